From an optimization exercise on the open Yosys and OpenROAD flow, aimed at small area; shortcuts taken in it are not production practice.
At most, simulation tests tie the RTL to the original design; equivalence was not proved.
Order is by start time. A run may have started before the one above it ended, and the first run may already hold edits.
Some runs may be left out. An edit can pass the tests and still lose a function that they never use.
The RTL of run 11 was laid out without a check of its function.
No driver is modelled on the clock port, so clocking that relies on it looks cheaper here than on a real chip.

--- flow/config.mk ---
export PLATFORM = sky130hd
export DESIGN_NAME = DE2_115
export DESIGN_NICKNAME = DE2_115
export VERILOG_FILES = /design/flow/design.v
export SDC_FILE = /design/flow/constraint.sdc
export NUM_CORES = 4
export LEC_CHECK = 0
export CAP_MARGIN = 20
export CORE_MARGIN = 2
export CORE_UTILIZATION = 40
export SLEW_MARGIN = 20
--- flow/design.v ---
module SevenHexDecoder(
	input [7:0] i_hex,
	input i_mode,
	output logic [6:0] o_seven_ten,
	output logic [6:0] o_seven_one
);
	parameter D0 = 7'b1000000;
	parameter D1 = 7'b1111001;
	parameter D2 = 7'b0100100;
	parameter D3 = 7'b0110000;
	parameter D4 = 7'b0011001;
	parameter D5 = 7'b0010010;
	parameter D6 = 7'b0000010;
	parameter D7 = 7'b1011000;
	parameter D8 = 7'b0000000;
	parameter D9 = 7'b0010000;
	parameter DA = 7'b0001000;
	parameter DB = 7'b0000011;
	parameter DC = 7'b1000110;
	parameter DD = 7'b0100001;
	parameter DE = 7'b0000110;
	parameter DF = 7'b0001110;
	always_comb begin
		if (i_mode == 0) begin
			case(i_hex[3:0])
				4'h0: begin o_seven_ten = D0; o_seven_one = D0; end
				4'h1: begin o_seven_ten = D0; o_seven_one = D1; end
				4'h2: begin o_seven_ten = D0; o_seven_one = D2; end
				4'h3: begin o_seven_ten = D0; o_seven_one = D3; end
				4'h4: begin o_seven_ten = D0; o_seven_one = D4; end
				4'h5: begin o_seven_ten = D0; o_seven_one = D5; end
				4'h6: begin o_seven_ten = D0; o_seven_one = D6; end
				4'h7: begin o_seven_ten = D0; o_seven_one = D7; end
				4'h8: begin o_seven_ten = D0; o_seven_one = D8; end
				4'h9: begin o_seven_ten = D0; o_seven_one = D9; end
				4'ha: begin o_seven_ten = D1; o_seven_one = D0; end
				4'hb: begin o_seven_ten = D1; o_seven_one = D1; end
				4'hc: begin o_seven_ten = D1; o_seven_one = D2; end
				4'hd: begin o_seven_ten = D1; o_seven_one = D3; end
				4'he: begin o_seven_ten = D1; o_seven_one = D4; end
				4'hf: begin o_seven_ten = D1; o_seven_one = D5; end
			endcase
		end
		else begin
			case(i_hex[3:0])
				4'h0: begin o_seven_one = D0; end
				4'h1: begin o_seven_one = D1; end
				4'h2: begin o_seven_one = D2; end
				4'h3: begin o_seven_one = D3; end
				4'h4: begin o_seven_one = D4; end
				4'h5: begin o_seven_one = D5; end
				4'h6: begin o_seven_one = D6; end
				4'h7: begin o_seven_one = D7; end
				4'h8: begin o_seven_one = D8; end
				4'h9: begin o_seven_one = D9; end
				4'ha: begin o_seven_one = DA; end
				4'hb: begin o_seven_one = DB; end
				4'hc: begin o_seven_one = DC; end
				4'hd: begin o_seven_one = DD; end
				4'he: begin o_seven_one = DE; end
				4'hf: begin o_seven_one = DF; end
			endcase
			case(i_hex[7:4])
				4'h0: begin o_seven_ten = D0; end
				4'h1: begin o_seven_ten = D1; end
				4'h2: begin o_seven_ten = D2; end
				4'h3: begin o_seven_ten = D3; end
				4'h4: begin o_seven_ten = D4; end
				4'h5: begin o_seven_ten = D5; end
				4'h6: begin o_seven_ten = D6; end
				4'h7: begin o_seven_ten = D7; end
				4'h8: begin o_seven_ten = D8; end
				4'h9: begin o_seven_ten = D9; end
				4'ha: begin o_seven_ten = DA; end
				4'hb: begin o_seven_ten = DB; end
				4'hc: begin o_seven_ten = DC; end
				4'hd: begin o_seven_ten = DD; end
				4'he: begin o_seven_ten = DE; end
				4'hf: begin o_seven_ten = DF; end
			endcase
		end
	end
endmodule
module Debounce(
	input i_in,
	input i_clk,
	input i_rst,
	output o_debounced,
	output o_neg,
	output o_pos
);
	parameter CNT_N = 7;
	localparam CNT_BIT = $clog2(CNT_N+1);
	logic o_debounced_r, o_debounced_w;
	logic [CNT_BIT-1:0] counter_r, counter_w;
	logic neg_r, neg_w, pos_r, pos_w;
	assign o_debounced = o_debounced_r;
	assign o_pos = pos_r;
	assign o_neg = neg_r;
	always_comb begin
		if (i_in != o_debounced_r) begin
			counter_w = counter_r - 1;
		end else begin
			counter_w = CNT_N;
		end
		if (counter_r == 0) begin
			o_debounced_w = ~o_debounced_r;
		end else begin
			o_debounced_w = o_debounced_r;
		end
		pos_w = ~o_debounced_r &  o_debounced_w;
		neg_w =  o_debounced_r & ~o_debounced_w;
	end
	always_ff @(posedge i_clk or negedge i_rst) begin
		if (!i_rst) begin
			o_debounced_r <= '0;
			counter_r <= '0;
			neg_r <= '0;
			pos_r <= '0;
		end else begin
			o_debounced_r <= o_debounced_w;
			counter_r <= counter_w;
			neg_r <= neg_w;
			pos_r <= pos_w;
		end
	end
endmodule
module Top(
	input i_clk,
	input i_rst,
	input i_start_0,
	input i_start_1,
	output logic [7:0] o_random_out,
	output logic o_mode
);
logic state;
logic [30:0] lfsr;
logic [63:0] counter;
logic [63:0] changed_count;
parameter IDLE = '0, RUN = '1;
parameter STEP = 1000;
parameter LIMIT = 50000;
always_ff @(posedge i_clk or negedge i_rst) begin
	if (!i_rst) begin
		state <= IDLE;
		lfsr <= 1;
		o_random_out <= 0;
		o_mode <= 0;
		counter <= 0;
		changed_count <= 0;
	end 
	else begin
		if (i_start_0) begin
			o_mode <= 0;
			counter <= 0;
			changed_count <= 0;
			state <= RUN;
		end
		else if (i_start_1) begin
			o_mode <= 1;
			counter <= 0;
			changed_count <= 0;
			state <= RUN;
		end
		else if (state == RUN) begin
		    counter <= counter + 1;
			if (counter == changed_count) begin
				changed_count <= changed_count + STEP;
				if (o_mode == 0) o_random_out <= {4'b0000, lfsr[30:27]};
				else o_random_out <= lfsr[30:23];
				counter <= 0;
				if (changed_count == LIMIT)
					state <= IDLE;
			end
		end
		lfsr <= {lfsr[28] ^ lfsr[0], lfsr[30:1]};
	end
end
endmodule
module DE2_115(
	input CLOCK_50,
	input RST_N,
	input KEY0,
	input KEY2,
	output [6:0] HEX0,
	output [6:0] HEX1
);
	logic keydown_0, keydown_1;
	logic [7:0] random_value;
	logic mode;
	Debounce deb0(
		.i_in(KEY0),
		.i_rst(RST_N),
		.i_clk(CLOCK_50),
		.o_debounced(),
		.o_neg(keydown_0),
		.o_pos()
	);
	Debounce deb1(
		.i_in(KEY2),
		.i_rst(RST_N),
		.i_clk(CLOCK_50),
		.o_debounced(),
		.o_neg(keydown_1),
		.o_pos()
	);
	Top top0(
		.i_clk(CLOCK_50),
		.i_rst(RST_N),
		.i_start_0(keydown_0),
		.i_start_1(keydown_1),
		.o_random_out(random_value),
		.o_mode(mode)
	);
	SevenHexDecoder seven_dec0(
		.i_hex(random_value),
		.i_mode(mode),
		.o_seven_ten(HEX1),
		.o_seven_one(HEX0)
	);
endmodule
--- flow/run.sh ---
#!/bin/bash
# synth_recipe.tcl (not shown) runs the flow's synth.tcl, then flattens the netlist and writes it again
# the make line also repeats each setting of config.mk as NAME=value (left out here)
make -C /OpenROAD-flow-scripts/flow DESIGN_CONFIG=/design/flow/config.mk WORK_HOME=/design/flow/orfs CLKGATE_MAP_FILE= SYNTH_SCRIPT=/design/flow/synth_recipe.tcl finish
--- flow/constraint.sdc ---
create_clock -name core_clock -period 8.0 [get_ports {CLOCK_50}]
set_input_delay 1.6000 -clock core_clock [delete_from_list [all_inputs] [get_ports {CLOCK_50}]]
set_output_delay 1.6000 -clock core_clock [all_outputs]
set_load 0.01 [all_outputs]
==> summary.md, run 1 <==
| Metric | Value |
|---|---|
| Yosys top cell area share | 45.1% |
| Worst-path clk slew | roughly 0.080 ns |
| R2R depth | 8 |
| Antenna violations before repair | 0 |
| CTS H-tree lvls | 4 |
| RR Startpoint | top0.changed_count[55] |
| Worst-Margin Slew | 0.951 ns |
| Post-synthesis cell area | 9710 um^2 |
| RSZ-0062 raised after global routing | false |
| CP cell instances | inv_1, nand2_1, o21ai_0, a32o_1, nand2_1, o21ai_0, clkdlybuf4s50_1 |
| Share of flip-flops with an asynchronous set or reset | between 90% and 100% |
| Core ar. | around 24,000 um^2 |
| Final wirelength | 24,700 um |
| Yosys cell types | between 60 and 70 |
| Post-CTS Setup Bufs | 0 |
| Setup CP Type | flip-flop to primary output |
| Critical Path Max Stage Delay | 0.83 ns |
| TritonCTS clock tree | built |
| Post-synthesis register bit count | between 150 and 200 |
| Startpoint types | flip-flop |
| Hold_sp | top0.lfsr[8] |
| Worst reg2reg setup slack | 4.68 ns |
| Fmax | ~240 MHz |
| Vias in the first global route | 7,216 |
| Drt pass-1 iters | 5 |
| # nets final | roughly 1,100 |
| # clock sinks | 176 |
| Clock buffer depth | 2 |
| WL per Instance | roughly 18 um |
| Max Slew Vio Count | 0 |
| Yosys warns | 3 |
| Max Cap Viol | 0 |
| Share of cells above drive strength 1 | between 7 and 8% |
| Rel. slew slack | roughly 37% |
| DR vias | slightly below 8,000 |
| Worst Hold Depth | 0 |
| Residual DRC | 0 |
| Clock latency (worst-skew pair) | 0.44 ns |
| Die width | ~160 um |
| CP max-delay cell | dfrtp_1 |
| Final period utilization | a little over half |
| P&R area growth vs syn | 10.9% |
| Via density | approximately 5.7 |
| Synth cell count leaders | 175 x dfrtp_1, 92 x nor2_1, 73 x nand2_1 |
| Initial Util | a little over 40% |
| Final setup fails | 0 |
| M1 wire length | between 10,000 and 15,000 um |
| Worst Setup SP | top0.o_mode |
| Root buffer cell | clkbuf_16 |
| Syn_area_per_cell | between 9 and 10 um^2 |
| Top-count cell post-synth | dfrtp_1 |
| Arrival time at the worst endpoint | roughly 2.6 ns |
| Worst min-delay path class | flip-flop to flip-flop |
| DR top layer | met4 |
| Largest net degree at the start of global routing | 100 |
| Most used DFF post-synth | dfrtp_1 |
| IO Pins | 18 |
| Initial DRC count | slightly above 700 |
| Antenna diode instance count | 0 |
| Largest area contributor in the netlist | dfrtp_1 |
| Minimum clock period | around 4.2 ns |
| First-pass GRT wire length | between 40,000 and 50,000 um |
| Status | no timing/DRC/antenna violations |
| Worst Path Max Fanout | 24 |
| CP endpoint kind | primary output |
| Gates resized, CTS repair | 0 |
| Clock skew | 0.0135 ns |
| Synthesized Nets | roughly 1,100 |
| Antenna-violating nets left | 0 |
| Hold Path End | top0.lfsr[7] |
| IO buf count | 17 |
| Final Wtd Congestion | slightly below 0.9 |
| Synth area leaders | dfrtp_1 45%, xor2_1 6.5%, xnor2_1 3.7% |
| CTS buffer count | 17 |
| Die ar. | around 26,000 um^2 |
| Capture point of the worst reg-to-reg path | top0.o_random_out[3] |
| Dpl hpwl | between 15,000 and 20,000 um |
| Met2 wire length | 11,700 um |
| WL met3 | approximately 1200 um |
| Post-Synthesis Cells | 1,038 |
| FP Rows | 57 |
| Final-report hold violation count | 0 |
| Register area share after synthesis | a little under half |
| Setup TNS | 0 ns |
| Remaining global-route overflow | 0 |
| EDFF count, synth | 0 |
| Die height | about 160 um |
| Hold-fix buffers, CTS | 0 |
| GRT Overall Usage | between 10% and 20% |
| Data required, critical path | roughly 6.4 ns |
==> how the worst max path moves through the flow <==
| stage | cells past startpoint | to | slack [ns] |
|---|---|---|---|
| 6_report | 7 | HEX0[1] | 3.78 |
| 4_1_cts | 6 | HEX0[1] | 3.75 |
| 5_1_grt | 7 | HEX0[1] | 3.52 |
| 3_3_place_gp | 6 | HEX0[1] | 4.27 |
| 3_5_place_dp | 6 | HEX0[1] | 4.23 |
| 2_1_floorplan | 5 | HEX1[3] | 4.95 |
==> layout by cell type (no fill, tap or decap), types with 5 or more instances in the layout <==
cell type        count
buf_4                6
or3_1               48
clkbuf_16           17
o21ai_0             48
clkinv_8             8
nand2_1             72
mux2i_1             14
and3_1              25
nand3_1             57
xor2_1              72
o211ai_1             5
o31ai_1             16
a21oi_1             65
mux2_2               5
or4_1               17
dfrtp_1            175
or2_2                5
nand4_1             38
nor4_1              30
nor3_1              19
xnor2_1             41
nand2b_1             8
and4_1               7
clkdlybuf4s50_1     16
nor2_1              92
inv_1               35
ha_1                19
==> logic make-up (layout without fill, tap and decap cells) <==
kind of cell,Yosys count,count (layout),share of synthesized area (%)
adder cells (fa/ha/maj),19,19,2.45
XOR/XNOR,113,113,10.2
AO/OA/AOI/OAI,168,168,10.3
buffers and inverters,90,93,3.76
AND/OR/NAND/NOR,451,451,25.4
multiplexers,21,21,2.49
flip-flops,176,176,45.4
==> stage by stage <==
stage | utilization, % | instance area, um^2 | instances | worst slack [ns] | hold slack, ns
final | 44.7 | 10800 | 1365 | 3.78 | 0.350
after global routing | 44.7 | 10800 | 1365 | 3.52 | 0.356
after CTS | 44.7 | 10800 | 1365 | 3.75 | 0.353
after detailed placement | 42.0 | 10100 | 1333 | 4.23 | 0.336
after global placement | 41.9 | 10100 | 1332 | 4.27 | 0.333
after floorplan | - | 9710 | 1038 | 4.95 | 0.331
==> critical path, delay by kind of cell, from the launching register on <==
family | cells | cell delay, ns
buffers and inverters | 2 | 0.77
and+or+nand+nor | 2 | 0.20
AOI/OAI and AO/OA | 3 | 0.38
DFF | 1 | 0.83
==> cell type report <==
class	count	area [um^2]
clock buffer	17	425
clock inverter	15	209
fill	2340	13300
inverter	37	139
multi-input combinational	772	4940
sequential	176	4410
tap	324	405
timing repair buffer	24	239
==> sequential cells by signal (all words and copies together), names as in the netlist <==
register,flops
deb1.neg_r,1
deb0.counter_r,3
top0.counter,64
top0.o_mode,1
top0.changed_count,61
top0.lfsr,31
deb0.neg_r,1
deb1.counter_r,3
deb1.o_debounced_r,1
top0.state,1
top0.o_random_out,8
deb0.o_debounced_r,1
==> routing by layer <==
metal	vias up	GRT usage, %
met3	31	3.09
li1	3706	-
met5	-	0
met1	3870	27.7
met2	205	31.9
met4	0	4.87
Power of run 1 is not shown: the default activity estimate is doubtful for this run.
==> run 2: changes to the inputs <==
--- a/flow/design.v
+++ b/flow/design.v
@@ -91,35 +91,18 @@
 );
-	parameter CNT_N = 7;
-	localparam CNT_BIT = $clog2(CNT_N+1);
-	logic o_debounced_r, o_debounced_w;
-	logic [CNT_BIT-1:0] counter_r, counter_w;
-	logic neg_r, neg_w, pos_r, pos_w;
-	assign o_debounced = o_debounced_r;
-	assign o_pos = pos_r;
+	logic deb_r, neg_r;
+	logic [2:0] cnt_r;
+	logic flip;
+	assign flip = (cnt_r == 3'd0);
+	assign o_debounced = deb_r;
 	assign o_neg = neg_r;
-	always_comb begin
-		if (i_in != o_debounced_r) begin
-			counter_w = counter_r - 1;
-		end else begin
-			counter_w = CNT_N;
-		end
-		if (counter_r == 0) begin
-			o_debounced_w = ~o_debounced_r;
-		end else begin
-			o_debounced_w = o_debounced_r;
-		end
-		pos_w = ~o_debounced_r &  o_debounced_w;
-		neg_w =  o_debounced_r & ~o_debounced_w;
-	end
+	assign o_pos = 1'b0;
 	always_ff @(posedge i_clk or negedge i_rst) begin
 		if (!i_rst) begin
-			o_debounced_r <= '0;
-			counter_r <= '0;
-			neg_r <= '0;
-			pos_r <= '0;
+			deb_r <= 1'b0;
+			cnt_r <= 3'd0;
+			neg_r <= 1'b0;
 		end else begin
-			o_debounced_r <= o_debounced_w;
-			counter_r <= counter_w;
-			neg_r <= neg_w;
-			pos_r <= pos_w;
+			deb_r <= deb_r ^ flip;
+			cnt_r <= (i_in != deb_r) ? cnt_r - 3'd1 : 3'd7;
+			neg_r <= deb_r & flip;
 		end
@@ -135,45 +118,38 @@
 );
-logic state;
-logic [30:0] lfsr;
-logic [63:0] counter;
-logic [63:0] changed_count;
-parameter IDLE = '0, RUN = '1;
-parameter STEP = 1000;
-parameter LIMIT = 50000;
-always_ff @(posedge i_clk or negedge i_rst) begin
-	if (!i_rst) begin
-		state <= IDLE;
-		lfsr <= 1;
-		o_random_out <= 0;
-		o_mode <= 0;
-		counter <= 0;
-		changed_count <= 0;
-	end 
-	else begin
-		if (i_start_0) begin
-			o_mode <= 0;
-			counter <= 0;
-			changed_count <= 0;
-			state <= RUN;
-		end
-		else if (i_start_1) begin
-			o_mode <= 1;
-			counter <= 0;
-			changed_count <= 0;
-			state <= RUN;
-		end
-		else if (state == RUN) begin
-		    counter <= counter + 1;
-			if (counter == changed_count) begin
-				changed_count <= changed_count + STEP;
-				if (o_mode == 0) o_random_out <= {4'b0000, lfsr[30:27]};
-				else o_random_out <= lfsr[30:23];
-				counter <= 0;
-				if (changed_count == LIMIT)
-					state <= IDLE;
+	localparam logic [9:0] LO_LAST = 10'b1010110010;  
+	localparam logic [5:0] IDX_LAST = 6'b010011;      
+	logic run;
+	logic [30:0] lfsr;
+	logic [9:0] lo;
+	logic [5:0] hi, idx;
+	logic start, lo_wrap, hit;
+	assign start = i_start_0 | i_start_1;
+	assign lo_wrap = (lo == LO_LAST);
+	assign hit = (lo == 10'd0) && (hi == idx);
+	always_ff @(posedge i_clk or negedge i_rst) begin
+		if (!i_rst) begin
+			run <= 1'b0;
+			lfsr <= 31'd1;
+			o_random_out <= 8'd0;
+			o_mode <= 1'b0;
+		end else begin
+			lfsr <= {lfsr[28] ^ lfsr[0], lfsr[30:1]};
+			if (start) begin
+				o_mode <= ~i_start_0;
+				run <= 1'b1;
+			end else if (run && hit) begin
+				if (o_mode) o_random_out <= lfsr[30:23];
+				else o_random_out <= {4'b0000, lfsr[30:27]};
+				if (idx == IDX_LAST) run <= 1'b0;
 			end
 		end
-		lfsr <= {lfsr[28] ^ lfsr[0], lfsr[30:1]};
 	end
-end
+	always_ff @(posedge i_clk) begin
+		if (start || hit || lo_wrap) lo <= 10'd0;
+		else lo <= {lo[8:0], ~(lo[9] ^ lo[6])};
+		if (start || hit) hi <= 6'd0;
+		else if (lo_wrap) hi <= {hi[4:0], ~(hi[5] ^ hi[4])};
+		if (start) idx <= 6'd0;
+		else if (hit) idx <= {idx[4:0], ~(idx[5] ^ idx[4])};
+	end
 endmodule
==> summary.md, run 2 <==
| Metric | Value |
|---|---|
| Synth cell count leaders | 50 x dfrtp_1, 28 x mux2i_1, 24 x nand2_1 |
| DR vias | 1,924 (-75%) |
| Startpoint types | flip-flop |
| Antenna diode instance count | 0 (unchanged) |
| Initial Util | 40.9% (+0.61 points) |
| Largest net degree at the start of global routing | 52 (-48%) |
| Antenna violations before repair | 0 (unchanged) |
| Drt pass-1 iters | 4 (-1) |
| Core ar. | 7650 um^2 (-68%) |
| Hold-fix buffers, CTS | 0 (unchanged) |
| Critical Path Max Stage Delay | 0.90 ns (+0.07 ns) |
| First-pass GRT wire length | 8420 um (-79%) |
| Die height | 92.4 um (-42%) |
| Worst Path Max Fanout | 29 (+21%) |
| Minimum clock period | 4.00 ns (-0.211 ns) |
| Clock skew | 0.0103 ns (-0.00319 ns) |
| CTS H-tree lvls | 3 (-1) |
| IO buf count | 17 (unchanged) |
| Share of cells above drive strength 1 | 10.1% (+2.9 points) |
| Final Wtd Congestion | 0.802 (-10%) |
| # clock sinks | 73 (-59%) |
| Die width | 92.4 um (-42%) |
| Data required, critical path | 6.40 ns (about the same) |
| Initial DRC count | 65 (-91%) |
| Remaining global-route overflow | 0 (unchanged) |
| Commonest non-fill, non-tap cell in the layout | dfrtp_1 |
| Max Cap Viol | 0 (unchanged) |
| Worst-path clk slew | 0.08 ns (about the same) |
| CP cell instances | o21ai_0, mux4_2, clkdlybuf4s50_1 |
| Cell family with most CP delay | flip-flops |
| Final wirelength | 4760 um (-81%) |
| Setup TNS | 0 ns (unchanged) |
| Post-synthesis cell area | 3130 um^2 (-68%) |
| Post-CTS Setup Bufs | 0 (unchanged) |
| CP max-delay cell | dfrtp_1 |
| Worst-Margin Slew | 0.856 ns (-0.0957 ns) |
| Yosys top cell area share | 40.0% (-5.1 points) |
| Fmax | 250 MHz (+5.3%) |
| Antenna-violating nets left | 0 (unchanged) |
| Register area share after synthesis | 54.9% (+9.6 points) |
| Dpl hpwl | 3220 um (-81%) |
| GRT Overall Usage | 12.4% (-7.3 points) |
| CP endpoint kind | primary output |
| Clock latency (worst-skew pair) | 0.34 ns (-0.10 ns) |
| Via density | 4.82 (-16%) |
| Vias in the first global route | 1,836 (-75%) |
| Gates resized, CTS repair | 0 (unchanged) |
| Largest register FFs | 31 (-52%) |
| RSZ-0062 raised after global routing | false |
| Yosys warns | 3 (unchanged) |
| Post-Synthesis Cells | 272 (-74%) |
| Max Slew Vio Count | 0 (unchanged) |
| IO Pins | 18 (unchanged) |
| Final setup fails | 0 (unchanged) |
| TritonCTS clock tree | built |
| Final-report hold violation count | 0 (unchanged) |
| Rel. slew slack | 43.0% (+6.4 points) |
| Synth area leaders | dfrtp_1 40%, dfxtp_1 14%, mux2i_1 9.0% |
| Post-synthesis register bit count | 73 (-59%) |
| Most used DFF post-synth | dfrtp_1 |
| Die ar. | 8540 um^2 (-67%) |
| Syn_area_per_cell | 11.5 um^2 (+23%) |
| Bufs and invs on worst path | 1 (-1) |
| FP Rows | 32 (-44%) |
| Largest area contributor in the netlist | dfrtp_1 |
| Status | no timing/DRC/antenna violations |
| Clock buffer depth | 2 (unchanged) |
| Yosys cell types | 45 (-35%) |
| Arrival time at the worst endpoint | 2.40 ns (-0.22 ns) |
| # nets final | 314 (-70%) |
| Regs by FF count | top0.lfsr x31, top0.lo x10, top0.o_random_out x8 |
| Top-count cell post-synth | dfrtp_1 |
| Most frequent cells in the layout | 50 x dfrtp_1, 28 x mux2i_1, 24 x nand2_1, 22 x dfxtp_1, 19 x nor2_1 |
| Share of flip-flops with an asynchronous set or reset | 69.9% (-30 points) |
| Root buffer cell | clkbuf_8 |
| Largest Register | top0.lfsr |
| Final period utilization | 50.0% (-2.6 points) |
| Setup CP Type | flip-flop to primary output |
| Worst min-delay path class | flip-flop to flip-flop |
| EDFF count, synth | 0 (unchanged) |
| P&R area growth vs syn | 15.6% |
| WL per Instance | 11.9 um (-34%) |
| CTS buffer count | 9 (-8) |
| Synthesized Nets | 294 (-72%) |
| # fillers | 710 (-70%) |
| Residual DRC | 0 (unchanged) |
-- run 2: final timing paths --
check / slack, ns / end / startpoint / cells past startpoint
min in group asynchronous: 1.34 / top0.lfsr[12] / RST_N / 2
worst max register to register: 5.63 / top0.hi[2] / top0.lo[0] / 4
worst min-delay path: 0.35 / top0.lfsr[5] / top0.lfsr[6] / 0
worst min register to register: 0.35 / top0.lfsr[5] / top0.lfsr[6] / 0
worst max-delay path: 4.00 / HEX0[0] / top0.o_mode / 3
max in group asynchronous: 6.24 / top0.o_random_out[5] / RST_N / 2
-- run 2: kinds of logic (layout without fill, tap and decap cells) --
group / count (synthesis) / in the layout / synth area share, %
XOR/XNOR: 13 / 13 / 3.64
adder cells (fa/ha/maj): 18 / 18 / 7.20
AND/OR/NAND/NOR: 78 / 78 / 13.1
buffers and inverters: 27 / 52 / 3.40
flip-flops: 73 / 73 / 54.9
AO/OA/AOI/OAI: 31 / 31 / 6.60
multiplexers: 32 / 32 / 11.1
-- run 2: layout make-up --
cell class              instances  area (um^2)  share of cell area, %
repair buffers                 19          180                   4.98
well taps                     102          128                   3.53
inverters                      17         63.8                   1.76
clock buffers                  10          128                   3.53
multi-input cells             172         1310                   36.2
clock inverters                 6         90.1                   2.49
flip-flops and latches         73         1720                   47.5
-- run 2: routing by layer --
layer / up-vias / share of wire (%) / GRT usage [%]
met4: 0 / 2.1 / 6.59
met1: 896 / 52 / 17.4
met3: 12 / 3.8 / 3.17
li1: 968 / - / -
met5: - / 0 / 0
met2: 48 / 42 / 17.6
-- run 2: metrics by stage --
stage	area [um^2]	setup WS, ns	util, %	hold WS [ns]	cells
after floorplan	3130	4.96	-	0.331	272
after global placement	3400	4.39	44.5	0.334	383
after detailed placement	3400	4.35	44.5	0.335	383
final	3620	4.00	47.3	0.351	399
after CTS	3620	3.98	47.3	0.352	399
after global routing	3620	3.79	47.3	0.357	399
Power of run 2 is not shown: the default activity estimate is doubtful for this run.
==> run 3: changes to the inputs <==
--- a/flow/config.mk
+++ b/flow/config.mk
@@ -9,3 +9,7 @@
 export CORE_MARGIN = 2
-export CORE_UTILIZATION = 40
+export CORE_UTILIZATION = 70
+export CTS_BUF_LIST = sky130_fd_sc_hd__clkbuf_8
+export CTS_CLUSTER_DIAMETER = 200
+export CTS_CLUSTER_SIZE = 80
+export PLACE_DENSITY = 0.8
 export SLEW_MARGIN = 20
==> summary.md, run 3 <==
| Metric | Value |
|---|---|
| Synthesized Nets | 294 (unchanged) |
| TritonCTS clock tree | built |
| Dpl hpwl | 3590 um (+12%) |
| Root buffer cell | clkbuf_8 |
| # nets final | 313 (-0.32%) |
| Largest register FFs | 31 (unchanged) |
| Post-CTS Setup Bufs | 0 (unchanged) |
| CP max-delay cell | dfrtp_1 |
| EDFF count, synth | 0 (unchanged) |
| Antenna-violating nets left | 0 (unchanged) |
| Setup TNS | 0 ns (unchanged) |
| Final setup fails | 0 (unchanged) |
| Core ar. | 4320 um^2 (-43%) |
| Fmax | 248 MHz (-0.59%) |
| Largest area contributor in the netlist | dfrtp_1 |
| Via density | 5.67 (+18%) |
| Clock skew | 0.00997 ns (-0.000356 ns) |
| Yosys cell types | 45 (unchanged) |
| Die width | 70.8 um (-23%) |
| P&R area growth vs syn | 12.6% |
| Largest Register | top0.lfsr |
| Antenna diode instance count | 0 (unchanged) |
| Register area share after synthesis | 54.9% (unchanged) |
| First-pass GRT wire length | 9220 um (+9.4%) |
| IO buf count | 17 (unchanged) |
| Post-Synthesis Cells | 272 (unchanged) |
| Regs by FF count | top0.lfsr x31, top0.lo x10, top0.o_random_out x8 |
| CTS buffer count | 9 (unchanged) |
| Worst hold slack | 0.351 ns (+0.000355 ns) |
| Max Cap Viol | 0 (unchanged) |
| Drt pass-1 iters | 4 (unchanged) |
| Critical Path Max Stage Delay | 0.94 ns (+0.04 ns) |
| Residual DRC | 0 (unchanged) |
| Worst min-delay path class | flip-flop to flip-flop |
| RR Startpoint | top0.lo[0] |
| Final Wtd Congestion | 0.872 (+8.7%) |
| CP cell instances | o21ai_0, mux4_2, clkdlybuf4s50_1 |
| Status | no timing/DRC/antenna violations |
| Rel. slew slack | 39.9% (-3.1 points) |
| Post-synthesis register bit count | 73 (unchanged) |
| Startpoint types | flip-flop |
| Synth area leaders | dfrtp_1 40%, dfxtp_1 14%, mux2i_1 9.0% |
| Gates resized, CTS repair | 0 (unchanged) |
| Initial DRC count | 62 (-4.6%) |
| GRT Overall Usage | 24.1% (+12 points) |
| Worst-path clk slew | 0.07 ns (about the same) |
| Most used DFF post-synth | dfrtp_1 |
| Cell family with most CP delay | flip-flops |
| Worst-Margin Slew | 0.902 ns (+0.0462 ns) |
| Most frequent cells in the layout | 50 x dfrtp_1, 28 x mux2i_1, 24 x nand2_1, 22 x dfxtp_1 |
| CP endpoint kind | primary output |
| Remaining global-route overflow | 0 (unchanged) |
| Commonest non-fill, non-tap cell in the layout | dfrtp_1 |
| Final wirelength | 5280 um (+11%) |
| Syn_area_per_cell | 11.5 um^2 (unchanged) |
| Antenna violations before repair | 0 (unchanged) |
| Arrival time at the worst endpoint | 2.43 ns (+0.03 ns) |
| Max Slew Vio Count | 0 (unchanged) |
| Design Area, Final | 3520 um^2 (-2.7%) |
| Yosys top cell area share | 40.0% (unchanged) |
| Synth cell count leaders | 50 x dfrtp_1, 28 x mux2i_1, 24 x nand2_1 |
| Placed inst area | 3330 um^2 (-2.1%) |
| FP Rows | 24 (-25%) |
| CTS H-tree lvls | 3 (unchanged) |
| Data required, critical path | 6.40 ns (about the same) |
| Post-synthesis cell area | 3130 um^2 (unchanged) |
| Top-count cell post-synth | dfrtp_1 |
| Worst Path Max Fanout | 29 (unchanged) |
| Bufs and invs on worst path | 1 (unchanged) |
| Minimum clock period | 4.03 ns (+0.0239 ns) |
| Clock buffer depth | 2 (unchanged) |
| Die ar. | 5020 um^2 (-41%) |
| IO Pins | 18 (unchanged) |
| Hold_sp | top0.lfsr[12] |
| Yosys warns | 3 (unchanged) |
| Worst Setup SP | top0.o_mode |
| Hold-fix buffers, CTS | 0 (unchanged) |
| Setup CP Type | flip-flop to primary output |
| Largest net degree at the start of global routing | 52 (unchanged) |
| Die height | 70.8 um (-23%) |
| DR vias | 1,972 (+2.5%) |
| Vias in the first global route | 2,048 (+12%) |
| RSZ-0062 raised after global routing | false |
| Initial Util | 72.3% (+31 points) |
| Clock latency (worst-skew pair) | 0.34 ns (about the same) |
| Share of flip-flops with an asynchronous set or reset | 69.9% (unchanged) |
| WL per Instance | 15.2 um (+27%) |
| # clock sinks | 73 (unchanged) |
| Final period utilization | 50.3% (+0.30 points) |
| Share of cells above drive strength 1 | 9.80% (-0.30 points) |
| Final-report hold violation count | 0 (unchanged) |
[run 3: path summary, 6_finish.rpt]
kind / endpoint / slack, ns / cells past startpoint
setup / recovery: HEX0[0] / 3.97 / 3
hold / removal: top0.lfsr[11] / 0.35 / 0
setup reg to reg: top0.lo[2] / 5.68 / 4
hold reg to reg: top0.lfsr[11] / 0.35 / 0
max in group asynchronous: top0.o_random_out[3] / 6.23 / 2
min in group asynchronous: top0.lfsr[3] / 1.34 / 2
[run 3: cell families after synthesis]
logic type / after synthesis / synth area share (%)
flops: 73 / 54.9
xor+xnor: 13 / 3.64
compound gates: 31 / 6.60
simple gates: 78 / 13.1
mux: 32 / 11.1
fa+ha+maj: 18 / 7.20
buf+inv: 27 / 3.40
[run 3: cell type report]
cell class / instances / area (um^2)
Inverter: 17 / 63.8
Fill cell: 257 / 803
Timing Repair Buffer: 18 / 173
Sequential cell: 73 / 1720
Tap cell: 52 / 65.1
Clock buffer: 11 / 151
Multi-Input combinational cell: 172 / 1320
Clock inverter: 5 / 31.3
[run 3: per-stage QoR]
stage                     setup slack (ns)  std cells  util, %
after floorplan                       4.96        272        -
after global placement                4.38        332     77.0
after detailed placement              4.36        332     77.0
after CTS                             3.98        348     81.2
after global routing                  3.76        348     81.4
final                                 3.97        348     81.4
[run 3: per-layer routing]
metal	GRT usage [%]	wire, um
met1	29.8	2340
met2	38.9	2610
met3	7.69	187
met4	11.3	143
met5	0	0
Power of run 3 is not shown: the default activity estimate is doubtful for this run.
==> run 4: changes to the inputs <==
--- a/flow/config.mk
+++ b/flow/config.mk
@@ -9,7 +9,6 @@
 export CORE_MARGIN = 2
-export CORE_UTILIZATION = 70
-export CTS_BUF_LIST = sky130_fd_sc_hd__clkbuf_8
-export CTS_CLUSTER_DIAMETER = 200
-export CTS_CLUSTER_SIZE = 80
-export PLACE_DENSITY = 0.8
+export CORE_UTILIZATION = 40
+export CTS_BUF_LIST = sky130_fd_sc_hd__clkbuf_4
+export CTS_CLUSTER_DIAMETER = 100
+export CTS_CLUSTER_SIZE = 40
 export SLEW_MARGIN = 20
==> summary.md, run 4 <==
| Metric | Value |
|---|---|
| Status | no timing/DRC/antenna violations |
| Vias in the first global route | 1,843 (-10%) |
| Cell family with most CP delay | flip-flops |
| Fmax | 245 MHz (-1.5%) |
| IO buf count | 17 (unchanged) |
| # nets final | 314 (+0.32%) |
| FP Rows | 32 (+33%) |
| Syn_area_per_cell | 11.5 um^2 (unchanged) |
| Critical Path Max Stage Delay | 0.91 ns (-0.03 ns) |
| Final setup fails | 0 (unchanged) |
| Synth area leaders | dfrtp_1 40%, dfxtp_1 14%, mux2i_1 9.0% |
| Drt pass-1 iters | 4 (unchanged) |
| Rel. slew slack | 43.4% (+3.5 points) |
| Antenna violations before repair | 0 (unchanged) |
| Hold_sp | top0.lfsr[4] |
| Clock latency (worst-skew pair) | 0.41 ns (+0.07 ns) |
| Top-count cell post-synth | dfrtp_1 |
| Startpoint types | flip-flop |
| Worst-path clk slew | 0.12 ns (+0.05 ns) |
| Final wirelength | 4770 um (-9.8%) |
| Hold-fix buffers, CTS | 0 (unchanged) |
| Design Area, Final | 3560 um^2 (+1.2%) |
| Post-synthesis cell area | 3130 um^2 (unchanged) |
| Share of cells above drive strength 1 | 10.4% (+0.64 points) |
| WL per Instance | 11.9 um (-21%) |
| DR vias | 1,910 (-3.1%) |
| Yosys top cell area share | 40.0% (unchanged) |
| Largest net degree at the start of global routing | 52 (unchanged) |
| Worst Setup SP | top0.o_mode |
| Die width | 92.4 um (+30%) |
| Dpl hpwl | 3220 um (-10%) |
| Synthesized Nets | 294 (unchanged) |
| Yosys cell types | 45 (unchanged) |
| Minimum clock period | 4.09 ns (+0.0593 ns) |
| Synth cell count leaders | 50 x dfrtp_1, 28 x mux2i_1, 24 x nand2_1 |
| RSZ-0062 raised after global routing | false |
| Arrival time at the worst endpoint | 2.49 ns (+0.06 ns) |
| Gates resized, CTS repair | 0 (unchanged) |
| Clock buffer depth | 2 (unchanged) |
| Setup TNS | 0 ns (unchanged) |
| IO Pins | 18 (unchanged) |
| Final-report hold violation count | 0 (unchanged) |
| Post-synthesis register bit count | 73 (unchanged) |
| Yosys warns | 3 (unchanged) |
| Antenna diode instance count | 0 (unchanged) |
| Register area share after synthesis | 54.9% (unchanged) |
| Residual DRC | 0 (unchanged) |
| CP endpoint kind | primary output |
| Largest area contributor in the netlist | dfrtp_1 |
| Max Cap Viol | 0 (unchanged) |
| Die height | 92.4 um (+30%) |
| RR Startpoint | top0.lo[0] |
| CTS H-tree lvls | 3 (unchanged) |
| Share of flip-flops with an asynchronous set or reset | 69.9% (unchanged) |
| Worst Path Max Fanout | 29 (unchanged) |
| EDFF count, synth | 0 (unchanged) |
| CP max-delay cell | dfrtp_1 |
| Core ar. | 7650 um^2 (+77%) |
| Final Wtd Congestion | 0.802 (-8.0%) |
| Final period utilization | 51.1% (+0.74 points) |
| Regs by FF count | top0.lfsr x31, top0.lo x10, top0.o_random_out x8 |
| CP cell instances | o21ai_0, mux4_2, clkdlybuf4s50_1 |
| Commonest non-fill, non-tap cell in the layout | dfrtp_1 |
| Placed inst area | 3400 um^2 (+2.1%) |
| Max Slew Vio Count | 0 (unchanged) |
| # clock sinks | 73 (unchanged) |
| Most frequent cells in the layout | 50 x dfrtp_1, 28 x mux2i_1, 24 x nand2_1, 22 x dfxtp_1, 19 x nor2_1 |
| Via density | 4.79 (-16%) |
| Antenna-violating nets left | 0 (unchanged) |
| First-pass GRT wire length | 8440 um (-8.5%) |
| GRT Overall Usage | 12.6% (-12 points) |
| Largest Register | top0.lfsr |
| CTS buffer count | 9 (unchanged) |
| Die ar. | 8540 um^2 (+70%) |
| Remaining global-route overflow | 0 (unchanged) |
| Root buffer cell | clkbuf_4 |
| Post-Synthesis Cells | 272 (unchanged) |
| Worst-Margin Slew | 0.850 ns (-0.0522 ns) |
| P&R area growth vs syn | 14.0% |
| TritonCTS clock tree | built |
| Initial DRC count | 60 (-3.2%) |
| Worst min-delay path class | flip-flop to flip-flop |
| Bufs and invs on worst path | 1 (unchanged) |
| Data required, critical path | 6.40 ns (about the same) |
| Setup CP Type | flip-flop to primary output |
| Clock skew | 0.0156 ns (+0.00564 ns) |
| Most used DFF post-synth | dfrtp_1 |
| Largest register FFs | 31 (unchanged) |
| Post-CTS Setup Bufs | 0 (unchanged) |
| # fillers | 708 (+180%) |
| Initial Util | 40.9% (-31 points) |
==> run 4: cell counts after synthesis <==
No cell type changed its count.
==> run 4: path summary, 6_finish.rpt <==
| check | slack, ns | depth (start not counted) | endpoint |
|---|---|---|---|
| min in group asynchronous | 1.25 | 2 | top0.lfsr[12] |
| worst max register to register | 5.61 | 4 | top0.hi[2] |
| worst min register to register | 0.36 | 0 | top0.lfsr[3] |
| worst max-delay path | 3.91 | 3 | HEX0[0] |
| worst min-delay path | 0.36 | 0 | top0.lfsr[3] |
| max in group asynchronous | 6.33 | 2 | top0.o_random_out[4] |
==> run 4: metrics by stage <==
| step | utilization [%] | cells | hold slack, ns | worst slack (ns) |
|---|---|---|---|---|
| CTS | 46.6 | 399 | 0.357 | 3.87 |
| global placement | 44.5 | 383 | 0.334 | 4.39 |
| finish | 46.6 | 399 | 0.356 | 3.91 |
| floorplan | - | 272 | 0.331 | 4.96 |
| detailed placement | 44.5 | 383 | 0.335 | 4.35 |
| global route | 46.6 | 399 | 0.362 | 3.68 |
==> run 4: metal layers <==
layer  part of all wire, %  up-vias  global-route usage [%]
met4                   2.3        0                    6.97
li1                      -      972                       -
met5                     0        -                       0
met3                   3.9        9                    3.66
met2                    42       42                    17.8
met1                    52      887                    17.3
==> run 4: final cells by class <==
type	count	area (um^2)	share of cell area, %
Tap cell	102	128	3.58
Inverter	17	63.8	1.79
Clock buffer	10	75.1	2.11
Timing Repair Buffer	19	180	5.05
Sequential cell	73	1720	48.2
Clock inverter	6	90.1	2.53
Multi-Input combinational cell	172	1310	36.7
==> run 4: logic make-up (layout without fill, tap and decap cells) <==
| family | Yosys count | after routing | synth area share [%] |
|---|---|---|---|
| fa+ha+maj | 18 | 18 | 7.20 |
| buf+inv | 27 | 52 | 3.40 |
| xor+xnor | 13 | 13 | 3.64 |
| compound gates | 31 | 31 | 6.60 |
| flops | 73 | 73 | 54.9 |
| mux | 32 | 32 | 11.1 |
| simple gates | 78 | 78 | 13.1 |
Power of run 4 is not shown: the default activity estimate is doubtful for this run.
==> run 5: changes to the inputs <==
==> flow/design.v (replaced) <==
module SevenHexDecoder(
	input [7:0] i_hex,
	input i_mode,
	output logic [6:0] o_seven_ten,
	output logic [6:0] o_seven_one
);
	function automatic logic [6:0] seg(input logic [3:0] d);
		case (d)
			4'h0: seg = 7'b1000000;
			4'h1: seg = 7'b1111001;
			4'h2: seg = 7'b0100100;
			4'h3: seg = 7'b0110000;
			4'h4: seg = 7'b0011001;
			4'h5: seg = 7'b0010010;
			4'h6: seg = 7'b0000010;
			4'h7: seg = 7'b1011000;
			4'h8: seg = 7'b0000000;
			4'h9: seg = 7'b0010000;
			4'ha: seg = 7'b0001000;
			4'hb: seg = 7'b0000011;
			4'hc: seg = 7'b1000110;
			4'hd: seg = 7'b0100001;
			4'he: seg = 7'b0000110;
			4'hf: seg = 7'b0001110;
		endcase
	endfunction
	logic ge10;
	logic [3:0] one, ten;
	assign ge10 = i_hex[3] & (i_hex[2] | i_hex[1]);
	assign one = (ge10 & ~i_mode) ? i_hex[3:0] - 4'd10 : i_hex[3:0];
	assign ten = i_mode ? i_hex[7:4] : {3'b000, ge10};
	assign o_seven_one = seg(one);
	assign o_seven_ten = seg(ten);
endmodule
module Debounce(
	input i_in,
	input i_clk,
	input i_rst,
	output o_debounced,
	output o_neg,
	output o_pos
);
	logic deb_r, neg_r;
	logic [2:0] cnt_r;
	logic flip;
	assign flip = (cnt_r == 3'd0);
	assign o_debounced = deb_r;
	assign o_neg = neg_r;
	assign o_pos = 1'b0;
	always_ff @(posedge i_clk or negedge i_rst) begin
		if (!i_rst) begin
			deb_r <= 1'b0;
			cnt_r <= 3'd0;
			neg_r <= 1'b0;
		end else begin
			deb_r <= deb_r ^ flip;
			cnt_r <= (i_in != deb_r) ? cnt_r - 3'd1 : 3'd7;
			neg_r <= deb_r & flip;
		end
	end
endmodule
module Top(
	input i_clk,
	input i_rst,
	input i_start_0,
	input i_start_1,
	output logic [7:0] o_random_out,
	output logic o_mode
);
	localparam logic [9:0] LO_LAST = 10'b1010110010;  
	localparam logic [5:0] IDX_LAST = 6'b010011;      
	logic run;
	logic [30:0] lfsr;
	logic [9:0] lo;
	logic [5:0] hi, idx;
	logic start, lo_wrap, hit;
	assign start = i_start_0 | i_start_1;
	assign lo_wrap = (lo == LO_LAST);
	assign hit = (lo == 10'd0) && (hi == idx);
	always_ff @(posedge i_clk or negedge i_rst) begin
		if (!i_rst) begin
			run <= 1'b0;
			lfsr <= 31'd1;
			o_random_out <= 8'd0;
			o_mode <= 1'b0;
		end else begin
			lfsr <= {lfsr[28] ^ lfsr[0], lfsr[30:1]};
			if (start) begin
				o_mode <= ~i_start_0;
				run <= 1'b1;
			end else if (run && hit) begin
				if (o_mode) o_random_out <= lfsr[30:23];
				else o_random_out <= {4'b0000, lfsr[30:27]};
				if (idx == IDX_LAST) run <= 1'b0;
			end
		end
	end
	always_ff @(posedge i_clk) begin
		if (start || hit || lo_wrap) lo <= 10'd0;
		else lo <= {lo[8:0], ~(lo[9] ^ lo[6])};
		if (start || hit) hi <= 6'd0;
		else if (lo_wrap) hi <= {hi[4:0], ~(hi[5] ^ hi[4])};
		if (start) idx <= 6'd0;
		else if (hit) idx <= {idx[4:0], ~(idx[5] ^ idx[4])};
	end
endmodule
module DE2_115(
	input CLOCK_50,
	input RST_N,
	input KEY0,
	input KEY2,
	output [6:0] HEX0,
	output [6:0] HEX1
);
	logic keydown_0, keydown_1;
	logic [7:0] random_value;
	logic mode;
	Debounce deb0(
		.i_in(KEY0),
		.i_rst(RST_N),
		.i_clk(CLOCK_50),
		.o_debounced(),
		.o_neg(keydown_0),
		.o_pos()
	);
	Debounce deb1(
		.i_in(KEY2),
		.i_rst(RST_N),
		.i_clk(CLOCK_50),
		.o_debounced(),
		.o_neg(keydown_1),
		.o_pos()
	);
	Top top0(
		.i_clk(CLOCK_50),
		.i_rst(RST_N),
		.i_start_0(keydown_0),
		.i_start_1(keydown_1),
		.o_random_out(random_value),
		.o_mode(mode)
	);
	SevenHexDecoder seven_dec0(
		.i_hex(random_value),
		.i_mode(mode),
		.o_seven_ten(HEX1),
		.o_seven_one(HEX0)
	);
endmodule
==> flow/flow/run.sh (new file) <==
#!/bin/bash
# Standard ORFS layout with two changes: port buffers are buf_1 cells, and the clock
# tree is built without dummy loads from clkbuf_16 cells in large clusters.
set -euo pipefail
export BUFFER_PORTS_ARGS="-buffer_cell sky130_fd_sc_hd__buf_1"
export CTS_ARGS="-sink_clustering_enable -repair_clock_nets -dont_use_dummy_load -sink_clustering_size 100 -sink_clustering_max_diameter 500 -buf_list sky130_fd_sc_hd__clkbuf_16"
bash standard.sh > standard.log 2>&1
==> flow/standard.sh (new file) <==
#!/bin/bash
# synth_recipe.tcl (not shown) runs the flow's synth.tcl, then flattens the netlist and writes it again
# the make line also repeats each setting of config.mk as NAME=value (left out here)
make -C /OpenROAD-flow-scripts/flow DESIGN_CONFIG=/design/flow/config.mk WORK_HOME=/design/flow/orfs CLKGATE_MAP_FILE= SYNTH_SCRIPT=/design/flow/synth_recipe.tcl "${@:-finish}"
--- a/flow/config.mk
+++ b/flow/config.mk
@@ -10,5 +10,2 @@
 export CORE_UTILIZATION = 40
-export CTS_BUF_LIST = sky130_fd_sc_hd__clkbuf_4
-export CTS_CLUSTER_DIAMETER = 100
-export CTS_CLUSTER_SIZE = 40
 export SLEW_MARGIN = 20
removed: flow/run.sh
==> summary.md, run 5 <==
| Metric | Value |
|---|---|
| Clock skew | 0.0152 ns (-0.000416 ns) |
| Synth area leaders | dfrtp_1 41%, dfxtp_1 15%, mux2i_1 6.3% |
| Worst min-delay path class | flip-flop to flip-flop |
| Die ar. | 8300 um^2 (-2.8%) |
| Initial DRC count | 75 (+25%) |
| # clock sinks | 73 (unchanged) |
| Startpoint types | flip-flop |
| Worst Setup SP | top0.o_mode |
| Clock latency (worst-skew pair) | 0.32 ns (-0.09 ns) |
| Critical Path Max Stage Delay | 0.76 ns (-0.15 ns) |
| Minimum clock period | 4.65 ns (+0.566 ns) |
| Cell family with most CP delay | compound AO/OA/AOI/OAI gates |
| Data required, critical path | 6.40 ns (about the same) |
| Final-report hold violation count | 0 (unchanged) |
| DR top layer | met4 |
| Initial Util | 41.6% (+0.74 points) |
| Hold-fix buffers, CTS | 0 (unchanged) |
| # nets final | 307 (-2.2%) |
| Antenna diode instance count | 0 (unchanged) |
| Hold_sp | top0.lfsr[2] |
| Most frequent cells in the layout | 50 x dfrtp_1, 24 x nand2_1, 24 x nor2_1, 22 x dfxtp_1, 19 x mux2i_1 |
| RSZ-0062 raised after global routing | false |
| Synthesized Nets | 289 (-1.7%) |
| Largest register FFs | 31 (unchanged) |
| Post-synthesis register bit count | 73 (unchanged) |
| Worst-path clk slew | 0.05 ns (-0.07 ns) |
| EDFF count, synth | 0 (unchanged) |
| Setup CP Type | flip-flop to primary output |
| Share of flip-flops with an asynchronous set or reset | 69.9% (unchanged) |
| M1 wire length | 2460 um (-0.40%) |
| Commonest non-fill, non-tap cell in the layout | dfrtp_1 |
| Largest net degree at the start of global routing | 52 (unchanged) |
| Yosys cell types | 38 (-16%) |
| Synth cell count leaders | 50 x dfrtp_1, 24 x nand2_1, 24 x nor2_1 |
| Max Cap Viol | 0 (unchanged) |
| Setup TNS | 0 ns (unchanged) |
| Gates resized, CTS repair | 0 (unchanged) |
| Clock buffer depth | 2 (unchanged) |
| Worst-Margin Slew | 0.964 ns (+0.114 ns) |
| Antenna violations before repair | 0 (unchanged) |
| IO buf count | 17 (unchanged) |
| Fmax | 215 MHz (-12%) |
| First-pass GRT wire length | 8060 um (-4.5%) |
| Die width | 91.1 um (-1.4%) |
| Core ar. | 7290 um^2 (-4.6%) |
| Largest area contributor in the netlist | dfrtp_1 |
| Yosys top cell area share | 41.2% (+1.2 points) |
| Worst Path Max Fanout | 21 (-28%) |
| Max Slew Vio Count | 0 (unchanged) |
| Final period utilization | 58.2% (+7.1 points) |
| Syn_area_per_cell | 11.2 um^2 (-2.2%) |
| Root buffer cell | clkbuf_16 |
| Residual DRC | 0 (unchanged) |
| Bufs and invs on worst path | 2 (+1) |
| CP endpoint kind | primary output |
| Vias in the first global route | 1,719 (-6.7%) |
| TritonCTS clock tree | built |
| WL per Instance | 12.2 um (+2.0%) |
| Antenna-violating nets left | 0 (unchanged) |
| Via density | 4.80 (+0.27%) |
| Arrival time at the worst endpoint | 3.05 ns (+0.56 ns) |
| P&R area growth vs syn | 12.0% |
| Regs by FF count | top0.lfsr x31, top0.lo x10, top0.o_random_out x8 |
| Drt pass-1 iters | 6 (+2) |
| FP Rows | 31 (-3.1%) |
| Final Wtd Congestion | 0.787 (-1.8%) |
| Status | no timing/DRC/antenna violations |
| CTS buffer count | 9 (unchanged) |
| CP max-delay cell | dfrtp_1 |
| Top-count cell post-synth | dfrtp_1 |
| Yosys warns | 3 (unchanged) |
| Most used DFF post-synth | dfrtp_1 |
| Rel. slew slack | 35.2% (-8.2 points) |
| Final wirelength | 4690 um (-1.5%) |
| DR vias | 1,848 (-3.2%) |
| Largest Register | top0.lfsr |
| Register area share after synthesis | 56.6% (+1.7 points) |
| RR Startpoint | top0.hi[4] |
| Met2 wire length | 1990 um (-0.15%) |
| Post-synthesis cell area | 3040 um^2 (-2.9%) |
| WL met3 | 172 um (-7.0%) |
| CP cell instances | nand2b_1, a21boi_0, inv_1, ha_1, nor2_1, a32o_1, a21oi_1, buf_1 |
| Post-Synthesis Cells | 270 (-0.74%) |
| Share of cells above drive strength 1 | 7.69% (-2.7 points) |
| Remaining global-route overflow | 0 (unchanged) |
| CTS H-tree lvls | 3 (unchanged) |
| GRT Overall Usage | 12.3% (-0.25 points) |
| IO Pins | 18 (unchanged) |
| Dpl hpwl | 3150 um (-2.1%) |
| Die height | 91.1 um (-1.4%) |
| Post-CTS Setup Bufs | 0 (unchanged) |
| Final setup fails | 0 (unchanged) |
| Final worst slack | 3.35 ns (-0.566 ns) |
| Pre-CTS WS | 3.67 ns (-0.681 ns) |
## run 5: cell types whose count changed after synthesis, sizes merged, moves of 5 or more
cell,change
nor3b,-5
mux2i,-9
nor3,+9
o22ai,+5
mux2,+5
nor2,+5
inv,-5
## run 5: final cells by class
cell class	instances	area, um^2
timing repair buffer	18	72.6
clock buffer	9	225
fill	705	3890
sequential	73	1720
multi-input combinational	174	1220
tap	99	124
inverter	12	45.0
## run 5: kinds of logic after synthesis
| logic type | synth area share (%) |
|---|---|
| mux | 9.11 |
| fa+ha+maj | 6.18 |
| flops | 56.6 |
| compound gates | 7.54 |
| simple gates | 12.9 |
| xor+xnor | 4.33 |
| buf+inv | 3.34 |
## run 5: path summary, 6_finish.rpt
path	end	slack [ns]	cells past startpoint
max	HEX1[3]	3.35	8
min	top0.lfsr[1]	0.35	0
max reg2reg	top0.o_random_out[3]	5.75	5
min reg2reg	top0.lfsr[1]	0.35	0
max in group asynchronous	top0.lfsr[4]	6.20	2
min in group asynchronous	top0.lfsr[23]	1.37	2
## run 5: per-stage QoR
step	utilization, %	hold slack (ns)	std cells	area (um^2)
global route	46.7	0.354	385	3400
CTS	46.7	0.349	385	3400
detailed placement	43.6	0.336	376	3180
finish	46.7	0.347	385	3400
floorplan	-	0.331	270	3040
global placement	43.6	0.336	376	3180
## run 5: routing by layer
metal	vias up	GRT usage [%]
met5	-	0
met4	0	4.92
met3	6	4.73
met2	26	18.0
met1	875	16.5
li1	941	-
Power of run 5 is not shown: the default activity estimate is doubtful for this run.
==> run 6: changes to the inputs <==
==> flow/flow/run.sh (replaced) <==
#!/bin/bash
# Own layout flow. It is the standard layout (standard.sh) with three changes:
#  1. after the standard synthesis, the combinational logic is mapped again with a stronger
#     ABC area script (flow/remap.tcl); every flip-flop instance is kept as it is;
#  2. port buffers are buf_1 cells;
#  3. the clock is buffered by flow/cts.tcl: the flip-flops are split into four groups by
#     position and each group gets one clock buffer, driven by the clock port.
# Each tool writes its full output to a log file of its own in this folder.
set -euo pipefail
R=orfs/results/sky130hd/DE2_115/base
export BUFFER_PORTS_ARGS="-buffer_cell sky130_fd_sc_hd__buf_1"

bash standard.sh synth > 1_standard_synth.log 2>&1
cp $R/1_2_yosys.v $R/1_2_yosys_standard.v
Y=$FLOW_HOME/../tools/install/yosys/bin/yosys; [ -x $Y ] || Y=yosys
$Y -c flow/remap.tcl > 1_remap_yosys.log 2>&1
rm -f $R/1_synth.odb
bash standard.sh place > 2_standard_place.log 2>&1
openroad -exit -no_init flow/cts.tcl > 3_cts_openroad.log 2>&1
cp $R/4_1_cts.odb $R/4_cts.odb
bash standard.sh > 4_standard_finish.log 2>&1
test -s out/final.def
==> flow/flow/cts.tcl (new file) <==
# Clock buffering in place of TritonCTS: the clock sinks are split into four groups by
# k-means on their positions and each group gets one buffer at its centre, driven
# straight from the clock port (which then feeds four cell pins).
set R orfs/results/sky130hd/DE2_115/base
set P $::env(FLOW_HOME)/platforms/sky130hd
read_liberty $P/lib/sky130_fd_sc_hd__tt_025C_1v80.lib
read_db $R/3_place.odb
read_sdc $R/3_place.sdc
source $P/setRC.tcl
set K 4
set cell sky130_fd_sc_hd__buf_12
set block [ord::get_db_block]
set sinks {}
foreach it [[$block findNet CLOCK_50] getITerms] {
  set inst [$it getInst]
  lassign [$inst getLocation] x y
  lappend sinks [list $x $y [$inst getName]/[[$it getMTerm] getName]]
}
set n [llength $sinks]
set cents {}
set sorted [lsort -real -index 0 $sinks]
for {set i 0} {$i < $K} {incr i} {
  set s [lindex $sorted [expr {int(($i + 0.5) * $n / $K)}]]
  lappend cents [list [lindex $s 0] [lindex $s 1]]
}
for {set iter 0} {$iter < 30} {incr iter} {
  set groups {}
  for {set i 0} {$i < $K} {incr i} { lappend groups {} }
  foreach s $sinks {
    set best 0; set bd 1e30
    for {set i 0} {$i < $K} {incr i} {
      lassign [lindex $cents $i] cx cy
      set d [expr {abs([lindex $s 0] - $cx) + abs([lindex $s 1] - $cy)}]
      if {$d < $bd} { set bd $d; set best $i }
    }
    lset groups $best [concat [lindex $groups $best] [list $s]]
  }
  set cents {}
  foreach g $groups {
    set sx 0; set sy 0
    foreach s $g { set sx [expr {$sx + [lindex $s 0]}]; set sy [expr {$sy + [lindex $s 1]}] }
    set m [llength $g]; if {$m == 0} { set m 1 }
    lappend cents [list [expr {$sx / $m}] [expr {$sy / $m}]]
  }
}
set dbu [$block getDbUnitsPerMicron]
set i 0
foreach g $groups c $cents {
  if {[llength $g] == 0} continue
  set pins {}
  foreach s $g { lappend pins [get_pins [lindex $s 2]] }
  puts "clock group $i: [llength $pins] sinks"
  insert_buffer -buffer_cell $cell -load_pins $pins \
    -location [list [expr {[lindex $c 0] / double($dbu)}] [expr {[lindex $c 1] / double($dbu)}]] \
    -buffer_name clkbuf_g$i -net_name clknet_g$i
  incr i
}
foreach inst [$block getInsts] {
  if {[string match clkbuf_g* [$inst getName]]} {
    foreach it [$inst getITerms] { if {[[$it getMTerm] getName] eq "X"} { [$it getNet] setSigType CLOCK } }
  }
}
detailed_placement
check_placement -verbose
set_propagated_clock [all_clocks]
estimate_parasitics -placement
report_clock_skew
report_worst_slack -max
report_worst_slack -min
write_db $R/4_1_cts.odb
exec cp $R/3_place.sdc $R/4_cts.sdc
==> flow/flow/remap.tcl (new file) <==
# Maps the combinational logic of the standard synthesis netlist again, for area.
# Flip-flops (and tie cells) are kept as the same instances; everything else is
# flattened into gates and mapped by ABC.
yosys -import
set R orfs/results/sky130hd/DE2_115/base
set lib /OpenROAD-flow-scripts/flow/platforms/sky130hd/lib/sky130_fd_sc_hd__tt_025C_1v80.lib
if {[info exists ::env(FLOW_HOME)]} { set lib $::env(FLOW_HOME)/platforms/sky130hd/lib/sky130_fd_sc_hd__tt_025C_1v80.lib }
set dont_use {}
foreach c {sky130_fd_sc_hd__probe_p_8 sky130_fd_sc_hd__probec_p_8 sky130_fd_sc_hd__lpflow_bleeder_1 sky130_fd_sc_hd__lpflow_clkbufkapwr_1 sky130_fd_sc_hd__lpflow_clkbufkapwr_16 sky130_fd_sc_hd__lpflow_clkbufkapwr_2 sky130_fd_sc_hd__lpflow_clkbufkapwr_4 sky130_fd_sc_hd__lpflow_clkbufkapwr_8 sky130_fd_sc_hd__lpflow_clkinvkapwr_1 sky130_fd_sc_hd__lpflow_clkinvkapwr_16 sky130_fd_sc_hd__lpflow_clkinvkapwr_2 sky130_fd_sc_hd__lpflow_clkinvkapwr_4 sky130_fd_sc_hd__lpflow_clkinvkapwr_8 sky130_fd_sc_hd__lpflow_decapkapwr_12 sky130_fd_sc_hd__lpflow_decapkapwr_3 sky130_fd_sc_hd__lpflow_decapkapwr_4 sky130_fd_sc_hd__lpflow_decapkapwr_6 sky130_fd_sc_hd__lpflow_decapkapwr_8 sky130_fd_sc_hd__lpflow_inputiso0n_1 sky130_fd_sc_hd__lpflow_inputiso0p_1 sky130_fd_sc_hd__lpflow_inputiso1n_1 sky130_fd_sc_hd__lpflow_inputiso1p_1 sky130_fd_sc_hd__lpflow_inputisolatch_1 sky130_fd_sc_hd__lpflow_isobufsrc_1 sky130_fd_sc_hd__lpflow_isobufsrc_16 sky130_fd_sc_hd__lpflow_isobufsrc_2 sky130_fd_sc_hd__lpflow_isobufsrc_4 sky130_fd_sc_hd__lpflow_isobufsrc_8 sky130_fd_sc_hd__lpflow_isobufsrckapwr_16 sky130_fd_sc_hd__lpflow_lsbuf_lh_hl_isowell_tap_1 sky130_fd_sc_hd__lpflow_lsbuf_lh_hl_isowell_tap_2 sky130_fd_sc_hd__lpflow_lsbuf_lh_hl_isowell_tap_4 sky130_fd_sc_hd__lpflow_lsbuf_lh_isowell_4 sky130_fd_sc_hd__lpflow_lsbuf_lh_isowell_tap_1 sky130_fd_sc_hd__lpflow_lsbuf_lh_isowell_tap_2 sky130_fd_sc_hd__lpflow_lsbuf_lh_isowell_tap_4} { lappend dont_use -dont_use $c }
read_liberty -ignore_miss_func $lib
read_verilog $R/1_2_yosys_standard.v
hierarchy -top DE2_115
setattr -mod -set keep_hierarchy 1 sky130_fd_sc_hd__df* sky130_fd_sc_hd__conb_1
flatten
opt_clean -purge
abc -liberty $lib {*}$dont_use -script "+strash;&get,-n;&deepsyn,-T,40;&put;dch,-f;amap;topo"
opt_clean -purge
hilomap -singleton -hicell sky130_fd_sc_hd__conb_1 HI -locell sky130_fd_sc_hd__conb_1 LO
splitnets
opt_clean -purge
select DE2_115
stat -liberty $lib
write_verilog -noattr -nohex -nodec -selected $R/1_2_yosys.v
==> summary.md, run 6 <==
| Metric | Value |
|---|---|
| Largest Register | top0.lfsr |
| Setup CP Type | flip-flop to primary output |
| FP Rows | 29 (-6.5%) |
| Share of cells above drive strength 1 | 2.51% (-5.2 points) |
| Minimum clock period | 3.67 ns (-0.988 ns) |
| RSZ-0062 raised after global routing | false |
| Post-synthesis cell area | 2610 um^2 (-14%) |
| Max Cap Viol | 0 (unchanged) |
| Routing usage on met1 | 18.6% (+2.1 points) |
| DR vias | 1,788 (-3.2%) |
| Clock skew | 0.0157 ns (+0.000454 ns) |
| Startpoint types | flip-flop |
| Max Slew Vio Count | 0 (unchanged) |
| Data required, critical path | 6.40 ns (about the same) |
| # fillers | 609 (-14%) |
| CP cell instances | o21ai_0, nor2_1, o211ai_1, nor2_1, clkinv_1, o221ai_1, nand2_1, a21oi_1, a21oi_1, nor3_1, buf_1 |
| Antenna violations before repair | 0 (unchanged) |
| Die width | 84.8 um (-6.9%) |
| WL per Instance | 12.0 um (-2.0%) |
| CP endpoint kind | primary output |
| Largest net degree at the start of global routing | 52 (unchanged) |
| Die height | 84.8 um (-6.9%) |
| Final worst slack | 4.33 ns (+0.988 ns) |
| GRT Overall Usage | 11.8% (-0.54 points) |
| GRT met2 Usage | 18.5% (+0.52 points) |
| Final period utilization | 45.8% (-12 points) |
| Dpl hpwl | 3040 um (-3.6%) |
| Worst-Margin Slew | 0.570 ns (-0.394 ns) |
| Status | no timing/DRC/antenna violations |
| Final design utilization | 45.1% (-1.6 points) |
| Initial DRC count | 102 (+36%) |
| Drt pass-1 iters | 4 (-2) |
| Final Wtd Congestion | 0.960 (+22%) |
| IO Pins | 18 (unchanged) |
| Residual DRC | 0 (unchanged) |
| P&R area growth vs syn | 9.53% |
| Die ar. | 7200 um^2 (-13%) |
| Vias in the first global route | 1,671 (-2.8%) |
| Antenna-violating nets left | 0 (unchanged) |
| Rel. slew slack | 61.0% (+26 points) |
| # nets final | 285 (-7.2%) |
| CP max-delay cell | dfrtp_1 |
| Largest register FFs | 31 (unchanged) |
| Yosys warns | 3 (unchanged) |
| Pre-CTS WS | 4.53 ns (+0.862 ns) |
| Antenna diode instance count | 0 (unchanged) |
| Critical Path Max Stage Delay | 0.46 ns (-0.30 ns) |
| Regs by FF count | top0.lfsr x31, top0.lo x10, top0.o_random_out x8 |
| Worst Path Max Fanout | 7 (-67%) |
| Synthesized Nets | 261 (-9.7%) |
| GR Layer Usage met3 | 0.681% (-4.0 points) |
| Final wirelength | 4260 um (-9.4%) |
| Commonest non-fill, non-tap cell in the layout | dfrtp_1 |
| Initial Util | 41.2% (-0.48 points) |
| First-pass GRT wire length | 7340 um (-8.9%) |
| Worst-path clk slew | 0.07 ns (+0.02 ns) |
| Worst min-delay path class | flip-flop to flip-flop |
| Final-report hold violation count | 0 (unchanged) |
| Fmax | 273 MHz (+27%) |
| Via density | 5.02 (+4.6%) |
| IO buf count | 17 (unchanged) |
| Syn_area_per_cell | 10.2 um^2 (-9.6%) |
| Clock latency (worst-skew pair) | 0.12 ns (-0.20 ns) |
| Arrival time at the worst endpoint | 2.07 ns (-0.98 ns) |
| Worst hold slack | 0.349 ns (+0.00205 ns) |
| Remaining global-route overflow | 0 (unchanged) |
| Post-Synthesis Cells | 257 (-4.8%) |
| Setup TNS | 0 ns (unchanged) |
| Most frequent cells in the layout | 50 x dfrtp_1, 43 x nor2_1, 41 x clkinv_1, 22 x dfxtp_1, 17 x o22ai_1 |
| Core ar. | 6350 um^2 (-13%) |
| Final setup fails | 0 (unchanged) |
| Most crowded layer after global routing | met1 |
## run 6: cell types whose count changed in the layout (fill, tap and decap cells not counted), sizes merged, moves of 12 or more
cell    previous run  this run
nand2             24        12
mux2i             19         0
o22ai              5        17
inv               12         0
ha                15         0
nor2              24        43
clkinv             0        41
## run 6: worst paths after layout
check,start,end,slack [ns],depth (start not counted)
worst max register to register,top0.hi[2],top0.o_random_out[3],5.00,9
max in group asynchronous,RST_N,top0.run,6.02,2
worst min-delay path,top0.lfsr[5],top0.lfsr[4],0.35,0
worst min register to register,top0.lfsr[5],top0.lfsr[4],0.35,0
worst max-delay path,top0.o_random_out[2],HEX0[2],4.33,11
min in group asynchronous,RST_N,top0.lfsr[13],1.57,2
## run 6: through the flow
stage                     cells  instance area (um^2)
after floorplan             257                  2610
after global placement      352                  2780
after detailed placement    352                  2780
after global routing        356                  2860
final                       356                  2860
## run 6: critical path: cells and delay by family (launching register included)
kind | cells | cell delay, ns
buffers and inverters | 2 | 0.26
and+or+nand+nor | 4 | 0.60
AOI/OAI and AO/OA | 5 | 0.64
DFF | 1 | 0.46
## run 6: final cells by class
cell class,count,area (um^2),area share (%)
timing repair buffer,18,72.6,2.53
inverter,41,154,5.38
multi-input combinational,143,742,25.9
sequential,73,1720,60.0
clock buffer,4,80.1,2.80
tap,77,96.3,3.37
## run 6: layer usage
layer	routed length, um	up-vias
met5	0	-
met4	61	0
met3	168	4
met2	1770	46
met1	2260	819
li1	-	919
Power of run 6 is not shown: the default activity estimate is doubtful for this run.
==> run 7: changes to the inputs <==
--- a/flow/flow/run.sh
+++ b/flow/flow/run.sh
@@ -3,6 +3,8 @@
 #  1. after the standard synthesis, the combinational logic is mapped again with a stronger
-#     ABC area script (flow/remap.tcl); every flip-flop instance is kept as it is;
+#     ABC area script (flow/remap.tcl, four seeds, smallest kept); every flip-flop instance
+#     is kept as it is;
 #  2. port buffers are buf_1 cells;
 #  3. the clock is buffered by flow/cts.tcl: the flip-flops are split into four groups by
-#     position and each group gets one clock buffer, driven by the clock port.
+#     position and each group gets one clock buffer (buf_8, or buf_12 if the estimated
+#     clock slew is high), driven by the clock port.
 # Each tool writes its full output to a log file of its own in this folder.
@@ -15,3 +17,10 @@
 Y=$FLOW_HOME/../tools/install/yosys/bin/yosys; [ -x $Y ] || Y=yosys
-$Y -c flow/remap.tcl > 1_remap_yosys.log 2>&1
+# four ABC runs with different seeds; the smallest netlist is kept
+for s in 2 3 5 6; do
+  REMAP_T=40 REMAP_SEED=$s REMAP_OUT=$R/1_2_yosys_remap$s.v $Y -c flow/remap.tcl > 1_remap_yosys_$s.log 2>&1 &
+done
+wait
+best=$(for s in 2 3 5 6; do echo "$(awk '/Chip area/ {print $NF}' $R/1_2_yosys_remap$s.v.stat) $s"; done | sort -g | head -1 | cut -d' ' -f2)
+echo "remap areas:"; for s in 2 3 5 6; do grep "Chip area" $R/1_2_yosys_remap$s.v.stat; done; echo "kept seed $best"
+cp $R/1_2_yosys_remap$best.v $R/1_2_yosys.v
 rm -f $R/1_synth.odb
--- a/flow/flow/cts.tcl
+++ b/flow/flow/cts.tcl
@@ -10,3 +10,3 @@
 set K 4
-set cell sky130_fd_sc_hd__buf_12
+set cell sky130_fd_sc_hd__buf_8
 set block [ord::get_db_block]
@@ -66,2 +66,18 @@
 estimate_parasitics -placement
+# If a flip-flop clock pin's estimated slew is high, use stronger buffers.
+proc max_clk_slew {} {
+  set mx 0
+  foreach p [get_pins -hierarchical */CLK] { set s [get_property $p slew_max]; if {$s > $mx} { set mx $s } }
+  return $mx
+}
+set slew [max_clk_slew]
+puts "max clock pin slew with $cell: $slew"
+if {$slew > 0.115} {
+  foreach inst [$block getInsts] {
+    if {[string match clkbuf_g* [$inst getName]]} { replace_cell [$inst getName] sky130_fd_sc_hd__buf_12 }
+  }
+  detailed_placement
+  estimate_parasitics -placement
+  puts "max clock pin slew with buf_12: [max_clk_slew]"
+}
 report_clock_skew
--- a/flow/flow/remap.tcl
+++ b/flow/flow/remap.tcl
@@ -15,3 +15,3 @@
 opt_clean -purge
-abc -liberty $lib {*}$dont_use -script "+strash;&get,-n;&deepsyn,-T,40;&put;dch,-f;amap;topo"
+abc -liberty $lib {*}$dont_use -script "+strash;&get,-n;&deepsyn,-T,$::env(REMAP_T),-S,$::env(REMAP_SEED);&put;dch,-f;amap;topo"
 opt_clean -purge
@@ -21,3 +21,3 @@
 select DE2_115
-stat -liberty $lib
-write_verilog -noattr -nohex -nodec -selected $R/1_2_yosys.v
+tee -o $::env(REMAP_OUT).stat stat -liberty $lib
+write_verilog -noattr -nohex -nodec -selected $::env(REMAP_OUT)
--- a/flow/config.mk
+++ b/flow/config.mk
@@ -9,3 +9,4 @@
 export CORE_MARGIN = 2
-export CORE_UTILIZATION = 40
+export CORE_UTILIZATION = 65
+export PLACE_DENSITY = 0.8
 export SLEW_MARGIN = 20
==> summary.md, run 7 <==
| Metric | Value |
|---|---|
| CP endpoint kind | primary output |
| Residual DRC | 0 (unchanged) |
| Status | no timing/DRC/antenna violations |
| Worst Path Max Fanout | 11 (+4) |
| Antenna diode instance count | 0 (unchanged) |
| R2R depth | 7 (-2) |
| P&R area growth vs syn | 7.42% |
| Drt pass-1 iters | 4 (unchanged) |
| Minimum clock period | 3.78 ns (+0.113 ns) |
| Clock skew | 0.0316 ns (+0.0159 ns) |
| Startpoint types | flip-flop |
| Setup TNS | 0 ns (unchanged) |
| Final period utilization | 47.2% (+1.4 points) |
| First-pass GRT wire length | 7300 um (-0.56%) |
| DR vias | 1,800 (+0.67%) |
| RSZ-0062 raised after global routing | false |
| Capture point of the worst reg-to-reg path | top0.o_random_out[0] |
| FP Rows | 22 (-24%) |
| CP max-delay cell | dfrtp_1 |
| Largest net degree at the start of global routing | 52 (unchanged) |
| Syn_area_per_cell | 10.4 um^2 (+2.2%) |
| Die height | 67.2 um (-21%) |
| Fmax | 265 MHz (-3.0%) |
| Yosys warns | 3 (unchanged) |
| GRT Overall Usage | 20.3% (+8.5 points) |
| IO Pins | 18 (unchanged) |
| Setup CP Type | flip-flop to primary output |
| Worst min-delay path class | flip-flop to flip-flop |
| Critical Path Max Stage Delay | 0.53 ns (+0.07 ns) |
| Share of cells above drive strength 1 | 2.57% (+0.065 points) |
| Commonest non-fill, non-tap cell in the layout | dfrtp_1 |
| Dpl hpwl | 3100 um (+1.8%) |
| Synthesized Nets | 254 (-2.7%) |
| Die ar. | 4520 um^2 (-37%) |
| # nets final | 278 (-2.5%) |
| RR Startpoint | top0.idx[2] |
| Post-synthesis cell area | 2600 um^2 (-0.62%) |
| Most frequent cells in the layout | 50 x dfrtp_1, 42 x clkinv_1, 29 x nor2_1, 22 x dfxtp_1, 21 x o22ai_1 |
| Worst-Margin Slew | 0.799 ns (+0.229 ns) |
| Rel. slew slack | 46.5% (-14 points) |
| Max Slew Vio Count | 0 (unchanged) |
| Max Cap Viol | 0 (unchanged) |
| Final setup fails | 0 (unchanged) |
| Via density | 5.63 (+12%) |
| Die width | 67.2 um (-21%) |
| Largest register FFs | 31 (unchanged) |
| Hold_sp | top0.lfsr[10] |
| Worst Hold Depth | 0 (unchanged) |
| Data required, critical path | 6.40 ns (about the same) |
| Antenna violations before repair | 0 (unchanged) |
| Arrival time at the worst endpoint | 2.18 ns (+0.11 ns) |
| Worst reg2reg setup slack | 5.47 ns (+0.47 ns) |
| IO buf count | 17 (unchanged) |
| Post-Synthesis Cells | 250 (-2.7%) |
| Final Wtd Congestion | 0.830 (-14%) |
| Largest Register | top0.lfsr |
| Hold Path End | top0.lfsr[9] |
| WL per Instance | 13.2 um (+10%) |
| Antenna-violating nets left | 0 (unchanged) |
| CP cell instances | clkinv_1, nor2_1, nor2_1, nand2_1, o32a_1, o22ai_1, nand2_1, o21ai_0, o32ai_1, buf_1 |
| Vias in the first global route | 1,665 (-0.36%) |
| Final wirelength | 4220 um (-0.75%) |
| Initial DRC count | 137 (+34%) |
| Core ar. | 3740 um^2 (-41%) |
| Worst-path clk slew | 0.10 ns (+0.03 ns) |
| Final-report hold violation count | 0 (unchanged) |
| Initial Util | 69.4% (+28 points) |
| Clock latency (worst-skew pair) | 0.13 ns (about the same) |
| Regs by FF count | top0.lfsr x31, top0.lo x10, top0.o_random_out x8 |
| Remaining global-route overflow | 0 (unchanged) |
==> run 7: cell types whose count changed in the layout (fill, tap and decap cells not counted), sizes merged, moves of 3 or more <==
cell and delta:
nor3 -9, a21oi -3, nand3 +3, nand2 +8, nor2 -14, o22ai +4
==> run 7: how the worst max path moves through the flow <==
stage / end / start / cells after the start
2_1_floorplan: HEX0[5] / top0.o_mode / 10
3_3_place_gp: HEX0[1] / top0.o_mode / 10
3_5_place_dp: HEX0[1] / top0.o_mode / 10
5_1_grt: HEX0[1] / top0.o_mode / 10
6_report: HEX0[1] / top0.o_mode / 10
==> run 7: cell type report <==
type	count	area, um^2
well taps	48	60.1
repair buffers	18	72.6
flip-flops and latches	73	1720
multi-input cells	135	722
clock buffers	4	60.1
inverters	42	158
fillers	265	953
==> run 7: critical path: cells and delay by family (launching register included) <==
kind	cells	cell delay, ns
AO/OA/AOI/OAI	4	0.60
buffers and inverters	2	0.44
AND/OR/NAND/NOR	4	0.48
flip-flops	1	0.53
==> run 7: stage by stage <==
step / cells / worst slack (ns) / hold WS [ns] / instance area, um^2 / util [%]
finish: 320 / 4.22 / 0.333 / 2790 / 74.5
global route: 320 / 4.01 / 0.339 / 2790 / 74.5
detailed placement: 316 / 4.39 / 0.336 / 2730 / 72.9
global placement: 316 / 4.52 / 0.333 / 2730 / 72.9
floorplan: 250 / 4.56 / 0.331 / 2600 / -
==> run 7: metal layers <==
layer | global-route usage, % | share of wire [%] | vias to the layer above
met4 | 1.53 | 0.88 | 0
li1 | - | - | 905
met3 | 1.83 | 3.8 | 3
met1 | 31.4 | 50 | 852
met5 | 0 | 0 | -
met2 | 33.3 | 45 | 40
Power of run 7 is not shown: the default activity estimate is doubtful for this run.
==> run 8: changes to the inputs <==
--- a/flow/config.mk
+++ b/flow/config.mk
@@ -9,4 +9,3 @@
 export CORE_MARGIN = 2
-export CORE_UTILIZATION = 65
-export PLACE_DENSITY = 0.8
+export CORE_UTILIZATION = 40
 export SLEW_MARGIN = 20
==> summary.md, run 8 <==
| Metric | Value |
|---|---|
| Status | no timing/DRC/antenna violations |
| Clock latency (worst-skew pair) | 0.13 ns (about the same) |
| # nets final | 278 (unchanged) |
| Die width | 84.6 um (+26%) |
| Worst Setup SP | top0.o_mode |
| CP max-delay cell | dfrtp_1 |
| DR vias | 1,755 (-2.5%) |
| First-pass GRT wire length | 7510 um (+2.9%) |
| Post-synthesis cell area | 2600 um^2 (unchanged) |
| RSZ-0062 raised after global routing | false |
| Arrival time at the worst endpoint | 2.13 ns (-0.05 ns) |
| Setup TNS | 0 ns (unchanged) |
| Synthesized Nets | 254 (unchanged) |
| Drt pass-1 iters | 4 (unchanged) |
| IO buf count | 17 (unchanged) |
| Final wirelength | 4180 um (-0.97%) |
| Worst Path Max Fanout | 11 (unchanged) |
| Max Cap Viol | 0 (unchanged) |
| GRT Overall Usage | 12.1% (-8.2 points) |
| FP Rows | 29 (+32%) |
| Most frequent cells in the layout | 50 x dfrtp_1, 42 x clkinv_1, 29 x nor2_1, 22 x dfxtp_1, 21 x o22ai_1 |
| Share of cells above drive strength 1 | 2.57% (unchanged) |
| Syn_area_per_cell | 10.4 um^2 (unchanged) |
| Setup crit end | HEX0[1] |
| RR Startpoint | top0.hi[5] |
| Via density | 5.03 (-11%) |
| Sequential standard cell area | 1720 um^2 (unchanged) |
| Data required, critical path | 6.40 ns (about the same) |
| Worst min-delay path class | flip-flop to flip-flop |
| Capture point of the worst reg-to-reg path | top0.o_random_out[4] |
| Dpl hpwl | 3040 um (-1.8%) |
| Yosys warns | 3 (unchanged) |
| Worst-Margin Slew | 0.825 ns (+0.0257 ns) |
| Commonest non-fill, non-tap cell in the layout | dfrtp_1 |
| Final-report hold violation count | 0 (unchanged) |
| Antenna-violating nets left | 0 (unchanged) |
| Largest net degree at the start of global routing | 52 (unchanged) |
| Vias in the first global route | 1,683 (+1.1%) |
| Rel. slew slack | 44.8% (-1.7 points) |
| Critical Path Max Stage Delay | 0.53 ns (about the same) |
| Final setup fails | 0 (unchanged) |
| Largest register FFs | 31 (unchanged) |
| Residual DRC | 0 (unchanged) |
| Worst reg2reg setup slack | 5.43 ns (-0.04 ns) |
| Die height | 84.6 um (+26%) |
| Largest Register | top0.lfsr |
| Antenna violations before repair | 0 (unchanged) |
| R2R depth | 9 (+2) |
| Die ar. | 7150 um^2 (+58%) |
| Regs by FF count | top0.lfsr x31, top0.lo x10, top0.o_random_out x8 |
| Initial DRC count | 116 (-15%) |
| Footprint of the multi-input gates | 722 um^2 (unchanged) |
| Clock skew | 0.0162 ns (-0.0154 ns) |
| Core ar. | 6310 um^2 (+69%) |
| Max Slew Vio Count | 0 (unchanged) |
| Startpoint types | flip-flop |
| Initial Util | 41.1% (-28 points) |
| # fillers | 614 (+130%) |
| Final Wtd Congestion | 0.931 (+12%) |
| Setup CP Type | flip-flop to primary output |
| WL per Instance | 12.0 um (-9.2%) |
| Worst Hold Depth | 0 (unchanged) |
| Remaining global-route overflow | 0 (unchanged) |
| CP endpoint kind | primary output |
| Fmax | 268 MHz (+1.3%) |
| IO Pins | 18 (unchanged) |
| Worst-path clk slew | 0.10 ns (about the same) |
| Minimum clock period | 3.73 ns (-0.0469 ns) |
| Final period utilization | 46.6% (-0.59 points) |
| Post-Synthesis Cells | 250 (unchanged) |
| CP cell instances | clkinv_1, nor2_1, nor2_1, nand2_1, o32a_1, o22ai_1, nand2_1, o21ai_0, o32ai_1, buf_1 |
| P&R area growth vs syn | 8.82% |
| Antenna diode instance count | 0 (unchanged) |
-- run 8: cell counts in the layout (fill, tap and decap cells not counted) --
No cell type changed its count.
-- run 8: cell type report --
type | count | area share [%]
multi-input cells | 135 | 25.5
flip-flops and latches | 73 | 60.8
repair buffers | 18 | 2.57
clock buffers | 4 | 2.12
well taps | 77 | 3.41
inverters | 42 | 5.58
-- run 8: how the worst min path moves through the flow --
| stage | startpoint | to | slack [ns] |
|---|---|---|---|
| 6_report | top0.lfsr[20] | top0.lfsr[19] | 0.35 |
| 5_1_grt | top0.lfsr[12] | top0.lfsr[11] | 0.36 |
| 3_5_place_dp | top0.lfsr[13] | top0.lfsr[12] | 0.33 |
| 3_3_place_gp | top0.lfsr[16] | top0.lfsr[15] | 0.33 |
| 2_1_floorplan | top0.lfsr[11] | top0.lfsr[10] | 0.33 |
-- run 8: metrics by stage --
step	utilization [%]	hold slack (ns)	cells	area, um^2	setup WS [ns]
after floorplan	-	0.331	250	2600	4.56
after global placement	43.8	0.334	345	2770	4.49
after detailed placement	43.8	0.335	345	2770	4.41
after global routing	44.8	0.364	349	2830	3.92
final	44.8	0.354	349	2830	4.27
-- run 8: critical path: cells and delay by family (launching register included) --
kind	cells	cell delay (ns)
AOI/OAI and AO/OA	4	0.57
DFF	1	0.53
buffers and inverters	2	0.44
and+or+nand+nor	4	0.48
-- run 8: layer usage --
metal / global-route usage (%) / wire, um / vias to the layer above
li1: - / - / 908
met1: 17.5 / 2100 / 823
met2: 21.0 / 1930 / 17
met3: 0.787 / 106 / 7
met4: 1.44 / 53 / 0
met5: 0 / 0 / -
Power of run 8 is not shown: the default activity estimate is doubtful for this run.
==> run 9: changes to the inputs <==
--- a/flow/flow/run.sh
+++ b/flow/flow/run.sh
@@ -3,3 +3,3 @@
 #  1. after the standard synthesis, the combinational logic is mapped again with a stronger
-#     ABC area script (flow/remap.tcl, four seeds, smallest kept); every flip-flop instance
+#     ABC area script (flow/remap.tcl, eight seeds, smallest kept); every flip-flop instance
 #     is kept as it is;
@@ -17,9 +17,11 @@
 Y=$FLOW_HOME/../tools/install/yosys/bin/yosys; [ -x $Y ] || Y=yosys
-# four ABC runs with different seeds; the smallest netlist is kept
-for s in 2 3 5 6; do
-  REMAP_T=40 REMAP_SEED=$s REMAP_OUT=$R/1_2_yosys_remap$s.v $Y -c flow/remap.tcl > 1_remap_yosys_$s.log 2>&1 &
+# eight ABC runs with different seeds, four at a time; the smallest netlist is kept
+SEEDS="1 2 3 4 5 6 7 8"
+for s in $SEEDS; do
+  REMAP_T=30 REMAP_SEED=$s REMAP_OUT=$R/1_2_yosys_remap$s.v $Y -c flow/remap.tcl > 1_remap_yosys_$s.log 2>&1 &
+  if [ $s -eq 4 ]; then wait; fi
 done
 wait
-best=$(for s in 2 3 5 6; do echo "$(awk '/Chip area/ {print $NF}' $R/1_2_yosys_remap$s.v.stat) $s"; done | sort -g | head -1 | cut -d' ' -f2)
-echo "remap areas:"; for s in 2 3 5 6; do grep "Chip area" $R/1_2_yosys_remap$s.v.stat; done; echo "kept seed $best"
+best=$(for s in $SEEDS; do echo "$(awk '/Chip area/ {print $NF}' $R/1_2_yosys_remap$s.v.stat) $s"; done | sort -g | head -1 | cut -d' ' -f2)
+echo "remap areas:"; for s in $SEEDS; do grep "Chip area" $R/1_2_yosys_remap$s.v.stat; done; echo "kept seed $best"
 cp $R/1_2_yosys_remap$best.v $R/1_2_yosys.v
--- a/flow/flow/remap.tcl
+++ b/flow/flow/remap.tcl
@@ -15,3 +15,27 @@
 opt_clean -purge
-abc -liberty $lib {*}$dont_use -script "+strash;&get,-n;&deepsyn,-T,$::env(REMAP_T),-S,$::env(REMAP_SEED);&put;dch,-f;amap;topo"
+design -save base
+# deepsyn (seeded, time limited) makes a small AIG; it is saved and then mapped with a few
+# scripts, and the smallest mapping is kept.
+set aig $::env(REMAP_OUT).aig.blif
+abc -liberty $lib {*}$dont_use -script "+strash;&get,-n;&deepsyn,-T,$::env(REMAP_T),-S,$::env(REMAP_SEED);&put;write_blif,$aig;dch,-f;amap;topo"
+proc chip_area {f} {
+  set fd [open $f]; set a 1e9
+  while {[gets $fd line] >= 0} { if {[regexp {Chip area[^:]*:\s*([0-9.]+)} $line -> v]} { set a $v } }
+  close $fd; return $a
+}
+tee -q -o $::env(REMAP_OUT).try stat -liberty $lib
+set best [chip_area $::env(REMAP_OUT).try]
+design -save best
+puts "mapping 0: $best"
+set i 0
+foreach m {"amap" "dch,-f,-p;amap" "dc2;dch,-f;amap" "dc2;amap" "&get,-n;&dch,-f;&put;amap" "dc2;dch,-f,-p;amap"} {
+  incr i
+  design -load base
+  abc -liberty $lib {*}$dont_use -script "+read_blif,$aig;strash;$m;topo"
+  tee -q -o $::env(REMAP_OUT).try stat -liberty $lib
+  set a [chip_area $::env(REMAP_OUT).try]
+  puts "mapping $i ($m): $a"
+  if {$a < $best} { set best $a; design -save best }
+}
+design -load best
 opt_clean -purge
==> summary.md, run 9 <==
| Metric | Value |
|---|---|
| Status | no timing/DRC/antenna violations |
| Antenna-violating nets left | 0 (unchanged) |
| Die height | 84.2 um (-0.41%) |
| Vias in the first global route | 1,685 (+0.12%) |
| Die ar. | 7100 um^2 (-0.83%) |
| Syn_area_per_cell | 10.4 um^2 (+0.34%) |
| Worst Path Max Fanout | 12 (+1) |
| Critical Path Max Stage Delay | 0.58 ns (+0.05 ns) |
| Most frequent cells in the layout | 50 x dfrtp_1, 37 x clkinv_1, 31 x nor2_1, 22 x o22ai_1, 22 x dfxtp_1 |
| Share of cells above drive strength 1 | 2.60% (+0.029 points) |
| Residual DRC | 0 (unchanged) |
| Core ar. | 6280 um^2 (-0.57%) |
| Die width | 84.2 um (-0.41%) |
| Data required, critical path | 6.40 ns (about the same) |
| Final wirelength | 4220 um (+0.93%) |
| Startpoint types | flip-flop |
| Final non-filler cell total | 346 (-0.86%) |
| Setup CP Type | flip-flop to primary output |
| Clock skew | 0.0200 ns (+0.00379 ns) |
| Drt pass-1 iters | 4 (unchanged) |
| Post-Synthesis Cells | 247 (-1.2%) |
| IO buf count | 17 (unchanged) |
| Synthesized Nets | 251 (-1.2%) |
| Regs by FF count | top0.lfsr x31, top0.lo x10, top0.o_random_out x8 |
| Arrival time at the worst endpoint | 2.06 ns (-0.07 ns) |
| Worst min-delay path class | flip-flop to flip-flop |
| Minimum clock period | 3.66 ns (-0.0744 ns) |
| Placed instance count | 342 (-0.87%) |
| Dpl hpwl | 2970 um (-2.1%) |
| FP Rows | 29 (unchanged) |
| Cell family with most CP delay | flip-flops |
| Largest Register | top0.lfsr |
| Top cell by count, worst path | nor2_1 |
| Largest register FFs | 31 (unchanged) |
| CP max-delay cell | dfrtp_1 |
| P&R area growth vs syn | 8.89% (about the same) |
| Via density | 5.16 (+2.6%) |
| RSZ-0062 raised after global routing | false |
| Commonest non-fill, non-tap cell in the layout | dfrtp_1 |
| Yosys warns | 3 (unchanged) |
| IO Pins | 18 (unchanged) |
| Fmax | 273 MHz (+2.0%) |
| First-pass GRT wire length | 7360 um (-2.0%) |
| Final period utilization | 45.7% (-0.93 points) |
| Rel. slew slack | 45.6% (+0.79 points) |
| Worst-Margin Slew | 0.813 ns (-0.0118 ns) |
| DR vias | 1,785 (+1.7%) |
| Worst-path clk slew | 0.08 ns (-0.02 ns) |
| CP endpoint kind | primary output |
| Setup TNS | 0 ns (unchanged) |
| Post-synthesis cell area | 2570 um^2 (-0.87%) |
| WL per Instance | 12.2 um (+1.8%) |
| Initial DRC count | 80 (-31%) |
| Final setup fails | 0 (unchanged) |
| Antenna violations before repair | 0 (unchanged) |
| Bufs and invs on worst path | 2 (unchanged) |
| Clock latency (worst-skew pair) | 0.13 ns (about the same) |
| Max Cap Viol | 0 (unchanged) |
| # nets final | 275 (-1.1%) |
| Remaining global-route overflow | 0 (unchanged) |
| Max Slew Vio Count | 0 (unchanged) |
| Initial Util | 41.0% (-0.12 points) |
| CP cell instances | clkinv_1, nor2_1, nor2_1, a31oi_1, a21oi_1, a31o_1, buf_1 |
| GRT Overall Usage | 11.8% (-0.30 points) |
| Largest net degree at the start of global routing | 52 (unchanged) |
| Final-report hold violation count | 0 (unchanged) |
| Antenna diode instance count | 0 (unchanged) |
| Final Wtd Congestion | 0.868 (-6.7%) |
## run 9: worst register-to-register path, cell delays in order (launching register included)
cell and delay (ns):
dfxtp_1 0.34, clkinv_1 0.11, a221oi_1 0.35, nand4_1 0.16
a21oi_1 0.21, nand2_1 0.20, nor2_1 0.67, nand2_1 0.24
o221ai_1 0.23
## run 9: layout make-up
cell class	instances	area, um^2
Clock buffer	4	60.1
Inverter	37	139
Tap cell	77	96.3
Multi-Input combinational cell	137	718
Fill cell	609	3470
Sequential cell	73	1720
Timing Repair Buffer	18	72.6
## run 9: stage by stage
| stage | util, % | cell area (um^2) | hold WS [ns] | worst slack, ns |
|---|---|---|---|---|
| after floorplan | - | 2570 | 0.331 | 4.89 |
| after global placement | 43.7 | 2740 | 0.336 | 4.65 |
| after detailed placement | 43.7 | 2740 | 0.335 | 4.53 |
| after global routing | 44.7 | 2800 | 0.363 | 4.12 |
| final | 44.7 | 2800 | 0.351 | 4.34 |
## run 9: per-layer routing
metal  track usage [%]  up-vias  part of all wire (%)
li1                  -      912                     -
met1              17.7      841                    52
met2              19.5       30                    44
met3              1.28        2                   3.9
met4              1.03        0                  0.73
met5                 0        -                     0
## run 9: worst paths after layout
check	slack (ns)	startpoint	cells after the start	endpoint
setup / recovery	4.34	top0.o_mode	7	HEX0[3]
hold / removal	0.35	top0.lfsr[12]	0	top0.lfsr[11]
setup reg to reg	5.42	top0.idx[3]	8	top0.o_random_out[0]
hold reg to reg	0.35	top0.lfsr[12]	0	top0.lfsr[11]
max in group asynchronous	6.02	RST_N	2	top0.o_mode
min in group asynchronous	1.56	RST_N	2	top0.o_random_out[2]
Power of run 9 is not shown: the default activity estimate is doubtful for this run.
==> run 10: changes to the inputs <==
--- a/flow/flow/run.sh
+++ b/flow/flow/run.sh
@@ -3,3 +3,3 @@
 #  1. after the standard synthesis, the combinational logic is mapped again with a stronger
-#     ABC area script (flow/remap.tcl, eight seeds, smallest kept); every flip-flop instance
+#     ABC area script (flow/remap.tcl, sixteen seeds, smallest kept); every flip-flop instance
 #     is kept as it is;
@@ -17,7 +17,7 @@
 Y=$FLOW_HOME/../tools/install/yosys/bin/yosys; [ -x $Y ] || Y=yosys
-# eight ABC runs with different seeds, four at a time; the smallest netlist is kept
-SEEDS="1 2 3 4 5 6 7 8"
+# sixteen ABC runs with different seeds, four at a time; the smallest netlist is kept
+SEEDS="1 2 3 4 5 6 7 8 9 10 11 12 13 14 15 16"
 for s in $SEEDS; do
   REMAP_T=30 REMAP_SEED=$s REMAP_OUT=$R/1_2_yosys_remap$s.v $Y -c flow/remap.tcl > 1_remap_yosys_$s.log 2>&1 &
-  if [ $s -eq 4 ]; then wait; fi
+  if [ $((s % 4)) -eq 0 ]; then wait; fi
 done
==> summary.md, run 10 <==
| Metric | Value |
|---|---|
| Worst reg2reg setup slack | 5.04 ns (-0.38 ns) |
| Data required, critical path | 6.40 ns (about the same) |
| First-pass GRT wire length | 7250 um (-1.6%) |
| Final setup fails | 0 (unchanged) |
| Share of cells above drive strength 1 | 2.67% (+0.070 points) |
| Post-synthesis cell area | 2560 um^2 (-0.68%) |
| Final period utilization | 48.7% (+3.0 points) |
| Most frequent cells in the layout | 50 x dfrtp_1, 33 x clkinv_1, 29 x nor2_1, 25 x o22ai_1, 22 x dfxtp_1 |
| Worst-path clk slew | 0.09 ns (about the same) |
| IO buf count | 17 (unchanged) |
| Die width | 84.0 um (-0.33%) |
| Die height | 84.0 um (-0.33%) |
| Hold Path End | top0.lfsr[16] |
| Setup TNS | 0 ns (unchanged) |
| # fillers | 611 (+0.33%) |
| # nets final | 268 (-2.5%) |
| Initial DRC count | 49 (-39%) |
| CP max-delay cell | dfrtp_1 |
| Synthesized Nets | 244 (-2.8%) |
| IO Pins | 18 (unchanged) |
| Cell family with most CP delay | compound AO/OA/AOI/OAI gates |
| Largest Register | top0.lfsr |
| Capture point of the worst reg-to-reg path | top0.o_random_out[5] |
| R2R depth | 9 (+1) |
| RR Startpoint | top0.hi[5] |
| Vias in the first global route | 1,544 (-8.4%) |
| Worst-Margin Slew | 0.698 ns (-0.115 ns) |
| GRT Overall Usage | 11.8% (+0.025 points) |
| WL per Instance | 12.1 um (-1.0%) |
| Hold_sp | top0.lfsr[17] |
| Worst min-delay path class | flip-flop to flip-flop |
| Core ar. | 6280 um^2 (unchanged) |
| Startpoint types | flip-flop |
| Clock latency (worst-skew pair) | 0.12 ns (about the same) |
| Drt pass-1 iters | 4 (unchanged) |
| Largest net degree at the start of global routing | 52 (unchanged) |
| Largest register FFs | 31 (unchanged) |
| Antenna diode instance count | 0 (unchanged) |
| Worst Path Max Fanout | 16 (+4) |
| Final wirelength | 4090 um (-3.0%) |
| Final Wtd Congestion | 0.918 (+5.7%) |
| Die ar. | 7050 um^2 (-0.65%) |
| Fmax | 257 MHz (-6.1%) |
| Final-report hold violation count | 0 (unchanged) |
| Arrival time at the worst endpoint | 2.30 ns (+0.24 ns) |
| Via density | 5.05 (-2.1%) |
| Critical Path Max Stage Delay | 0.64 ns (+0.06 ns) |
| Setup CP Type | flip-flop to primary output |
| Remaining global-route overflow | 0 (unchanged) |
| CP cell instances | nand2_1, o21ai_0, clkinv_1, o32ai_1, and3_1, nor3_1, clkinv_1, o21ai_0, a31oi_1, nor2_1, buf_1 |
| Initial Util | 40.7% (-0.28 points) |
| Commonest non-fill, non-tap cell in the layout | dfrtp_1 |
| Rel. slew slack | 53.3% (+7.7 points) |
| Clock skew | 0.0135 ns (-0.00644 ns) |
| Worst Hold Depth | 0 (unchanged) |
| Post-Synthesis Cells | 240 (-2.8%) |
| Regs by FF count | top0.lfsr x31, top0.lo x10, top0.o_random_out x8 |
| Bufs and invs on worst path | 3 (+1) |
| DR vias | 1,712 (-4.1%) |
| P&R area growth vs syn | 8.95% (about the same) |
| Dpl hpwl | 2860 um (-3.8%) |
| Max Slew Vio Count | 0 (unchanged) |
| Status | no timing/DRC/antenna violations |
| CP endpoint kind | primary output |
| Syn_area_per_cell | 10.7 um^2 (+2.2%) |
| FP Rows | 29 (unchanged) |
| Antenna-violating nets left | 0 (unchanged) |
| Footprint of the multi-input gates | 716 um^2 (-0.35%) |
| RSZ-0062 raised after global routing | false |
| Residual DRC | 0 (unchanged) |
| Yosys warns | 3 (unchanged) |
| Max Cap Viol | 0 (unchanged) |
| Sequential standard cell area | 1720 um^2 (unchanged) |
| Minimum clock period | 3.90 ns (+0.239 ns) |
| Antenna violations before repair | 0 (unchanged) |
-- run 10: worst max-delay path by stage --
stage                 from       to  depth (start not counted)
2_1_floorplan  top0.o_mode  HEX1[5]                         10
3_3_place_gp   top0.o_mode  HEX1[5]                         11
3_5_place_dp   top0.o_mode  HEX1[5]                         11
5_1_grt        top0.o_mode  HEX1[5]                         11
6_report       top0.o_mode  HEX1[5]                         11
-- run 10: layout make-up --
cell class,instances,area share (%)
flip-flops and latches,73,61.7
multi-input cells,134,25.7
inverters,33,4.45
well taps,77,3.46
repair buffers,18,2.60
clock buffers,4,2.16
-- run 10: per-stage QoR --
stage | setup WS, ns | hold slack, ns | util (%) | instances | area, um^2
final | 4.10 | 0.338 | 44.4 | 339 | 2790
after floorplan | 4.38 | 0.331 | - | 240 | 2560
after global placement | 4.39 | 0.332 | 43.4 | 335 | 2730
after global routing | 3.75 | 0.361 | 44.4 | 339 | 2790
after detailed placement | 4.29 | 0.335 | 43.4 | 335 | 2730
-- run 10: routing by layer --
layer / vias up / GRT usage (%) / wire [um]
met1: 807 / 19.4 / 2180
met4: 0 / 1.17 / 37
met5: - / 0 / 0
met3: 4 / 1.29 / 128
met2: 19 / 17.6 / 1750
li1: 882 / - / -
Power of run 10 is not shown: the default activity estimate is doubtful for this run.
==> run 11: changes to the inputs <==
--- a/flow/design.v
+++ b/flow/design.v
@@ -44,4 +44,6 @@
 	logic [2:0] cnt_r;
-	logic flip;
-	assign flip = (cnt_r == 3'd0);
+	logic flip, diff, fb;
+	assign flip = (cnt_r == 3'b000);
+	assign diff = i_in ^ deb_r;
+	assign fb = ~(cnt_r[2] ^ (cnt_r[1] & ~cnt_r[0]));
 	assign o_debounced = deb_r;
@@ -52,3 +54,3 @@
 			deb_r <= 1'b0;
-			cnt_r <= 3'd0;
+			cnt_r <= 3'b000;
 			neg_r <= 1'b0;
@@ -56,3 +58,3 @@
 			deb_r <= deb_r ^ flip;
-			cnt_r <= (i_in != deb_r) ? cnt_r - 3'd1 : 3'd7;
+			cnt_r <= diff ? {cnt_r[1:0], fb} : 3'b001;
 			neg_r <= deb_r & flip;
==> summary.md, run 11 <==
| Metric | Value |
|---|---|
| Status | no timing/DRC/antenna violations |
| Yosys warns | 3 (unchanged) |
| Bufs and invs on worst path | 3 (unchanged) |
| Post-Synthesis Cells | 247 (+2.9%) |
| Antenna-violating nets left | 0 (unchanged) |
| Worst hold slack | 0.356 ns (+0.0182 ns) |
| Antenna violations before repair | 0 (unchanged) |
| # fillers | 607 (-0.65%) |
| P&R area growth vs syn | 8.86% (about the same) |
| Remaining global-route overflow | 0 (unchanged) |
| Setup crit end | HEX0[3] |
| Data required, critical path | 6.40 ns (about the same) |
| Capture point of the worst reg-to-reg path | top0.o_random_out[1] |
| Post-synthesis cell area | 2580 um^2 (+1.0%) |
| Die height | 84.4 um (+0.49%) |
| Max Slew Vio Count | 0 (unchanged) |
| Clock skew | 0.0119 ns (-0.00162 ns) |
| Arrival time at the worst endpoint | 2.38 ns (+0.08 ns) |
| DR top layer | met4 |
| Worst-Margin Slew | 0.603 ns (-0.0952 ns) |
| R2R depth | 9 (unchanged) |
| CP cell instances | clkinv_1, a22oi_1, o21ai_0, a21oi_1, o21ai_0, clkinv_1, a21oi_1, o21bai_1, nor2_1, a221o_1, buf_1 |
| Residual DRC | 0 (unchanged) |
| Max Cap Viol | 0 (unchanged) |
| Share of cells above drive strength 1 | 2.60% (-0.070 points) |
| Cell family with most CP delay | compound AO/OA/AOI/OAI gates |
| Dpl hpwl | 3050 um (+6.6%) |
| Critical Path Max Stage Delay | 0.42 ns (-0.22 ns) |
| First-pass GRT wire length | 7680 um (+6.0%) |
| Worst Path Max Fanout | 5 (-11) |
| Final-report hold violation count | 0 (unchanged) |
| Most frequent cells in the layout | 50 x dfrtp_1, 44 x clkinv_1, 38 x nor2_1, 24 x o22ai_1, 22 x dfxtp_1 |
| Placed inst area | 2750 um^2 (+0.96%) |
| Design Area, Final | 2810 um^2 (+0.94%) |
| Synthesized Nets | 251 (+2.9%) |
| Setup TNS | 0 ns (unchanged) |
| Syn_area_per_cell | 10.5 um^2 (-1.8%) |
| Final design utilization | 44.6% (+0.16 points) |
| Worst reg2reg setup slack | 5.22 ns (+0.18 ns) |
| Worst min-delay path class | flip-flop to flip-flop |
| DR vias | 1,763 (+3.0%) |
| RR Startpoint | top0.idx[3] |
| Worst-path clk slew | 0.10 ns (about the same) |
| Core ar. | 6310 um^2 (+0.58%) |
| Final period utilization | 49.7% (+1.0 points) |
| Met2 wire length | 1800 um (+2.6%) |
| Final setup fails | 0 (unchanged) |
| CP max-delay cell | dfrtp_1 |
| # nets final | 275 (+2.6%) |
| M1 wire length | 2170 um (-0.14%) |
| Clock latency (worst-skew pair) | 0.13 ns (about the same) |
| Initial Util | 40.9% (+0.18 points) |
| RSZ-0062 raised after global routing | false |
| Largest Register | top0.lfsr |
| Startpoint types | flip-flop |
| Rel. slew slack | 59.8% (+6.5 points) |
| Via density | 5.10 (+0.90%) |
| Final Wtd Congestion | 0.881 (-4.0%) |
| Worst path depth | 11 (unchanged) |
| CP endpoint kind | primary output |
| Largest register FFs | 31 (unchanged) |
| Commonest non-fill, non-tap cell in the layout | dfrtp_1 |
| Vias in the first global route | 1,665 (+7.8%) |
| WL met3 | 195 um (+52%) |
| FP Rows | 29 (unchanged) |
| Initial DRC count | 91 (+86%) |
| Regs by FF count | top0.lfsr x31, top0.lo x10, top0.o_random_out x8 |
| WL per Instance | 12.2 um (+1.0%) |
| Die width | 84.4 um (+0.49%) |
| Sequential standard cell area | 1720 um^2 (unchanged) |
| Worst Setup SP | top0.o_random_out[3] |
| Fmax | 252 MHz (-2.0%) |
| Antenna diode instance count | 0 (unchanged) |
| Largest net degree at the start of global routing | 52 (unchanged) |
| Minimum clock period | 3.98 ns (+0.0797 ns) |
| GRT Overall Usage | 12.5% (+0.63 points) |
| IO buf count | 17 (unchanged) |
| Die ar. | 7120 um^2 (+0.98%) |
| Final wirelength | 4220 um (+3.1%) |
| Footprint of the multi-input gates | 701 um^2 (-2.1%) |
| Drt pass-1 iters | 4 (unchanged) |
| Setup CP Type | flip-flop to primary output |
| IO Pins | 18 (unchanged) |
==> run 11: cell types whose count changed in the layout (fill, tap and decap cells not counted), sizes merged, moves of 4 or more <==
| cell | previous run | this run |
|---|---|---|
| clkinv | 33 | 44 |
| nor2 | 29 | 38 |
| a21oi | 6 | 12 |
| o21ai | 16 | 10 |
| nand2 | 13 | 9 |
| nand3 | 6 | 2 |
==> run 11: layer usage <==
metal / GRT usage [%] / up-vias
li1: - / 893
met1: 19.4 / 826
met2: 19.8 / 38
met3: 1.38 / 6
met4: 1.30 / 0
met5: 0 / -
==> run 11: cell type report <==
type / instances / share of cell area [%]
clock buffer: 4 / 2.14
inverter: 44 / 5.87
multi-input combinational: 130 / 24.9
sequential: 73 / 61.1
tap: 77 / 3.43
timing repair buffer: 18 / 2.58
==> run 11: worst min path at each step <==
stage,cells after the start,slack [ns],from,end
6_report,0,0.36,top0.lfsr[15],top0.lfsr[14]
3_5_place_dp,0,0.33,top0.lfsr[18],top0.lfsr[17]
3_3_place_gp,0,0.33,top0.lfsr[22],top0.lfsr[21]
2_1_floorplan,0,0.33,top0.lfsr[11],top0.lfsr[10]
5_1_grt,0,0.37,top0.lfsr[5],top0.lfsr[4]
==> run 11: metrics by stage <==
stage | setup WS (ns) | instances
finish | 4.02 | 346
global route | 3.78 | 346
floorplan | 4.42 | 247
global placement | 4.36 | 342
detailed placement | 4.26 | 342
==> run 11: worst register-to-register path: stages, from the launching register on <==
cell	delay (ns)
dfxtp_1	0.32
clkinv_1	0.09
o22ai_1	0.08
or4_1	0.41
nor4_1	0.36
nand2b_1	0.26
nor2b_1	0.49
clkinv_1	0.24
nor2_1	0.28
a221oi_1	0.13
Power of run 11 is not shown: the default activity estimate is doubtful for this run.
==> run 12: changes to the inputs <==
==> flow/design.v: back to that of run 2 <==
==> summary.md, run 12 <==
| Metric | Value |
|---|---|
| Status | no timing/DRC/antenna violations |
| Sequential standard cell area | 1720 um^2 (unchanged) |
| Minimum clock period | 3.79 ns (-0.180 ns) |
| Core ar. | 6310 um^2 (unchanged) |
| Final wirelength | 4170 um (-1.2%) |
| Initial Util | 41.1% (+0.18 points) |
| Worst hold slack | 0.345 ns (-0.0110 ns) |
| Final worst slack | 4.21 ns (+0.180 ns) |
| GRT Overall Usage | 11.9% (-0.60 points) |
| Commonest non-fill, non-tap cell in the layout | dfrtp_1 |
| Pre-CTS WS | 4.40 ns (+0.141 ns) |
| CP max-delay cell | dfrtp_1 |
| Startpoint types | flip-flop |
| P&R area growth vs syn | 8.82% (about the same) |
| # nets final | 270 (-1.8%) |
| Footprint of the multi-input gates | 731 um^2 (+4.3%) |
| Setup TNS | 0 ns (unchanged) |
| CP endpoint kind | primary output |
| IO buf count | 17 (unchanged) |
| Final-report hold violation count | 0 (unchanged) |
| CP cell instances | clkinv_1, nor2_1, o31ai_1, o32ai_1, a21oi_1, nand2_1, nand2_1, clkinv_1, o221ai_1, buf_1 |
| Data required, critical path | 6.40 ns (about the same) |
| Dpl hpwl | 2920 um (-4.3%) |
| DR vias | 1,731 (-1.8%) |
| Worst Setup SP | top0.o_mode |
| Antenna diode instance count | 0 (unchanged) |
| WL met3 | 208 um (+6.7%) |
| Via density | 5.08 (-0.38%) |
| Clock skew | 0.0215 ns (+0.00961 ns) |
| Largest net degree at the start of global routing | 52 (unchanged) |
| Worst-path clk slew | 0.10 ns (about the same) |
| Post-Synthesis Cells | 242 (-2.0%) |
| Regs by FF count | top0.lfsr x31, top0.lo x10, top0.o_random_out x8 |
| Critical Path Max Stage Delay | 0.47 ns (+0.05 ns) |
| Antenna-violating nets left | 0 (unchanged) |
| Residual DRC | 0 (unchanged) |
| Drt pass-1 iters | 4 (unchanged) |
| Worst-Margin Slew | 0.596 ns (-0.00749 ns) |
| First-pass GRT wire length | 7400 um (-3.6%) |
| Worst min-delay path class | flip-flop to flip-flop |
| Clock latency (worst-skew pair) | 0.13 ns (about the same) |
| Arrival time at the worst endpoint | 2.19 ns (-0.19 ns) |
| Largest Register | top0.lfsr |
| # fillers | 597 (-1.6%) |
| IO Pins | 18 (unchanged) |
| Final period utilization | 47.4% (-2.3 points) |
| M1 wire length | 2210 um (+1.7%) |
| Max Cap Viol | 0 (unchanged) |
| Final setup fails | 0 (unchanged) |
| Post-synthesis cell area | 2590 um^2 (+0.44%) |
| Worst Hold Depth | 0 (unchanged) |
| Die ar. | 7150 um^2 (+0.42%) |
| Most frequent cells in the layout | 50 x dfrtp_1, 39 x clkinv_1, 24 x nor2_1, 22 x dfxtp_1, 17 x nand2_1 |
| Largest register FFs | 31 (unchanged) |
| Remaining global-route overflow | 0 (unchanged) |
| Initial DRC count | 95 (+4.4%) |
| FP Rows | 29 (unchanged) |
| Final Wtd Congestion | 0.875 (-0.68%) |
| Die width | 84.5 um (+0.21%) |
| RSZ-0062 raised after global routing | false |
| Setup CP Type | flip-flop to primary output |
| DR top layer | met4 |
| Met2 wire length | 1690 um (-5.8%) |
| WL per Instance | 12.2 um (+0.24%) |
| Share of cells above drive strength 1 | 2.65% (+0.049 points) |
| Die height | 84.5 um (+0.21%) |
| Worst reg2reg setup slack | 5.23 ns (about the same) |
| Synthesized Nets | 246 (-2.0%) |
| Vias in the first global route | 1,598 (-4.0%) |
| Worst Path Max Fanout | 7 (+2) |
| Yosys warns | 3 (unchanged) |
| Antenna violations before repair | 0 (unchanged) |
| Rel. slew slack | 60.3% (+0.50 points) |
| Hold_sp | top0.lfsr[2] |
| Syn_area_per_cell | 10.7 um^2 (+2.5%) |
| RR Startpoint | top0.idx[4] |
| R2R depth | 10 (+1) |
| Fmax | 264 MHz (+4.8%) |
| Max Slew Vio Count | 0 (unchanged) |
## run 12: worst paths after layout
path                                        endpoint
worst max-delay path                         HEX0[3]
worst min-delay path                    top0.lfsr[1]
worst max register to register  top0.o_random_out[4]
worst min register to register          top0.lfsr[1]
max in group asynchronous       top0.o_random_out[5]
min in group asynchronous       top0.o_random_out[2]
## run 12: metrics by stage
stage	utilization, %	instances	area [um^2]
floorplan	-	242	2590
global placement	43.8	337	2760
detailed placement	43.8	337	2760
global route	44.7	341	2820
finish	44.7	341	2820
## run 12: area by class of cell
cell class	count	share of cell area, %
timing repair buffer	18	2.57
tap	77	3.41
sequential	73	60.8
multi-input combinational	130	25.9
inverter	39	5.18
clock buffer	4	2.13
## run 12: routing by layer
metal	vias to the layer above	track usage, %
met5	-	0
met4	0	1.44
li1	883	-
met2	38	18.2
met1	802	18.7
met3	8	1.57
## run 12: critical path: cells and delay by family (launching register included)
kind | cells | cell delay, ns
AOI/OAI and AO/OA | 4 | 0.75
buffers and inverters | 3 | 0.39
DFF | 1 | 0.47
and+or+nand+nor | 3 | 0.45
Power of run 12 is not shown: the default activity estimate is doubtful for this run.

==> what the ideal ports hide <==
In the flow no input, the clock included, has a driving cell. The finished layouts below were timed again as built, in two steps. Step 1 (the two cells are an assumption about what drives the block):
set clk [get_ports {CLOCK_50}]
set_driving_cell -lib_cell sky130_fd_sc_hd__clkbuf_16 $clk
set_driving_cell -lib_cell sky130_fd_sc_hd__buf_2 [delete_from_list [all_inputs] $clk]
Step 2 times the ports against the registers' clock, not the clock port: input delays grow and output delays shrink by t, the midpoint of the rising clock arrivals with the driver on. Slacks: ideal ports / drivers / drivers and shift; pairs: ideal ports / drivers.
run	t (ns)	setup slack, ns	worst setup path after step 2	slew at the worst register clock pin (ns)	worst data-port slew with drivers (ns)
run 1	0.475	3.785 / 3.738 / 4.214	register to output	0.08 / 0.08	0.04
run 2	0.360	3.996 / 3.969 / 4.330	register to output	0.08 / 0.08	0.03
run 3	0.363	3.973 / 3.947 / 4.310	register to output	0.07 / 0.07	0.03
run 4	0.431	3.913 / 3.889 / 4.320	register to output	0.12 / 0.12	0.03
run 5	0.346	3.347 / 3.315 / 3.660	register to output	0.06 / 0.06	0.03
run 6	0.189	4.335 / 4.259 / 4.448	register to output	0.08 / 0.08	0.03
run 7	0.183	4.222 / 4.156 / 4.339	register to output	0.10 / 0.10	0.03
run 8	0.186	4.269 / 4.202 / 4.388	register to output	0.10 / 0.10	0.03
run 9	0.187	4.343 / 4.278 / 4.465	register to output	0.11 / 0.10	0.03
run 10	0.187	4.105 / 4.035 / 4.222	register to output	0.09 / 0.09	0.03
run 11	0.191	4.025 / 3.955 / 4.146	register to output	0.10 / 0.10	0.03
run 12	0.191	4.205 / 4.135 / 4.326	register to output	0.10 / 0.10	0.03
After both steps every run listed still meets setup and hold.
